This is an optimization exercise on Yosys and OpenROAD, whose aim is small area, not a production implementation.
At most, simulation tests tie the RTL to the original design; equivalence was not proved.
Order is by start time. A run may have started before the one above it ended, and the first run may already hold edits.
Not every run is shown, and edits may drop behaviour that the tests do not exercise.
For run 14, only the layout was checked, not whether the RTL still works.
Power figures rest on the tool's default switching activity, not on a simulated workload.

==> design.v <==
module clk_divider #(
    parameter   input_clk_freq  = 100_000_000,       
    parameter   output_clk_freq =   1_000_000        
)(
    input       clk,
    input       rst_n,
    output      clk_1MHz                                    
);
    reg         clk_1MHz_temp;
    integer     count;
    localparam  integer half_cycle = input_clk_freq / output_clk_freq / 2 - 1;
    always @(posedge clk, negedge rst_n) begin
        if (!rst_n) begin
            clk_1MHz_temp <= 1'b0;
            count <= 0;
        end else if (count == half_cycle) begin
            clk_1MHz_temp <= ~clk_1MHz_temp;
            count <= 0;
        end else
            count <= count + 1;
    end
    assign clk_1MHz = (count == half_cycle) && !clk_1MHz_temp;
endmodule
module i2c_writeframe(
    input       clk,                     
    input       clk_1MHz,                
    input       rst_n,                   
    input       en_write,                
    input       start_frame,             
    input       stop_frame,              
    input [7:0] data,                    
    input       sda_in,                  
    output      sda_low,                 
    output reg  scl,                     
    output      done                     
);
    localparam  DELAY       = 10;        
    reg [20:0]  cnt;                     
    reg         cnt_clr;                 
    localparam  WaitEn      = 0,         
                PreStart    = 1,         
                Start       = 2,         
                AfterStart  = 3,         
                PreWrite    = 4,         
                WriteLow    = 5,         
                WriteHigh   = 6,         
                WriteDone   = 7,         
                WaitAck     = 8,         
                Ack1        = 9,         
                Ack2        = 10,        
                AckDone     = 11,        
                PreStop     = 12,        
                Stop        = 13,        
                Done        = 14;        
    reg [3:0]   state, next_state;
    reg [3:0]   bit_cnt;                 
    reg         sda_out;                 
    reg         sda_en;                  
    assign sda_low = sda_en & ~sda_out;
    always @(posedge clk, negedge rst_n) begin
        if (!rst_n)
            cnt <= 21'd0;
        else if (clk_1MHz) begin
            if (cnt_clr)
                cnt <= 21'd0;
            else
                cnt <= cnt + 1'b1;
        end
    end
    always @(posedge clk, negedge rst_n) begin
        if (!rst_n)
            state <= WaitEn;
        else if (clk_1MHz)
            state <= next_state;
    end
    always @(*) begin
        if (!rst_n)
            next_state = WaitEn;             
        else begin
            case (state)
                WaitEn:     next_state = en_write ? (start_frame ? PreStart : PreWrite) : WaitEn;
                PreStart:   next_state = (cnt == DELAY) ? Start : PreStart;
                Start:      next_state = (cnt == DELAY) ? AfterStart : Start;
                AfterStart: next_state = (cnt == DELAY) ? WriteLow : AfterStart;
                PreWrite:   next_state = (cnt == DELAY) ? WriteLow : PreWrite;
                WriteLow:   next_state = (cnt == DELAY) ? WriteHigh : WriteLow;
                WriteHigh:  next_state = (cnt == DELAY && bit_cnt == 4'd8) ? WriteDone : ((cnt == DELAY) ? WriteLow : WriteHigh);
                WriteDone:  next_state = (cnt == DELAY) ? WaitAck : WriteDone;
                WaitAck:    next_state = (sda_in == 1'b0) ? Ack1 : WaitAck;
                Ack1:       next_state = (cnt == DELAY) ? Ack2 : Ack1;
                Ack2:       next_state = (cnt == DELAY) ? AckDone : Ack2;
                AckDone:    next_state = (cnt == DELAY) ? (stop_frame ? PreStop : Done) : AckDone;
                PreStop:    next_state = (cnt == DELAY) ? Stop : PreStop;
                Stop:       next_state = (cnt == DELAY) ? Done : Stop;
                Done:       next_state = WaitEn;
                default:            next_state = WaitEn;    
            endcase
        end
    end   
    always @(posedge clk, negedge rst_n) begin
        if (!rst_n) begin                    
            sda_en  <= 1'b1;                       
            sda_out <= 1'b1;                 
            scl     <= 1'b1;                 
            cnt_clr <= 1'b1;            
        end else if (clk_1MHz) begin
            case (state)
                WaitEn: begin
                    sda_en  <= 1'b1;         
                    cnt_clr <= 1'b1;         
                end
                PreStart: begin
                    sda_out <= 1'b1;                                 
                    scl     <= 1'b1;        
                    cnt_clr <= (cnt == DELAY-1) ? 1'b1 : 1'b0;       
                end
                Start: begin
                    sda_out <= 1'b0;                                 
                    cnt_clr <= (cnt == DELAY-1) ? 1'b1 : 1'b0;       
                end
                AfterStart: begin
                    scl     <= 1'b0;                                 
                    cnt_clr <= (cnt == DELAY-1) ? 1'b1 : 1'b0;       
                end
                PreWrite: begin
                    cnt_clr <= (cnt == DELAY-1) ? 1'b1 : 1'b0;       
                end
                WriteLow: begin
                    scl     <= 1'b0;                                 
                    if (bit_cnt != 4'd0)                             
                        sda_out <= data[7-(bit_cnt-1)] ? 1'b1 : 1'b0;    
                    cnt_clr <= (cnt == DELAY-1) ? 1'b1 : 1'b0;       
                end
                WriteHigh: begin
                    scl     <= 1'b1;                                 
                    cnt_clr <= (cnt == DELAY-1) ? 1'b1 : 1'b0;       
                end
                WriteDone: begin
                    scl     <= 1'b0;                                 
                    sda_en  <= 1'b0;                                 
                    cnt_clr <= (cnt == DELAY-1) ? 1'b1 : 1'b0;       
                end
                WaitAck: begin
                    cnt_clr <= 1'b1;                                 
                end
                Ack1: begin
                    scl     <= 1'b1;                                 
                    cnt_clr <= (cnt == DELAY-1) ? 1'b1 : 1'b0;       
                end
                Ack2: begin
                    scl     <= 1'b0;                                 
                    cnt_clr <= (cnt == DELAY-1) ? 1'b1 : 1'b0;       
                end
                AckDone: begin      
                    cnt_clr <= (cnt == DELAY-1) ? 1'b1 : 1'b0;       
                end
                PreStop: begin
                    scl     <= 1'b1;                                 
                    cnt_clr <= (cnt == DELAY-1) ? 1'b1 : 1'b0;       
                end   
                Stop: begin
                    sda_en  <= 1'b1;                                 
                    sda_out <= 1'b1;                                 
                    cnt_clr <= (cnt == DELAY-1) ? 1'b1 : 1'b0;       
                end
                Done: begin
                    cnt_clr <= 1'b1;                                 
                end
            endcase
        end
    end
    always @(posedge clk, negedge rst_n) begin
        if (!rst_n)
            bit_cnt <= 4'd0;
        else if (clk_1MHz) begin
            case (state)
                WriteLow:   bit_cnt <= (cnt == 1'b0) ? bit_cnt + 1'b1 : bit_cnt;     
                WaitEn:     bit_cnt <= 4'd0;
                Done:       bit_cnt <= 4'd0;
                default:    bit_cnt <= bit_cnt;
            endcase
        end
    end
    assign done = (state == Done);
endmodule
module lcd_write_cmd_data(
    input       clk,                         
    input       clk_1MHz,                    
    input       rst_n,                       
    input [7:0] data,                        
    input       cmd_data,                    
    input       ena,                         
    input [6:0] i2c_addr,                    
    input       sda_in,                      
    output      sda_low,                     
    output      scl,                         
    output      done                         
);
    localparam  DELAY               = 50;    
    reg [20:0]  cnt;                         
    reg         cnt_clr;                     
    localparam  WaitEn              = 0,     
                Write_Addr          = 1,     
                Wait_AddrDone       = 2,     
                Write_HighNibble1   = 3,     
                Wait_High1Done      = 4,     
                Delay_CMD1          = 5,     
                Write_HighNibble2   = 6,     
                Wait_High2Done      = 7,     
                Write_LowNibble1    = 8,     
                Wait_Low1Done       = 9,     
                Delay_CMD2          = 10,    
                Write_LowNibble2    = 11,    
                Wait_Low2Done       = 12,    
                Done                = 13;    
    reg [3:0]   state, next_state;
    reg         en_write;                    
    wire        en_i2cwrite = en_write;
    wire        i2c_done;                    
    reg [7:0]   i2c_data;                    
    reg         start_frame;                 
    reg         stop_frame;                  
    always @(posedge clk, negedge rst_n) begin
        if (!rst_n)
            cnt <= 21'd0;
        else if (clk_1MHz) begin
            if (cnt_clr)
                cnt <= 21'd0;
            else
                cnt <= cnt + 1'b1;
        end
    end
    always @(posedge clk, negedge rst_n) begin
        if (!rst_n)
            state <= WaitEn;
        else if (clk_1MHz)
            state <= next_state;
    end
    always @(*) begin
        if (!rst_n)
            next_state = WaitEn;                 
        else begin
            case (state)
                WaitEn:             next_state = ena ? Write_Addr : WaitEn;
                Write_Addr:         next_state = Wait_AddrDone;
                Wait_AddrDone:      next_state = i2c_done ? Write_HighNibble1 : Wait_AddrDone;
                Write_HighNibble1:  next_state = Wait_High1Done;
                Wait_High1Done:     next_state = i2c_done ? Delay_CMD1 : Wait_High1Done;
                Delay_CMD1:         next_state = (cnt == DELAY) ? Write_HighNibble2 : Delay_CMD1;
                Write_HighNibble2:  next_state = Wait_High2Done;
                Wait_High2Done:     next_state = i2c_done ? Write_LowNibble1 : Wait_High2Done;
                Write_LowNibble1:   next_state = Wait_Low1Done;
                Wait_Low1Done:      next_state = i2c_done ? Delay_CMD2 : Wait_Low1Done;
                Delay_CMD2:         next_state = (cnt == DELAY) ? Write_LowNibble2 : Delay_CMD2;
                Write_LowNibble2:   next_state = Wait_Low2Done;
                Wait_Low2Done:      next_state = i2c_done ? Done : Wait_Low2Done;
                Done:               next_state = WaitEn;
                default:            next_state = WaitEn;    
            endcase
        end
    end
    always @(posedge clk, negedge rst_n) begin
        if (!rst_n) begin                    
            i2c_data <= 8'd0;
            en_write <= 1'b0;
            cnt_clr  <= 1'b1;
        end else if (clk_1MHz) begin
            case (state)
                WaitEn: begin
                    i2c_data    <= 8'd0;
                    en_write    <= 1'b0;
                    cnt_clr     <= 1'b1;
                end
                Write_Addr: begin
                    start_frame <= 1'b1;                 
                    stop_frame  <= 1'b0;
                    i2c_data    <= {i2c_addr, 1'b0};     
                    en_write    <= 1'b1;                 
                end
                Wait_AddrDone: begin
                    en_write    <= 1'b0;                 
                end
                Write_HighNibble1: begin
                    start_frame <= 1'b0;
                    stop_frame  <= 1'b0;
                    i2c_data    <= (data & 8'hF0) | 8'h0C | cmd_data;
                    en_write    <= 1'b1;                 
                end
                Wait_High1Done: begin
                    en_write    <= 1'b0;                 
                end
                Delay_CMD1: begin
                    cnt_clr     <= 1'b0;                 
                end
                Write_HighNibble2: begin
                    start_frame <= 1'b0;
                    stop_frame  <= 1'b0;
                    i2c_data    <= ((data & 8'hF0) | 8'h0C | cmd_data) & 8'hFB;
                    en_write    <= 1'b1;                 
                    cnt_clr     <= 1'b1;                 
                end
                Wait_High2Done: begin
                    en_write    <= 1'b0;                 
                end
                Write_LowNibble1: begin              
                    start_frame <= 1'b0;
                    stop_frame  <= 1'b0;
                    i2c_data    <= ((data & 8'h0F) << 4) | 8'h0C | cmd_data;
                    en_write    <= 1'b1;                
                end
                Wait_Low1Done: begin
                    en_write    <= 1'b0;                 
                end
                Delay_CMD2: begin
                    cnt_clr     <= 1'b0;                 
                end
                Write_LowNibble2: begin
                    start_frame <= 1'b0;
                    stop_frame  <= 1'b1;                 
                    i2c_data    <= (((data & 8'h0F) << 4) | 8'h0C | cmd_data) & 8'hFB;
                    en_write    <= 1'b1;                 
                    cnt_clr     <= 1'b1;                 
                end
                Wait_Low2Done: begin
                    en_write    <= 1'b0;                 
                end
            endcase
        end
    end
    assign done = (state == Done);
    i2c_writeframe i2c_writframe_inst(
        .clk        (clk),
        .clk_1MHz   (clk_1MHz),
        .rst_n      (rst_n),
        .en_write   (en_i2cwrite),
        .start_frame(start_frame),
        .stop_frame (stop_frame),
        .data       (i2c_data),
        .sda_in     (sda_in),
        .sda_low    (sda_low),
        .scl        (scl),
        .done       (i2c_done)
    );
endmodule
module lcd_display(
    input           clk,                     
    input           clk_1MHz,                
    input           rst_n,                   
    input           ena,                     
    input           done_write,              
    input  [127:0]  row1,                    
    input  [127:0]  row2,                    
    output reg[7:0] data,                    
    output          cmd_data,                
    output reg      ena_write                
);
    localparam  DELAY           = 50;        
    localparam  WaitEn          = 0,
                Write           = 1,
                WaitWrite       = 3,
                WaitDelay       = 4,
                Done            = 5;
    reg [2:0]   state, next_state;          
    reg [20:0]  cnt;                         
    reg         cnt_clr;                     
    wire [7:0]  cmd_data_array [0:39];
    assign cmd_data_array[0]    = 8'h02;     
    assign cmd_data_array[1]    = 8'h28;     
    assign cmd_data_array[2]    = 8'h0C;     
    assign cmd_data_array[3]    = 8'h06;     
    assign cmd_data_array[4]    = 8'h01;     
    assign cmd_data_array[5]    = 8'h80;     
    assign cmd_data_array[22]   = 8'hC0;     
    assign cmd_data_array[39]   = 8'h00;     
    generate
        genvar i;
        for (i = 1; i < 17; i=i+1) begin: for_name
            assign cmd_data_array[22-i] = row1[(i*8)-1:i*8-8];       
            assign cmd_data_array[39-i] = row2[(i*8)-1:i*8-8];       
        end
    endgenerate
    reg [5:0]   ptr;                         
    assign cmd_data = (ptr <= 6'd6 || ptr == 6'd23) ? 1'b0 : 1'b1;   
    always @(posedge clk, negedge rst_n) begin
        if (!rst_n)
            cnt <= 21'd0;
        else if (clk_1MHz) begin
            if (cnt_clr)
                cnt <= 21'd0;
            else 
                cnt <= cnt + 1'b1;
        end
    end
    always @(posedge clk, negedge rst_n) begin
        if (!rst_n)
            state <= WaitEn;
        else if (clk_1MHz)
            state <= next_state;
    end
    always @(*) begin
        if (!rst_n)
            next_state = WaitEn;
        else begin
            case (state)
                WaitEn:     next_state = ena ? Write : WaitEn;
                Write:      next_state = WaitWrite;
                WaitWrite:  next_state = done_write ? WaitDelay : WaitWrite;
                WaitDelay:  next_state = (ptr == 6'd39) ? Done : ((cnt == DELAY) ? Write : WaitDelay);
                Done:       next_state = Done;
                default:            next_state = WaitEn;    
            endcase
        end
    end
    always @(posedge clk, negedge rst_n) begin
        if (!rst_n) begin
            cnt_clr    <= 1'b1;
            ena_write  <= 1'b0;
        end else if (clk_1MHz) begin
            case (state)
                WaitEn: begin
                    cnt_clr    <= 1'b1;                  
                    ena_write  <= 1'b0;                  
                end
                Write: begin
                    cnt_clr    <= 1'b1;                  
                    data       <= cmd_data_array[ptr];   
                    ena_write  <= 1'b1;                  
                end
                WaitWrite: begin
                    ena_write  <= 1'b0;                  
                end
                WaitDelay: begin
                    cnt_clr    <= 1'b0;
                end
            endcase
        end
    end
    always @(posedge clk, negedge rst_n) begin
        if (!rst_n)
            ptr <= 6'd0;
        else if (clk_1MHz && state == Write)
            ptr <= ptr + 1'b1;
        else
            ptr <= ptr;
    end
endmodule
module lcd_i2c_top(
    input           clk,                     
    input           rst_n,                   
    input  [6:0]    i2c_addr,                
    input  [127:0]  row1,                    
    input  [127:0]  row2,                    
    input           sda_in,                  
    output          scl,                     
    output          sda_low                  
);
    wire            clk_1MHz;
    wire            done_write;
    wire [7:0]      data;
    wire            cmd_data;
    wire            ena_write;
    clk_divider clk_1MHz_gen(
        .clk        (clk),
        .rst_n      (rst_n),
        .clk_1MHz   (clk_1MHz)
    );
    lcd_display lcd_display_inst(
        .clk        (clk),
        .clk_1MHz   (clk_1MHz),
        .rst_n      (rst_n),
        .ena        (1'b1),
        .done_write (done_write),
        .row1       (row1),
        .row2       (row2),
        .data       (data),
        .cmd_data   (cmd_data),
        .ena_write  (ena_write)
    );
    lcd_write_cmd_data lcd_write_cmd_data_inst(
        .clk        (clk),
        .clk_1MHz   (clk_1MHz),
        .rst_n      (rst_n),
        .data       (data),
        .cmd_data   (cmd_data),
        .ena        (ena_write),
        .i2c_addr   (i2c_addr),
        .sda_in     (sda_in),
        .sda_low    (sda_low),
        .scl        (scl),
        .done       (done_write)
    );
endmodule
==> run.sh <==
#!/bin/bash
# synth_recipe.tcl (not shown) runs the flow's synth.tcl, then flattens the netlist and writes it again
# the make line also repeats each setting of config.mk as NAME=value (left out here)
make -C /OpenROAD-flow-scripts/flow DESIGN_CONFIG=/design/flow/config.mk WORK_HOME=/design/flow/orfs CLKGATE_MAP_FILE= SYNTH_SCRIPT=/design/flow/synth_recipe.tcl finish
==> config.mk <==
export PLATFORM = sky130hd
export DESIGN_NAME = lcd_i2c_top
export DESIGN_NICKNAME = lcd_i2c_top
export VERILOG_FILES = /design/flow/design.v
export SDC_FILE = /design/flow/constraint.sdc
export NUM_CORES = 4
export LEC_CHECK = 0
export CAP_MARGIN = 20
export CORE_MARGIN = 2
export CORE_UTILIZATION = 40
export SLEW_MARGIN = 20
==> constraint.sdc <==
create_clock -name core_clock -period 10.0 [get_ports {clk}]
set_input_delay 2.0000 -clock core_clock [delete_from_list [all_inputs] [get_ports {clk}]]
set_output_delay 2.0000 -clock core_clock [all_outputs]
set_load 0.01 [all_outputs]
==> run notes, run 1 <==
WL/cell 25.28 µm; Unique masters post-synth 88; unrepaired setup endpoints after global routing false; worst hold-check path type register to register; # setup viols final 0; Die Height 167.2 µm; Worst Setup Path Type register to primary output; CTS Buffer Depth 2; Period Utilization, post-route 37.41%; detailed-route via count 11.69k; Buf/Inv on CP 1; worst-skew pair later-pin latency 0.43 ns; Worst Path Max Fanout 4; Final Max Tran Viols 0; Total GRT Usage 32.41%; most numerous cell in the Yosys netlist dfrtp_1; PortBufs 267; Critical Path Max Stage Delay 0.57 ns; H-tree levels 4; CP max-delay cell clkdlybuf4s50_1; TNS Setup 0 ns; max_slew headroom 32.77%; highest metal used met5; share of the synthesized area in the top cell type 29.85%; DP HPWL 35290 µm; Max-Cap Viols 0; post-CTS setup buffers 0; min Tclk post-route 3.741 ns; Primary FF master, synth dfrtp_1; TritonCTS clock tree done; syn_nets 1560; leakage 5.543 nW; share of cells above drive strength 1 6.242%; Worst Min Path Start clk_1MHz_gen.count[31]$_DFF_PN0_; synthesized area 10650 µm²; Routed met3 length 2566 µm; largest net degree at the start of global routing 88; Placed Instances 1793; register area share after synthesis 34.15%; clk_skew 0.01470 ns; Synthesis Warnings 4; Post-synth EDFFs 10; clock sink count 143; FFs w/ async S/R, synth 93.01%; Post-CTS Hold Buffers 0; area grow syn2layout 31.80%; Req. time, crit path 8.00 ns; Rows 59; post-cts resize count 0; initial antenna violation count 14; Top delay family on crit path buffers and inverters; Syn Area/Cell 8.332 µm²; CP Cell Sequence nor2b_1 > clkdlybuf4s50_1; Reg2Reg Launch Point lcd_display_inst.ptr[0]$_DFFE_PN0P_; vias in the first global route 11.38k; clk slew on worst S/H paths 0.07 ns; VDD IR max 0.00007530 V; Worst Setup Start Kind register; Pwr Density 95.20 nW/µm²; met2 WL post-DR 22960 µm; Congestion Overflow GR 0; Min Hold Slack 0.4948 ns; final net count 1759; gpl congestion 0.9934; DIE WIDTH 167.2 µm; DRT Pass-1 Iters 17; post-synthesis register bit count 143; Starting Density 40.74%; met1 WL 18270 µm; drt total wl 46410 µm; Non-Filler Instances 1836; clock root buffer clkbuf_16; initial DRC count 1324; number of primary I/O pins 268; global-route wire length before repair 68950 µm; core area 26130 µm²; DRT antenna net count 0; Hold Fails Final Rpt 0; synth top area cells dfrtp_1 30%, nand3_1 5.2%, o21ai_0 3.9%, nand4_1 3.6%, nand2_1 3.6%; fmax 0.2673 GHz; Commonest cells post-synth 127 x dfrtp_1, 111 x nand3_1, 101 x nand2_1; number of CTS-inserted buffers 17; critical path arrival 1.74 ns; critical path capture point type primary output; worst-margin pin slew 0.9992 ns; die area 27940 µm²; status no timing/DRC/antenna violations; synthesized netlist cell count 1278; Via density 6.365; Yosys top cell by area dfrtp_1; DRC 0
## registers in the layout, indices dropped and copies added, names as in the netlist, 3 cells and up
name and flops:
lcd_display_inst.data 8, lcd_display_inst.ptr 6, lcd_display_inst.cnt 21, lcd_write_cmd_data_inst.i2c_writframe_inst.cnt 21, lcd_write_cmd_data_inst.i2c_writframe_inst.state 4, lcd_display_inst.state 3
clk_1MHz_gen.count 32, lcd_write_cmd_data_inst.i2c_writframe_inst.bit_cnt 4, lcd_write_cmd_data_inst.state 4, lcd_write_cmd_data_inst.cnt 21, lcd_write_cmd_data_inst.i2c_data 8
## path summary, 6_finish.rpt
path | endpoint | slack (ns) | cells past startpoint
worst min-delay path | clk_1MHz_gen.count[31]$_DFF_PN0_ | 0.49 | 1
worst min register to register | clk_1MHz_gen.count[31]$_DFF_PN0_ | 0.49 | 1
worst max-delay path | sda_low | 6.26 | 2
worst max register to register | lcd_display_inst.data[3]$_DFFE_PP_ | 6.54 | 8
min in group asynchronous | clk_1MHz_gen.count[16]$_DFF_PN0_ | 1.62 | 1
max in group asynchronous | lcd_display_inst.state[0]$_DFFE_PN0P_ | 7.17 | 2
## placed cells by master, fill, tap and decap left out, drive strengths merged, types with 7 or more instances in the layout
cell             n
nand3          111
nor3            25
xor2            12
a31oi           19
dfrtp          127
a32oi           41
xnor2           24
a22o            11
and2            34
a22oi           41
o211ai          12
buf             20
nand2          102
diode           11
edfxtp          10
clkdlybuf4s50  266
o41ai           10
or3              9
and4            13
ha              16
nand2b          14
inv             49
nor4            34
clkbuf          17
a2111oi          7
mux2             8
nor2            66
a21o             7
a21oi           27
or4             15
and3            39
nor2b           18
nand4           62
nor3b            8
o21ai           86
o31ai           15
## area by class of cell
| type | count | area [µm²] |
|---|---|---|
| multi-input cells | 989 | 6417 |
| clock buffers | 17 | 425.4 |
| diodes | 11 | 27.53 |
| well taps | 335 | 419.2 |
| fillers | 2503 | 12100 |
| flip-flops and latches | 143 | 3636 |
| inverters | 40 | 150.1 |
| clock inverters | 15 | 141.4 |
| repair buffers | 286 | 2816 |
## where the power goes
| part | internal, mW | switching, mW |
|---|---|---|
| clock network | 0.332 | 0.288 |
| logic | 0.0926 | 0.0404 |
| registers | 0.583 | 0 |
| total | 1.01 | 0.328 |
## cells by family after synthesis
| kind of cell | Yosys count | synth area share (%) |
|---|---|---|
| XOR/XNOR | 36 | 2.961 |
| AO/OA/AOI/OAI | 347 | 23.53 |
| flip-flops | 143 | 34.15 |
| multiplexers | 14 | 1.645 |
| AND/OR/NAND/NOR | 576 | 29.91 |
| adder cells (fa/ha/maj) | 16 | 1.880 |
| buffers and inverters | 146 | 5.934 |
## layer usage
layer	global-route usage [%]	vias up
li1	-	5345
met1	38.07	5715
met2	56.02	504
met4	18.90	6
met5	0	-
met3	5.412	117
## metrics by stage
step	power (mW)	area [µm²]	setup slack, ns	util [%]
CTS	1.345	14010	6.220	53.60
global route	1.377	14030	6.184	53.70
global placement	0.7270	13440	5.963	51.43
floorplan	0.5981	10650	6.701	-
finish	1.336	14030	6.259	53.70
detailed placement	0.7267	13440	5.981	51.43
==> run 2, diff against run 1 <==
==> design.v (replaced) <==
module lcd_i2c_top(
    input           clk,                     
    input           rst_n,                   
    input  [6:0]    i2c_addr,                
    input  [127:0]  row1,                    
    input  [127:0]  row2,                    
    input           sda_in,                  
    output          scl,                     
    output          sda_low                  
);
    reg  [6:0]  pre;
    wire        tick = (pre == 7'd49);
    always @(posedge clk, negedge rst_n) begin
        if (!rst_n)
            pre <= 7'd0;
        else
            pre <= (pre == 7'd99) ? 7'd0 : pre + 7'd1;
    end
    localparam  WAIT   = 4'd0,   
                START  = 4'd1,   
                ASTART = 4'd2,   
                WL     = 4'd3,   
                WH     = 4'd4,   
                WDONE  = 4'd5,   
                WACK   = 4'd6,   
                ACK1   = 4'd7,   
                ACK2   = 4'd8,   
                ACKD   = 4'd9,   
                GAP    = 4'd10,  
                ACKDL  = 4'd11,  
                PSTOP  = 4'd12,  
                STOP   = 4'd13,  
                FIN    = 4'd14;  
    reg  [3:0]  ph;
    reg  [6:0]  cnt;                         
    reg  [2:0]  kb;                          
    reg         A;                           
    reg  [1:0]  q;                           
    reg  [1:0]  s;                           
    reg  [3:0]  j;                           
    reg         scl_r, sda_out, sda_en;
    assign scl     = scl_r;
    assign sda_low = sda_en & ~sda_out;
    wire [255:0] rows = {row1, row2};
    wire [255:0] rrev;
    genvar g;
    generate
        for (g = 0; g < 256; g = g + 1) begin : rv
            assign rrev[g] = rows[255 - g];
        end
    endgenerate
    wire        rbit = rrev[{s[1], j, q[1], kb[1:0]}];
    reg  [7:0]  cmd;
    always @(*) begin
        case (j[2:0])
            3'd2:    cmd = 8'h02;
            3'd3:    cmd = 8'h28;
            3'd4:    cmd = 8'h0C;
            3'd5:    cmd = 8'h06;
            3'd6:    cmd = 8'h01;
            default: cmd = {1'b1, s[1], 6'd0};
        endcase
    end
    wire [7:0]  cmdr = {cmd[0], cmd[1], cmd[2], cmd[3], cmd[4], cmd[5], cmd[6], cmd[7]};
    wire        cbit = cmdr[{q[1], kb[1:0]}];
    wire        dbit = s[0] ? rbit : cbit;
    reg         tail;
    always @(*) begin
        case (kb[1:0])
            2'd0:    tail = 1'b1;            
            2'd1:    tail = ~q[0];           
            2'd2:    tail = 1'b0;            
            default: tail = s[0];            
        endcase
    end
    wire [7:0]  abyte = {i2c_addr, 1'b0};
    wire        abit  = abyte[3'd7 - kb];
    wire        bit_o = A ? abit : (kb[2] ? tail : dbit);
    wire        pend  = (cnt == 7'd10);
    wire        last  = (s == 2'd3) && (j == 4'd15);
    always @(posedge clk, negedge rst_n) begin
        if (!rst_n) begin
            ph      <= WAIT;
            cnt     <= 7'd122;
            kb      <= 3'd0;
            A       <= 1'b1;
            q       <= 2'd0;
            s       <= 2'd0;
            j       <= 4'd10;
            scl_r   <= 1'b1;
            sda_out <= 1'b1;
            sda_en  <= 1'b1;
        end else if (tick) begin
            cnt <= cnt + 7'd1;
            case (ph)
                WAIT:   if (pend) begin ph <= START; cnt <= 7'd0; end
                START:  begin
                    sda_out <= 1'b0;
                    if (pend) begin ph <= ASTART; cnt <= 7'd0; end
                end
                ASTART: begin
                    scl_r <= 1'b0;
                    if (pend) begin ph <= WL; cnt <= 7'd0; kb <= 3'd0; end
                end
                WL:     begin
                    scl_r <= 1'b0;
                    if (cnt != 7'd0) sda_out <= bit_o;
                    if (pend) begin ph <= WH; cnt <= 7'd0; end
                end
                WH:     begin
                    scl_r <= 1'b1;
                    if (pend) begin
                        cnt <= 7'd0;
                        kb  <= kb + 3'd1;
                        ph  <= (kb == 3'd7) ? WDONE : WL;
                    end
                end
                WDONE:  begin
                    scl_r  <= 1'b0;
                    sda_en <= 1'b0;
                    if (pend) begin ph <= WACK; cnt <= 7'd0; end
                end
                WACK:   begin
                    cnt <= 7'd127;
                    if (!sda_in) ph <= ACK1;
                end
                ACK1:   begin
                    scl_r <= 1'b1;
                    if (pend) begin ph <= ACK2; cnt <= 7'd0; end
                end
                ACK2:   begin
                    scl_r <= 1'b0;
                    if (pend) begin
                        if (!A && q == 2'd3) begin ph <= ACKDL; cnt <= 7'd0; end
                        else begin ph <= ACKD; cnt <= 7'd127; end
                    end
                end
                ACKD:   if (pend) begin
                    ph  <= GAP;
                    cnt <= (!A && !q[0]) ? 7'd73 : 7'd125;
                    A   <= 1'b0;
                    q   <= A ? 2'd0 : q + 2'd1;
                end
                GAP:    begin
                    sda_en <= 1'b1;
                    if (pend) begin ph <= WL; cnt <= 7'd0; kb <= 3'd0; end
                end
                ACKDL:  if (pend) begin ph <= PSTOP; cnt <= 7'd0; end
                PSTOP:  begin
                    scl_r <= 1'b1;
                    if (pend) begin ph <= STOP; cnt <= 7'd0; end
                end
                STOP:   begin
                    sda_en  <= 1'b1;
                    sda_out <= 1'b1;
                    if (pend) begin
                        cnt <= 7'd69;
                        A   <= 1'b1;
                        q   <= 2'd0;
                        ph  <= last ? FIN : WAIT;
                        j   <= (s == 2'd1 && j == 4'd15) ? j : j + 4'd1;
                        s   <= (j == 4'd15) ? s + 2'd1 : s;
                    end
                end
                default: ;
            endcase
        end
    end
endmodule
==> run notes, run 2 <==
WL/cell 20.96 µm; Via density 5.879; VDD IR max 0.00007552 V; Primary FF master, synth dfrtp_1; PortBufs 267; post-synthesis register bit count 33; CTS Buffer Depth 2; most numerous cell in the Yosys netlist nand2_1; area grow syn2layout 59.56%; number of CTS-inserted buffers 5; setup ws final 6.323 ns; drt total wl 17610 µm; share of cells above drive strength 1 9.756%; critical path arrival 3.87 ns; number of primary I/O pins 268; share of the synthesized area in the top cell type 20.78%; unrepaired setup endpoints after global routing false; max_slew headroom 35.71%; synthesized area 4678 µm²; detailed-route via count 4938; register area share after synthesis 17.95%; Unique masters post-synth 71; initial DRC count 390; Top delay family on crit path compound AO/OA/AOI/OAI gates; status no timing/DRC/antenna violations; commonest cells after routing, fill and taps aside 267 x clkdlybuf4s50_1, 49 x nand2_1, 38 x nor2_1; Hold Fails Final Rpt 0; post-CTS setup buffers 0; Post-synth EDFFs 0; worst-margin pin slew 0.9643 ns; Period Utilization, post-route 36.77%; Post-CTS Hold Buffers 0; clk slew on worst S/H paths 0.06 ns; most common cell after layout, fill and taps aside clkdlybuf4s50_1; TritonCTS clock tree done; Placed Instances 832; Max-Cap Viols 0; Congestion Overflow GR 0; worst hold-check path type register to register; critical path capture point type register; Commonest cells post-synth 49 x nand2_1, 38 x nor2_1, 37 x mux4_1; post-cts resize count 0; Syn Area/Cell 10.28 µm²; synthesized netlist cell count 455; Req. time, crit path 10.20 ns; Ant. Diodes 0; Reg2Reg Setup Slack 6.78 ns; Place WS 6.051 ns; Yosys top cell by area mux4_1; clock sink count 33; DRT antenna net count 0; Worst Path Max Fanout 1; global-route wire length before repair 27560 µm; DIE WIDTH 112.1 µm; Rows 39; Worst Setup Start Kind primary input; H-tree levels 2; CP max-delay cell clkdlybuf4s50_1; DRC 0; TNS Setup 0 ns; Die Height 112.1 µm; DP HPWL 14470 µm; leakage 2.791 nW; Non-Filler Instances 840; Total GRT Usage 27.65%; Worst Setup Path Type primary input to register; initial antenna violation count 0; # setup viols final 0; syn_nets 738; Buf/Inv on CP 1; gpl congestion 0.8678; fmax 0.2720 GHz; Pwr Density 56.27 nW/µm²; CP Cell Sequence clkdlybuf4s50_1 > mux4_1 > nand2_1 > nand3_1 > o21ai_0 > a221oi_1 > a31oi_1 > a211oi_1; min Tclk post-route 3.677 ns; die area 12580 µm²; FFs w/ async S/R, synth 100.0%; DRT Pass-1 Iters 4; Final Max Tran Viols 0; largest registers cnt (7), pre (7); largest net degree at the start of global routing 53; Critical Path Max Stage Delay 0.49 ns; vias in the first global route 5162; synth top area cells mux4_1 21%, dfrtp_1 12%, mux4_2 11%, dfstp_2 6.2%, ha_1 4.5%; worst-skew pair later-pin latency 0.28 ns; Starting Density 40.97%; clk_skew 0.003243 ns; clock root buffer clkbuf_16; final net count 979; core area 11420 µm²; Synthesis Warnings 1
run 2: changes by cell type after synthesis, moves of 37 or more:
| cell | change |
|---|---|
| nand2_1 | -52 |
| nand4_1 | -58 |
| mux4_1 | +37 |
| clkbuf_1 | -59 |
| a32oi_1 | -41 |
| dfrtp_1 | -105 |
| nand3_1 | -96 |
| o21ai_0 | -61 |
run 2: area by class of cell:
class	instances	area (µm²)
Clock buffer	6	128.9
Clock inverter	2	10.01
Fill cell	924	3954
Inverter	20	75.07
Multi-Input combinational cell	366	3531
Sequential cell	33	845.8
Tap cell	143	178.9
Timing Repair Buffer	270	2695
run 2: where the power goes:
group	switching, mW	internal, mW	leakage (nW)
registers	0	0.134	0.391
logic	0.0262	0.109	2.33
clock network	0.0599	0.0915	0.0706
total	0.0861	0.334	2.79
run 2: final timing paths:
kind / from / endpoint / depth (start not counted)
min in group asynchronous: rst_n / pre[4]$_DFF_PN0_ / 2
max in group asynchronous: rst_n / kb[0]$_DFFE_PN0P_ / 2
worst max-delay path: row2[123] / sda_out$_DFFE_PN1P_ / 8
worst max register to register: kb[1]$_DFFE_PN0P_ / sda_out$_DFFE_PN1P_ / 9
worst min-delay path: pre[0]$_DFF_PN0_ / pre[0]$_DFF_PN0_ / 1
worst min register to register: pre[0]$_DFF_PN0_ / pre[0]$_DFF_PN0_ / 1
run 2: cell families after synthesis:
kind of cell / count (synthesis) / synth area share [%]
AND/OR/NAND/NOR: 149 / 15.49
buffers and inverters: 56 / 6.579
flip-flops: 33 / 17.95
multiplexers: 89 / 38.27
AO/OA/AOI/OAI: 103 / 15.67
XOR/XNOR: 8 / 1.498
adder cells (fa/ha/maj): 17 / 4.547
run 2: per-layer routing:
layer	up-vias	routed length, µm	part of all wire (%)	track usage, %
li1	2299	-	-	-
met1	2436	7045	40	34.96
met2	174	9177	52	49.16
met3	29	986	5.6	4.752
met4	0	398	2.3	7.154
met5	-	0	0	0
run 2: metrics by stage:
stage | utilization, % | total power [mW] | hold slack, ns | instance area (µm²)
after floorplan | - | 0.1600 | 0.4535 | 4678
after global placement | 64.16 | 0.2690 | 0.4700 | 7326
after detailed placement | 64.16 | 0.2708 | 0.4903 | 7326
after CTS | 65.37 | 0.4221 | 0.4978 | 7465
after global routing | 65.37 | 0.4340 | 0.5139 | 7465
final | 65.37 | 0.4201 | 0.4929 | 7465
==> run 3, diff against run 2 <==
==> design.v (replaced) <==
module lcd_i2c_top(
    input           clk,                     
    input           rst_n,                   
    input  [6:0]    i2c_addr,                
    input  [127:0]  row1,                    
    input  [127:0]  row2,                    
    input           sda_in,                  
    output          scl,                     
    output          sda_low                  
);
    reg  [6:0]  pre;
    wire        tick = (pre == 7'd49);
    always @(posedge clk, negedge rst_n) begin
        if (!rst_n)
            pre <= 7'd0;
        else
            pre <= (pre == 7'd99) ? 7'd0 : pre + 7'd1;
    end
    localparam  HEAD  = 3'd0,    
                BITS  = 3'd1,    
                WDONE = 3'd2,    
                WACK  = 3'd3,    
                ACK   = 3'd4,    
                FIN   = 3'd5;    
    reg  [2:0]  ph;
    reg  [3:0]  c;
    reg  [3:0]  b;
    reg         A;                           
    reg  [1:0]  q;                           
    reg  [1:0]  s;                           
    reg  [3:0]  j;                           
    reg         scl_r, sl;
    assign scl     = scl_r;
    assign sda_low = sl;
    wire [2:0]  kb = b[3:1];
    wire [255:0] rows = {row1, row2};
    wire [255:0] rrev;
    genvar g;
    generate
        for (g = 0; g < 256; g = g + 1) begin : rv
            assign rrev[g] = rows[255 - g];
        end
    endgenerate
    wire [2:0]  i1 = {q[1], kb[1:0]};
    wire [2:0]  i2 = j[2:0];
    wire [1:0]  i3 = {s[1], j[3]};
    wire [7:0]  l1 = ~(8'd1 << i1);
    wire [7:0]  l2 = ~(8'd1 << i2);
    wire [3:0]  l3 = ~(4'd1 << i3);
    wire [31:0] c1;
    wire [3:0]  c2;
    generate
        for (g = 0; g < 32; g = g + 1) begin : m1
            lcd_sel8 u1 (.d(rrev[g*8 +: 8]), .l(l1), .y(c1[g]));
        end
        for (g = 0; g < 4; g = g + 1) begin : m2
            lcd_sel8 u2 (.d(c1[g*8 +: 8]), .l(l2), .y(c2[g]));
        end
    endgenerate
    wire        rbit = &(c2 | l3);
    reg  [7:0]  cmd;
    always @(*) begin
        case (j[2:0])
            3'd2:    cmd = 8'h02;
            3'd3:    cmd = 8'h28;
            3'd4:    cmd = 8'h0C;
            3'd5:    cmd = 8'h06;
            3'd6:    cmd = 8'h01;
            default: cmd = {1'b1, s[1], 6'd0};
        endcase
    end
    wire [7:0]  cmdr = {cmd[0], cmd[1], cmd[2], cmd[3], cmd[4], cmd[5], cmd[6], cmd[7]};
    wire        cbit = cmdr[{q[1], kb[1:0]}];
    wire        dbit = s[0] ? rbit : cbit;
    reg         tail;
    always @(*) begin
        case (kb[1:0])
            2'd0:    tail = 1'b1;            
            2'd1:    tail = ~q[0];           
            2'd2:    tail = 1'b0;            
            default: tail = s[0];            
        endcase
    end
    wire [7:0]  abyte = {i2c_addr, 1'b0};
    wire        abit  = abyte[3'd7 - kb];
    wire        bit_o = A ? abit : (kb[2] ? tail : dbit);
    wire        rend  = (c == 4'd10);         
    wire        fin_b = !A && (q == 2'd3);   
    wire        last  = (s == 2'd3) && (j == 4'd15);
    always @(posedge clk, negedge rst_n) begin
        if (!rst_n) begin
            ph    <= HEAD;
            c     <= 4'd5;
            b     <= 4'd5;
            A     <= 1'b1;
            q     <= 2'd0;
            s     <= 2'd0;
            j     <= 4'd10;
            scl_r <= 1'b1;
            sl    <= 1'b0;
        end else if (tick) begin
            c <= rend ? 4'd0 : c + 4'd1;
            if (rend) b <= b + 4'd1;
            case (ph)
                HEAD: begin
                    if (b == 4'd7 && c == 4'd0) sl <= 1'b1;          
                    if (b == 4'd8) scl_r <= 1'b0;
                    if (b == 4'd8 && rend) begin ph <= BITS; b <= 4'd0; end
                end
                BITS: begin
                    scl_r <= b[0];
                    if (!b[0] && c == 4'd1) sl <= ~bit_o;
                    if (b == 4'd15 && rend) begin ph <= WDONE; end
                end
                WDONE: begin
                    scl_r <= 1'b0;
                    sl    <= 1'b0;
                    if (rend) ph <= WACK;
                end
                WACK: begin
                    c <= 4'd15;
                    b <= 4'd0;
                    if (!sda_in) ph <= ACK;
                end
                ACK: begin
                    if (b == 4'd0) scl_r <= 1'b1;
                    if (b == 4'd1) scl_r <= 1'b0;
                    if (fin_b) begin
                        if (b == 4'd3) scl_r <= 1'b1;                 
                        if (b == 4'd4) sl <= 1'b0;                    
                        if (b == 4'd4 && rend) begin
                            ph <= last ? FIN : HEAD;
                            c  <= 4'd7;
                            b  <= 4'd0;
                            A  <= 1'b1;
                            q  <= 2'd0;
                            j  <= (s == 2'd1 && j == 4'd15) ? j : j + 4'd1;
                            s  <= (j == 4'd15) ? s + 2'd1 : s;
                        end
                    end else begin
                        if (b == 4'd3 && c == 4'd1) sl <= A | ~s[0];   
                        if ((!A && !q[0]) ? (b == 4'd9 && c == 4'd0) : (b == 4'd4 && c == 4'd3)) begin
                            ph <= BITS;
                            c  <= 4'd0;
                            b  <= 4'd0;
                            A  <= 1'b0;
                            q  <= A ? 2'd0 : q + 2'd1;
                        end
                    end
                end
                default: ;
            endcase
        end
    end
endmodule
module lcd_sel8(
    input  [7:0] d,
    input  [7:0] l,
    output       y
);
    assign y = &(d | l);
endmodule
==> flow/run.sh (new file) <==
#!/bin/bash
# Layout flow: the standard ORFS flow (standard.sh, unchanged synthesis), with every
# input and output port buffered by the smallest buffer cell, sky130_fd_sc_hd__buf_1,
# instead of the buffer that buffer_ports picks by itself.
# The make output goes to flow_make.log; each ORFS step also logs to orfs/logs/.
set -euo pipefail
bash standard.sh 'BUFFER_PORTS_ARGS=-buffer_cell sky130_fd_sc_hd__buf_1' finish > flow_make.log 2>&1
==> standard.sh (new file) <==
#!/bin/bash
# synth_recipe.tcl (not shown) runs the flow's synth.tcl, then flattens the netlist and writes it again
# the make line also repeats each setting of config.mk as NAME=value (left out here)
make -C /OpenROAD-flow-scripts/flow DESIGN_CONFIG=/design/flow/config.mk WORK_HOME=/design/flow/orfs CLKGATE_MAP_FILE= SYNTH_SCRIPT=/design/flow/synth_recipe.tcl "${@:-finish}"
--- a/config.mk
+++ b/config.mk
@@ -10,2 +10,3 @@
 export CORE_UTILIZATION = 40
 export SLEW_MARGIN = 20
+export SYNTH_HIERARCHICAL = 1
removed: run.sh
==> run notes, run 3 <==
Synthesis Warnings 7; Worst Path Max Fanout 22; CP max-delay cell dfrtp_1; Placed Instances 811; setup ws final 5.775 ns; synthesized netlist cell count 440; number of primary I/O pins 268; Top reg by flops pre; worst hold-check path type register to register; Worst Setup Path Type register to register; Max-Cap Viols 0; Req. time, crit path 10.17 ns; Via density 6.178; DIE WIDTH 99.03 µm; Period Utilization, post-route 42.25%; Comb pwr share 22.8%; FFs w/ async S/R, synth 100.0%; clk slew on worst S/H paths 0.06 ns; initial antenna violation count 1; Syn Area/Cell 8.210 µm²; Yosys top cell by area o22ai_1; Top delay family on crit path simple AND/OR/NAND/NOR gates; share of the synthesized area in the top cell type 24.94%; Tot Pwr 0.2753 mW; clock sink count 29; drt total wl 17230 µm; most common cell after layout, fill and taps aside buf_1; DRT antenna net count 0; synthesized area 3612 µm²; Die Height 99.03 µm; final net count 990; min Tclk post-route 4.225 ns; most numerous cell in the Yosys netlist o22ai_1; Post-synth EDFFs 0; Sw Share 27.44%; DRT Pass-1 Iters 7; VDD IR max 0.00004476 V; Largest register FFs 7; Non-Filler Instances 820; Rows 34; register area share after synthesis 20.37%; Final Cell Area 4835 µm²; Starting Density 41.42%; Post-CTS Hold Buffers 0; largest net degree at the start of global routing 30; clk_skew 0.009990 ns; leakage 1.635 nW; fmax 0.2367 GHz; critical path capture point type register; # setup viols final 0; share of cells above drive strength 1 10.55%; Pint 0.1998 mW; synth top area cells o22ai_1 25%, dfrtp_1 15%, nor4_2 13%, dfstp_2 5.8%, ha_1 4.8%; TritonCTS clock tree done; DRC 0; max_slew headroom 53.55%; die area 9807 µm²; Total GRT Usage 33.19%; number of CTS-inserted buffers 5; Buf/Inv on CP 1; H-tree levels 2; post-CTS setup buffers 0; Hold Fails Final Rpt 0; detailed-route via count 5066; global-route wire length before repair 25660 µm; WL/cell 21.01 µm; CTS Buffer Depth 2; Worst Setup Start Kind register; initial DRC count 461; post-synthesis register bit count 29; Critical Path Max Stage Delay 0.74 ns; core area 8721 µm²; status no timing/DRC/antenna violations; Psw 0.07553 mW; CP Cell Sequence nor2b_1 > nand2_1 > buf_4 > o22ai_1 > nor4_2 > o22ai_1 > nor4_2 > mux4_2 > nor3b_1 > a2111oi_0 > o31a_1 > o31ai_1; Sequential Power Share 42.7%; final core utilization 55.44%; post-cts resize count 0; vias in the first global route 4701; DP Area 4750 µm²; Commonest cells post-synth 144 x o22ai_1, 37 x nor4_2, 34 x nand2_1; worst-skew pair later-pin latency 0.29 ns; syn_nets 720; Place WS 5.620 ns; Min Hold Slack 0.4927 ns; Pwr Density 56.94 nW/µm²; critical path arrival 4.39 ns; worst-margin pin slew 0.6951 ns; TNS Setup 0 ns; gpl congestion 1.034; DP HPWL 13930 µm; Final Max Tran Viols 0; area grow syn2layout 33.84%; Congestion Overflow GR 0; PortBufs 267; Unique masters post-synth 60; Primary FF master, synth dfrtp_1; unrepaired setup endpoints after global routing false; clock root buffer clkbuf_8; commonest cells after routing, fill and taps aside 267 x buf_1, 144 x o22ai_1, 37 x nor4_2; clock power share 34.5%
[run 3: cell count changes after synthesis, sizes merged, moves of 12 or more]
cell / before / now
nand2: 49 / 35
nor4: 3 / 38
mux2i: 18 / 4
buf: 23 / 6
o21ai: 24 / 10
o22ai: 1 / 144
nor2: 38 / 26
mux4: 59 / 1
[run 3: area by class of cell]
type	count	area, µm²
Antenna cell	1	2.502
Clock buffer	6	72.57
Clock inverter	2	10.01
Fill cell	890	3886
Inverter	12	45.04
Multi-Input combinational cell	386	2764
Sequential cell	29	735.7
Tap cell	108	135.1
Timing Repair Buffer	276	1070
[run 3: cells by family (layout without fill, tap and decap cells)]
group	count (synthesis)	count (layout)	share of synthesized area [%]
buffers and inverters	25	296	3.117
xor gates and xnor gates	11	11	2.667
muxes	9	9	3.291
and+or+nand+nor	152	152	30.00
AOI/OAI and AO/OA	200	200	35.71
adders and majority gates	14	14	4.849
DFF	29	29	20.37
other	0	1	0
[run 3: worst paths after layout]
path | cells after the start | to | slack, ns | start
worst min register to register | 1 | pre[0]$_DFF_PN0_ | 0.49 | pre[0]$_DFF_PN0_
min in group asynchronous | 2 | c[1]$_DFFE_PN0N_ | 1.70 | rst_n
worst max-delay path | 12 | sl$_DFFE_PN0P_ | 5.77 | b[1]$_DFFE_PN0N_
max in group asynchronous | 2 | b[0]$_DFFE_PN1N_ | 7.96 | rst_n
worst max register to register | 12 | sl$_DFFE_PN0P_ | 5.77 | b[1]$_DFFE_PN0N_
worst min-delay path | 1 | pre[0]$_DFF_PN0_ | 0.49 | pre[0]$_DFF_PN0_
[run 3: per-module statistics from Yosys (local to each module, per instance)]
| module | cells | area (µm²) | copies in the design | flip-flops and latches |
|---|---|---|---|---|
| lcd_i2c_top | 260 | 2261 | 1 | 29 |
| lcd_sel8 | 5 | 37.54 | 36 | 0 |
[run 3: metal layers]
| layer | global-route usage (%) | vias up | part of all wire, % |
|---|---|---|---|
| met5 | 0 | - | 0 |
| met4 | 10.22 | 0 | 2.9 |
| met3 | 8.794 | 49 | 9.2 |
| met2 | 54.05 | 269 | 48 |
| met1 | 43.04 | 2366 | 40 |
| li1 | - | 2382 | - |
[run 3: power by group through the flow]
stage | sequential [mW] | clock [mW] | combinational (mW)
floorplan | 0.120 | 0 | 0.0153
global placement | 0.120 | 0 | 0.0613
detailed placement | 0.120 | 0 | 0.0616
CTS | 0.117 | 0.0977 | 0.0620
global route | 0.117 | 0.102 | 0.0677
finish | 0.117 | 0.0951 | 0.0628
==> run 4, diff against run 3 <==
==> design.v (replaced) <==
module lcd_i2c_top(
    input           clk,                     
    input           rst_n,                   
    input  [6:0]    i2c_addr,                
    input  [127:0]  row1,                    
    input  [127:0]  row2,                    
    input           sda_in,                  
    output          scl,                     
    output          sda_low                  
);
    reg  [6:0]  pre;
    wire        tick = (pre == 7'd113);
    always @(posedge clk, negedge rst_n) begin
        if (!rst_n)
            pre <= 7'd48;
        else
            pre <= {pre[5:0], pre[6] ^ pre[5] ^ tick};
    end
    reg  [3:0]  c;
    reg  [4:0]  r;
    reg  [2:0]  y;                           
    reg  [1:0]  s;                           
    reg  [3:0]  j;                           
    reg         scl_r, sl;
    assign scl     = scl_r;
    assign sda_low = sl;
    wire        A     = y[2];
    wire [2:0]  kb    = r[3:1];              
    wire        cend  = (c == 4'd15);
    wire        fin_b = (y == 3'b011);       
    wire        lgap  = !y[2] && !y[0];      
    wire        done  = (s == 2'd0) && (j == 4'd0);
    wire        hold  = (r == 5'd17 && c == 4'd3 && sda_in) || (done && r == 5'd22);
    wire        inc   = tick && !hold;
    wire [255:0] rows = {row1, row2};
    wire [255:0] rrev;
    genvar g;
    generate
        for (g = 0; g < 256; g = g + 1) begin : rv
            assign rrev[g] = rows[255 - g];
        end
    endgenerate
    wire [3:0]  l1 = ~(4'd1 << kb[1:0]);
    wire [3:0]  l2 = ~(4'd1 << {j[0], y[1]});
    wire [3:0]  l3 = ~(4'd1 << j[2:1]);
    wire [3:0]  l4 = ~(4'd1 << {s[1], j[3]});
    wire [63:0] m1;
    wire [15:0] m2;
    wire [3:0]  m3;
    wire        rbit;
    generate
        for (g = 0; g < 64; g = g + 1) begin : s1
            lcd_sel4 u (.d(rrev[g*4 +: 4]), .l(l1), .y(m1[g]));
        end
        for (g = 0; g < 16; g = g + 1) begin : s2
            lcd_sel4 u (.d(m1[g*4 +: 4]), .l(l2), .y(m2[g]));
        end
        for (g = 0; g < 4; g = g + 1) begin : s3
            lcd_sel4 u (.d(m2[g*4 +: 4]), .l(l3), .y(m3[g]));
        end
    endgenerate
    lcd_sel4 s4 (.d(m3), .l(l4), .y(rbit));
    reg  [7:0]  cmd;
    always @(*) begin
        case (j[2:0])
            3'd2:    cmd = 8'h02;
            3'd3:    cmd = 8'h28;
            3'd4:    cmd = 8'h0C;
            3'd5:    cmd = 8'h06;
            3'd6:    cmd = 8'h01;
            default: cmd = {1'b1, s[1], 6'd0};
        endcase
    end
    wire [7:0]  cmdr = {cmd[0], cmd[1], cmd[2], cmd[3], cmd[4], cmd[5], cmd[6], cmd[7]};
    wire        cbit = cmdr[{y[1], kb[1:0]}];
    wire        dbit = s[0] ? rbit : cbit;
    reg         tail;
    always @(*) begin
        case (kb[1:0])
            2'd0:    tail = 1'b1;            
            2'd1:    tail = ~y[0];           
            2'd2:    tail = 1'b0;            
            default: tail = s[0];            
        endcase
    end
    wire [7:0]  abyte = {i2c_addr, 1'b0};
    wire        abit  = abyte[3'd7 - kb];
    wire        bit_o = A ? abit : (kb[2] ? tail : dbit);
    always @(posedge clk, negedge rst_n) begin
        if (!rst_n) begin
            c     <= 4'd10;
            r     <= 5'd28;
            y     <= 3'b100;
            s     <= 2'd0;
            j     <= 4'd10;
            scl_r <= 1'b1;
            sl    <= 1'b0;
        end else if (tick) begin
            if (!r[4])
                scl_r <= r[0];
            else if (r == 5'd16 || r == 5'd18 || r == 5'd31)
                scl_r <= 1'b0;
            else if ((r == 5'd17 && c == 4'd4) || (r == 5'd21 && c == 4'd12))
                scl_r <= 1'b1;
            if (!r[4] && !r[0] && c == 4'd6)
                sl <= ~bit_o;                                
            else if (r == 5'd16)
                sl <= 1'b0;                                  
            else if (r == 5'd30 && c == 4'd5 && A)
                sl <= 1'b1;                                  
            else if ((r == 5'd30 && c == 4'd13) || (r == 5'd26 && c == 4'd5))
                if (!A) sl <= (y == 3'b000) | ~s[0];         
            if (inc) begin
                if (cend) begin
                    if (r == 5'd16) begin
                        c <= 4'd3;
                        r <= 5'd17;
                    end else if (r == 5'd18) begin
                        c <= lgap ? 4'd15 : 4'd12;
                        r <= fin_b ? 5'd20 : (lgap ? 5'd24 : 5'd29);
                        y <= y[2] ? 3'b000 : (fin_b ? 3'b100 : y + 3'd1);
                        if (fin_b) begin
                            j <= (s == 2'd1 && j == 4'd15) ? j : j + 4'd1;
                            s <= (j == 4'd15) ? s + 2'd1 : s;
                        end
                    end else begin
                        c <= 4'd5;
                        r <= r + 5'd1;
                    end
                end else
                    c <= c + 4'd1;
            end
        end
    end
endmodule
module lcd_sel4(
    input  [3:0] d,
    input  [3:0] l,
    output       y
);
    assign y = &(d | l);
endmodule
==> flow/run.sh (replaced) <==
#!/bin/bash
# Layout flow: the standard ORFS flow (standard.sh) with two changes.
#  - Synthesis maps the logic with an area-oriented ABC script (flow/abc.script, used in
#    place of ORFS's abc_speed.script in a private copy of ORFS's scripts folder) and
#    without ORFS's adder extraction (ADDER_MAP_FILE empty). Registers are mapped exactly
#    as in the standard synthesis (same names and cells).
#  - Every input and output port is buffered with sky130_fd_sc_hd__buf_1.
# make's output goes to flow_make.log here; each ORFS step also logs to orfs/logs/.
set -euo pipefail
W=$(pwd)
rm -rf "$W/orfs_scripts"
cp -r "$FLOW_HOME/scripts" "$W/orfs_scripts"
cp "$W/flow/abc.script" "$W/orfs_scripts/abc_speed.script"
bash standard.sh "SCRIPTS_DIR=$W/orfs_scripts" "ADDER_MAP_FILE=" \
    'BUFFER_PORTS_ARGS=-buffer_cell sky130_fd_sc_hd__buf_1' finish > flow_make.log 2>&1
==> flow/abc.script (new file) <==
strash
&get -n
&dch -f
&nf -R 1000
&put
--- a/config.mk
+++ b/config.mk
@@ -10,3 +10,2 @@
 export CORE_UTILIZATION = 40
 export SLEW_MARGIN = 20
-export SYNTH_HIERARCHICAL = 1
==> run notes, run 4 <==
synthesized netlist cell count 407; Worst Path Max Fanout 40; TritonCTS clock tree done; drt total wl 13590 µm; Commonest cells post-synth 131 x o22ai_1, 80 x o21ai_0, 35 x nand2_1; DRC 0; clk slew on worst S/H paths 0.10 ns; PortBufs 267; Req. time, crit path 10.15 ns; Total GRT Usage 32.91%; Largest register FFs 7; post-CTS setup buffers 0; worst-skew pair later-pin latency 0.28 ns; leakage 1.273 nW; status no timing/DRC/antenna violations; Place WS 6.137 ns; # setup viols final 0; fmax 0.2640 GHz; Via density 6.149; Final Max Tran Viols 0; share of cells above drive strength 1 3.947%; Die Height 88.66 µm; vias in the first global route 4314; Placed Instances 776; TNS Setup 0 ns; Primary FF master, synth dfrtp_1; H-tree levels 1; clock root buffer clkbuf_8; number of primary I/O pins 268; CP startpoint r[2]$_DFFE_PN1P_; critical path capture point type register; core area 6869 µm²; number of CTS-inserted buffers 3; Psw 0.06385 mW; Ant. Diodes 0; initial antenna violation count 0; Syn Area/Cell 7.043 µm²; gpl congestion 0.9800; critical path arrival 3.94 ns; Yosys top cell by area o22ai_1; VDD IR max 0.00005256 V; Post-synth EDFFs 0; Sw Share 27.36%; most numerous cell in the Yosys netlist o22ai_1; Top reg by flops pre; FFs w/ async S/R, synth 100.0%; Starting Density 41.73%; Reg2Reg Launch Point r[2]$_DFFE_PN1P_; worst-margin pin slew 0.9611 ns; max_slew headroom 35.89%; syn_nets 673; synth top area cells o22ai_1 29%, dfrtp_1 14%, o21ai_0 14%, dfstp_2 10%, nand2_1 4.6%; Unique masters post-synth 37; Post-CTS Hold Buffers 0; post-cts resize count 0; Rows 30; clock power share 28.9%; most common cell after layout, fill and taps aside buf_1; Pwr Density 56.93 nW/µm²; Comb pwr share 24.2%; Sequential Power Share 46.9%; clk_skew 0.004623 ns; die area 7860 µm²; register area share after synthesis 24.05%; Worst Min Path Start pre[4]$_DFF_PN1_; Hold Fails Final Rpt 0; Max-Cap Viols 0; Worst Setup Path Type register to register; min Tclk post-route 3.789 ns; synthesized area 2866 µm²; FILL cells 689; DRT Pass-1 Iters 5; Pint 0.1695 mW; clock sink count 27; setup ws final 6.211 ns; WL/cell 17.43 µm; area grow syn2layout 42.99%; largest net degree at the start of global routing 67; DIE WIDTH 88.66 µm; DP HPWL 10350 µm; largest registers pre (7), r (5); commonest cells after routing, fill and taps aside 267 x buf_1, 131 x o22ai_1, 80 x o21ai_0; Period Utilization, post-route 37.89%; global-route wire length before repair 20510 µm; DRT antenna net count 0; CTS Buffer Depth 2; share of the synthesized area in the top cell type 28.59%; Congestion Overflow GR 0; worst hold-check path type register to register; initial DRC count 307; unrepaired setup endpoints after global routing false; Worst Setup Start Kind register; Synthesis Warnings 1; final net count 951; Non-Filler Instances 780; detailed-route via count 4796; post-synthesis register bit count 27
==> run 4: kinds of logic after synthesis <==
group           Yosys count  synth area share (%)
compound gates          249                 51.68
xor+xnor                  8                 2.444
buf+inv                   7                0.9168
flops                    27                 24.05
mux                       3                 1.135
simple gates            113                 19.77
==> run 4: power groups by stage <==
stage,Sequential (mW),Combinational [mW],Clock [mW]
floorplan,0.111,0.0114,0
global placement,0.111,0.0547,0
detailed placement,0.111,0.0552,0
CTS,0.109,0.0558,0.0684
global route,0.109,0.0627,0.0731
finish,0.109,0.0566,0.0674
==> run 4: layout make-up <==
cell class | count | area (µm²) | share of cell area (%)
inverter | 7 | 26.28 | 0.6410
tap | 96 | 120.1 | 2.930
clock buffer | 3 | 41.29 | 1.007
sequential | 27 | 689.4 | 16.82
timing repair buffer | 273 | 1047 | 25.55
multi-input combinational | 373 | 2166 | 52.84
clock inverter | 1 | 8.758 | 0.2137
==> run 4: worst paths after layout <==
kind / slack, ns / endpoint / cells after the start
worst max-delay path: 6.21 / sl$_DFFE_PN0P_ / 14
worst min-delay path: 0.38 / pre[5]$_DFF_PN1_ / 0
worst max register to register: 6.21 / sl$_DFFE_PN0P_ / 14
worst min register to register: 0.38 / pre[5]$_DFF_PN1_ / 0
max in group asynchronous: 7.98 / c[3]$_DFFE_PN1P_ / 2
min in group asynchronous: 1.70 / c[2]$_DFFE_PN0P_ / 2
==> run 4: through the flow <==
| stage | hold slack, ns | util [%] | cell area, µm² | power, mW |
|---|---|---|---|---|
| 4_1_cts | 0.3833 | 59.64 | 4096 | 0.2335 |
| 6_report | 0.3822 | 59.67 | 4099 | 0.2333 |
| 5_1_grt | 0.3886 | 59.67 | 4099 | 0.2452 |
| 2_1_floorplan | 0.3463 | - | 2867 | 0.1227 |
| 3_3_place_gp | 0.3654 | 58.87 | 4044 | 0.1660 |
| 3_5_place_dp | 0.3631 | 58.91 | 4046 | 0.1665 |
==> run 4: worst max-delay path, cell delays in order (launching register included) <==
cell and delay [ns]:
dfstp_2 0.66, clkinv_1 0.27, nand2_2 0.51, buf_4 0.49, o22ai_1 0.14, o21ai_0 0.37
nand4_1 0.17, a22oi_1 0.25, nand3_1 0.12, nand3_1 0.09, a41oi_1 0.11, mux2i_1 0.18
o22ai_1 0.10, nand2_1 0.08, a41oi_1 0.10
==> run 4: per-layer routing <==
metal / up-vias / global-route usage (%) / share of wire (%)
met5: - / 0 / 0
met4: 0 / 7.438 / 1.4
met3: 31 / 6.903 / 9.0
met2: 295 / 57.19 / 49
met1: 2182 / 41.84 / 41
li1: 2288 / - / -
==> run 5, diff against run 4 <==
--- a/design.v
+++ b/design.v
@@ -29,8 +29,9 @@
     wire        cend  = (c == 4'd15);
     wire        fin_b = (y == 3'b011);       
-    wire        lgap  = !y[2] && !y[0];      
     wire        done  = (s == 2'd0) && (j == 4'd0);
     wire        hold  = (r == 5'd17 && c == 4'd3 && sda_in) || (done && r == 5'd22);
     wire        inc   = tick && !hold;
+    wire        gend  = (!y[2] && !y[0]) ? (r == 5'd26 && c == 4'd5)
+                                         : (r == 5'd21 && c == 4'd8 && !fin_b);
     wire [255:0] rows = {row1, row2};
     wire [255:0] rrev;
@@ -41,24 +42,18 @@
         end
     endgenerate
-    wire [3:0]  l1 = ~(4'd1 << kb[1:0]);
-    wire [3:0]  l2 = ~(4'd1 << {j[0], y[1]});
-    wire [3:0]  l3 = ~(4'd1 << j[2:1]);
-    wire [3:0]  l4 = ~(4'd1 << {s[1], j[3]});
-    wire [63:0] m1;
-    wire [15:0] m2;
-    wire [3:0]  m3;
-    wire        rbit;
+    wire [7:0]  l1 = ~(8'd1 << {y[1], kb[1:0]});
+    wire [7:0]  l2 = ~(8'd1 << j[2:0]);
+    wire [3:0]  l3 = ~(4'd1 << {s[1], j[3]});
+    wire [31:0] m1;
+    wire [3:0]  m2;
     generate
-        for (g = 0; g < 64; g = g + 1) begin : s1
-            lcd_sel4 u (.d(rrev[g*4 +: 4]), .l(l1), .y(m1[g]));
+        for (g = 0; g < 32; g = g + 1) begin : s1
+            assign m1[g] = &(rrev[g*8 +: 8] | l1);
         end
-        for (g = 0; g < 16; g = g + 1) begin : s2
-            lcd_sel4 u (.d(m1[g*4 +: 4]), .l(l2), .y(m2[g]));
-        end
-        for (g = 0; g < 4; g = g + 1) begin : s3
-            lcd_sel4 u (.d(m2[g*4 +: 4]), .l(l3), .y(m3[g]));
+        for (g = 0; g < 4; g = g + 1) begin : s2
+            assign m2[g] = &(m1[g*8 +: 8] | l2);
         end
     endgenerate
-    lcd_sel4 s4 (.d(m3), .l(l4), .y(rbit));
+    wire        rbit = &(m2 | l3);
     reg  [7:0]  cmd;
     always @(*) begin
@@ -90,5 +85,5 @@
         if (!rst_n) begin
             c     <= 4'd10;
-            r     <= 5'd28;
+            r     <= 5'd27;
             y     <= 3'b100;
             s     <= 2'd0;
@@ -99,7 +94,7 @@
             if (!r[4])
                 scl_r <= r[0];
-            else if (r == 5'd16 || r == 5'd18 || r == 5'd31)
+            else if (r == 5'd16 || r == 5'd18 || r == 5'd30)
                 scl_r <= 1'b0;
-            else if ((r == 5'd17 && c == 4'd4) || (r == 5'd21 && c == 4'd12))
+            else if ((r == 5'd17 && c != 4'd3) || (r == 5'd20 && fin_b))
                 scl_r <= 1'b1;
             if (!r[4] && !r[0] && c == 4'd6)
@@ -107,25 +102,24 @@
             else if (r == 5'd16)
                 sl <= 1'b0;                                  
-            else if (r == 5'd30 && c == 4'd5 && A)
+            else if (r == 5'd29)
                 sl <= 1'b1;                                  
-            else if ((r == 5'd30 && c == 4'd13) || (r == 5'd26 && c == 4'd5))
-                if (!A) sl <= (y == 3'b000) | ~s[0];         
+            else if (r == 5'd20 && c == 4'd6 && !fin_b)
+                sl <= A | ~s[0];                             
             if (inc) begin
-                if (cend) begin
-                    if (r == 5'd16) begin
+                if (gend) begin
+                    c <= 4'd5;
+                    r <= 5'd0;
+                    y <= y[2] ? 3'b000 : y + 3'd1;
+                end else if (cend) begin
+                    r <= (r == 5'd30) ? 5'd0 : r + 5'd1;
+                    if (r == 5'd16)
                         c <= 4'd3;
-                        r <= 5'd17;
-                    end else if (r == 5'd18) begin
-                        c <= lgap ? 4'd15 : 4'd12;
-                        r <= fin_b ? 5'd20 : (lgap ? 5'd24 : 5'd29);
-                        y <= y[2] ? 3'b000 : (fin_b ? 3'b100 : y + 3'd1);
-                        if (fin_b) begin
-                            j <= (s == 2'd1 && j == 4'd15) ? j : j + 4'd1;
-                            s <= (j == 4'd15) ? s + 2'd1 : s;
-                        end
-                    end else begin
+                    else if (r == 5'd21 && fin_b) begin
+                        c <= 4'd12;
+                        y <= 3'b100;
+                        j <= (s == 2'd1 && j == 4'd15) ? j : j + 4'd1;
+                        s <= (j == 4'd15) ? s + 2'd1 : s;
+                    end else
                         c <= 4'd5;
-                        r <= r + 5'd1;
-                    end
                 end else
                     c <= c + 4'd1;
@@ -134,9 +128,2 @@
     end
 endmodule
-module lcd_sel4(
-    input  [3:0] d,
-    input  [3:0] l,
-    output       y
-);
-    assign y = &(d | l);
-endmodule
==> run notes, run 5 <==
status no timing/DRC/antenna violations; syn_nets 640; max_slew headroom 25.37%; synthesized area 2824 µm²; Placed Instances 747; global-route wire length before repair 20880 µm; storage element area 690.7 µm²; DRT antenna net count 0; Req. time, crit path 10.16 ns; WL/cell 18.71 µm; Pwr Density 55.68 nW/µm²; fmax 0.2536 GHz; Rows 30; post-synthesis register bit count 27; Min Hold Slack 0.3737 ns; # setup viols final 0; PortBufs 267; number of primary I/O pins 268; TritonCTS clock tree done; largest registers pre (7), r (5); Primary FF master, synth dfrtp_1; Die Height 88.03 µm; worst-margin pin slew 1.105 ns; worst hold-check path type register to register; Period Utilization, post-route 39.44%; CP max-delay cell o41ai_1; CP Cell Sequence buf_1 > o22ai_1 > o41ai_1 > nand4_1 > nor2_1 > or3_1 > nand4_1 > a21oi_1 > nor2_1 > a311oi_1 > o21ai_0 > nand2_1 > a41oi_1; Place WS 5.805 ns; Post-CTS Hold Buffers 0; FFs w/ async S/R, synth 100.0%; CTS Buffer Depth 2; area grow syn2layout 44.13%; Top reg by flops pre; Syn Area/Cell 7.551 µm²; most common cell after layout, fill and taps aside buf_1; register area share after synthesis 24.46%; DRC 0; clock sink count 27; Commonest cells post-synth 130 x o22ai_1, 37 x nand2_1, 32 x o41ai_1; Congestion Overflow GR 0; initial DRC count 284; largest net degree at the start of global routing 33; Tot Pwr 0.2266 mW; gpl congestion 0.9862; VDD IR max 0.00005204 V; FILL cells 695; vias in the first global route 4340; min Tclk post-route 3.944 ns; post-CTS setup buffers 0; final net count 922; drt total wl 14050 µm; leakage 1.236 nW; share of the synthesized area in the top cell type 28.80%; share of cells above drive strength 1 4.122%; most numerous cell in the Yosys netlist o22ai_1; Worst Setup Start Kind primary input; Buf/Inv on CP 1; Final Max Tran Viols 0; Post-synth EDFFs 0; Starting Density 41.34%; final core utilization 59.58%; detailed-route via count 4647; Top delay family on crit path compound AO/OA/AOI/OAI gates; unrepaired setup endpoints after global routing false; DRT Pass-1 Iters 5; worst-skew pair later-pin latency 0.28 ns; clk_skew 0.004087 ns; Hold Fails Final Rpt 0; TNS Setup 0 ns; number of CTS-inserted buffers 3; die area 7748 µm²; Max-Cap Viols 0; Worst Path Max Fanout 1; DIE WIDTH 88.03 µm; Total GRT Usage 34.48%; Critical Path Max Stage Delay 0.65 ns; DP HPWL 10870 µm; Synthesis Warnings 1; critical path capture point type register; Ant. Diodes 0; core area 6832 µm²; synthesized netlist cell count 374; clk slew on worst S/H paths 0.10 ns; commonest cells after routing, fill and taps aside 267 x buf_1, 130 x o22ai_1, 37 x nand2_1; post-cts resize count 0; synth top area cells o22ai_1 29%, dfrtp_1 13%, dfstp_2 11%, o41ai_1 9.9%, nand2_1 4.9%; clock root buffer clkbuf_8; H-tree levels 1; Unique masters post-synth 43; Final Cell Area 4070 µm²; critical path arrival 4.10 ns; Yosys top cell by area o22ai_1; Worst Setup Path Type primary input to register; Via density 6.188; area of the multi-input gates 2115 µm²; Largest register FFs 7; setup ws final 6.056 ns; DP Area 4021 µm²; initial antenna violation count 0; Non-Filler Instances 751
-- run 5: path summary, 6_finish.rpt --
kind,slack (ns),start,depth (start not counted),end
max,6.06,row2[87],13,sl$_DFFE_PN0P_
min,0.37,pre[4]$_DFF_PN1_,0,pre[5]$_DFF_PN1_
max reg2reg,6.27,r[2]$_DFFE_PN0P_,15,sl$_DFFE_PN0P_
min reg2reg,0.37,pre[4]$_DFF_PN1_,0,pre[5]$_DFF_PN1_
max in group asynchronous,7.99,rst_n,2,r[3]$_DFFE_PN1P_
min in group asynchronous,1.70,rst_n,2,pre[0]$_DFF_PN0_
-- run 5: routing by layer --
layer	GRT usage (%)	share of wire (%)
met5	0	0
met4	12.95	3.4
met3	4.053	6.7
met2	61.98	49
met1	42.17	41
-- run 5: final cells by class --
class,count,share of cell area [%]
clock inverter,1,0.1844
sequential,27,16.97
timing repair buffer,277,26.47
inverter,5,0.4611
clock buffer,3,1.014
tap,96,2.951
multi-input combinational,342,51.95
-- run 5: where the power goes --
part           leakage, nW  switching [mW]  internal (mW)
Combinational        0.896          0.0213         0.0300
Clock               0.0217          0.0376         0.0284
Sequential           0.318               0          0.109
-- run 5: cell families (layout without fill, tap and decap cells) --
| family | after synthesis | count (layout) | share of synthesized area, % |
|---|---|---|---|
| AO/OA/AOI/OAI | 205 | 205 | 48.47 |
| AND/OR/NAND/NOR | 127 | 127 | 22.73 |
| flip-flops | 27 | 27 | 24.46 |
| XOR/XNOR | 8 | 8 | 2.481 |
| buffers and inverters | 5 | 286 | 0.6647 |
| multiplexers | 2 | 2 | 1.196 |
==> run 6, diff against run 5 <==
--- a/design.v
+++ b/design.v
@@ -42,5 +42,5 @@
         end
     endgenerate
-    wire [7:0]  l1 = ~(8'd1 << {y[1], kb[1:0]});
+    wire [7:0]  l1 = ~(8'd1 << {A ? kb[2] : y[1], kb[1:0]});
     wire [7:0]  l2 = ~(8'd1 << j[2:0]);
     wire [3:0]  l3 = ~(4'd1 << {s[1], j[3]});
@@ -56,17 +56,17 @@
     endgenerate
     wire        rbit = &(m2 | l3);
-    reg  [7:0]  cmd;
-    always @(*) begin
-        case (j[2:0])
-            3'd2:    cmd = 8'h02;
-            3'd3:    cmd = 8'h28;
-            3'd4:    cmd = 8'h0C;
-            3'd5:    cmd = 8'h06;
-            3'd6:    cmd = 8'h01;
-            default: cmd = {1'b1, s[1], 6'd0};
-        endcase
-    end
-    wire [7:0]  cmdr = {cmd[0], cmd[1], cmd[2], cmd[3], cmd[4], cmd[5], cmd[6], cmd[7]};
-    wire        cbit = cmdr[{y[1], kb[1:0]}];
+    function [7:0] rev8(input [7:0] v);
+        rev8 = {v[0], v[1], v[2], v[3], v[4], v[5], v[6], v[7]};
+    endfunction
+    wire [7:0]  cg;
+    assign cg[0] = 1'b0;
+    assign cg[1] = 1'b0;
+    assign cg[2] = &(rev8(8'h02) | l1);
+    assign cg[3] = &(rev8(8'h28) | l1);
+    assign cg[4] = &(rev8(8'h0C) | l1);
+    assign cg[5] = &(rev8(8'h06) | l1);
+    assign cg[6] = &(rev8(8'h01) | l1);
+    assign cg[7] = &(rev8({1'b1, s[1], 6'd0}) | l1);     
+    wire        cbit = &(cg | l2);
     wire        dbit = s[0] ? rbit : cbit;
     reg         tail;
@@ -79,6 +79,6 @@
         endcase
     end
-    wire [7:0]  abyte = {i2c_addr, 1'b0};
-    wire        abit  = abyte[3'd7 - kb];
+    wire [7:0]  arev  = {1'b0, i2c_addr[0], i2c_addr[1], i2c_addr[2], i2c_addr[3], i2c_addr[4], i2c_addr[5], i2c_addr[6]};
+    wire        abit  = &(arev | l1);
     wire        bit_o = A ? abit : (kb[2] ? tail : dbit);
     always @(posedge clk, negedge rst_n) begin
--- a/config.mk
+++ b/config.mk
@@ -6,6 +6,8 @@
 export NUM_CORES = 4
 export LEC_CHECK = 0
-export CAP_MARGIN = 20
+export CAP_MARGIN = 0
 export CORE_MARGIN = 2
 export CORE_UTILIZATION = 40
-export SLEW_MARGIN = 20
+export CTS_BUF_LIST = sky130_fd_sc_hd__clkbuf_8
+export GPL_TIMING_DRIVEN = 0
+export SLEW_MARGIN = 0
==> run notes, run 6 <==
fmax 0.2385 GHz; storage element area 690.7 µm²; Worst Path Max Fanout 34; Total GRT Usage 36.41%; PortBufs 267; CTS Buffer Depth 2; clock sink count 27; H-tree levels 1; Die Height 86.43 µm; Req. time, crit path 10.16 ns; DP Area 3854 µm²; Final Max Tran Viols 0; register area share after synthesis 25.41%; synth top area cells o22ai_1 30%, dfrtp_1 14%, dfstp_2 12%, o41ai_1 10%, nor2_1 4.0%; Reg2Reg Launch Point r[3]$_DFFE_PN1P_; DRT antenna net count 0; Ant. Diodes 0; Non-Filler Instances 709; Syn Area/Cell 7.677 µm²; clk_skew 0.01125 ns; DIE WIDTH 86.43 µm; DP HPWL 10720 µm; status no timing/DRC/antenna violations; syn_nets 620; Critical Path End sl$_DFFE_PN0P_; Rows 30; Post-CTS Hold Buffers 0; most common cell after layout, fill and taps aside buf_1; Worst Setup Start Kind register; area grow syn2layout 46.04%; worst-skew pair later-pin latency 0.29 ns; Commonest cells post-synth 131 x o22ai_1, 32 x o41ai_1, 29 x nor2_1; FILL cells 671; critical path arrival 4.36 ns; post-synthesis register bit count 27; # setup viols final 0; core area 6681 µm²; Starting Density 40.67%; largest net degree at the start of global routing 36; largest registers pre (7), r (5); Pwr Density 56.67 nW/µm²; worst-margin pin slew 1.380 ns; leakage 1.248 nW; Largest register FFs 7; Period Utilization, post-route 41.93%; drt total wl 14600 µm; WL/cell 20.59 µm; cells on worst reg2reg path 11; Placed Instances 702; DRC 0; clock root buffer clkbuf_8; Max-Cap Viols 0; initial DRC count 394; max_slew headroom 7.749%; initial antenna violation count 0; vias in the first global route 4181; number of primary I/O pins 268; global-route wire length before repair 21290 µm; Post-synth EDFFs 0; most numerous cell in the Yosys netlist o22ai_1; min Tclk post-route 4.193 ns; number of CTS-inserted buffers 3; reg-to-reg endpoint sl$_DFFE_PN0P_; final core utilization 59.40%; Unique masters post-synth 43; DRT Pass-1 Iters 5; critical path capture point type register; synthesized area 2718 µm²; Hold Crit Depth 0; Congestion Overflow GR 0; detailed-route via count 4601; unrepaired setup endpoints after global routing false; post-cts resize count 0; Yosys top cell by area o22ai_1; die area 7469 µm²; Worst Min Path Start pre[4]$_DFF_PN1_; commonest cells after routing, fill and taps aside 266 x buf_1, 131 x o22ai_1, 32 x o41ai_1; CP startpoint r[3]$_DFFE_PN1P_; share of the synthesized area in the top cell type 30.16%; Primary FF master, synth dfrtp_1; final net count 896; Via density 6.489; post-CTS setup buffers 0; gpl congestion 0.9264; FFs w/ async S/R, synth 100.0%; VDD IR max 0.00008653 V; Synthesis Warnings 1; Top reg by flops pre; Min Hold Slack 0.3780 ns; Worst Setup Path Type register to register; clk slew on worst S/H paths 0.10 ns; share of cells above drive strength 1 3.339%; worst hold-check path type register to register; Reg2Reg Setup Slack 5.81 ns; TritonCTS clock tree done; Final Cell Area 3969 µm²; TNS Setup 0 ns; synthesized netlist cell count 354; Hold Fails Final Rpt 0; area of the multi-input gates 2009 µm²
==> run 6: cell types whose count changed in the layout (fill, tap and decap cells not counted), sizes merged, moves of 4 or more <==
cell	delta
a21oi	-4
nand2b	-8
nand2	-15
buf	-6
or3	-4
nor2	+6
nor2b	-6
==> run 6: cell type report <==
| cell class | instances | share of cell area (%) |
|---|---|---|
| Multi-Input combinational cell | 321 | 50.63 |
| Timing Repair Buffer | 271 | 27.74 |
| Sequential cell | 27 | 17.40 |
| Tap cell | 80 | 2.522 |
| Clock buffer | 3 | 1.040 |
| Inverter | 6 | 0.5675 |
| Clock inverter | 1 | 0.09458 |
==> run 6: metrics by stage <==
step | power, mW | worst slack, ns
2_1_floorplan | 0.1177 | 6.353
3_3_place_gp | 0.1599 | 5.721
3_5_place_dp | 0.1603 | 5.768
4_1_cts | 0.2234 | 5.890
5_1_grt | 0.2324 | 5.572
6_report | 0.2249 | 5.807
==> run 6: kinds of logic (layout without fill, tap and decap cells) <==
family,after synthesis,in the layout,synth area share [%]
AOI/OAI and AO/OA,208,208,51.15
buffers and inverters,6,281,0.8287
DFF,27,27,25.41
muxes,1,1,0.4143
and+or+nand+nor,104,104,19.61
xor gates and xnor gates,8,8,2.578
==> run 6: how the worst min path moves through the flow <==
stage                                   to  slack (ns)
final                     pre[5]$_DFF_PN1_        0.38
after CTS                 pre[5]$_DFF_PN1_        0.38
after floorplan           pre[1]$_DFF_PN0_        0.35
after global routing      pre[5]$_DFF_PN1_        0.38
after detailed placement  pre[2]$_DFF_PN0_        0.36
after global placement    pre[5]$_DFF_PN1_        0.36
==> run 6: critical path: stages (launching register included) <==
cell	delay, ns
dfstp_2	0.68
a21oi_1	0.20
nand2_1	1.04
o22ai_1	0.15
o41ai_1	0.80
nand4_1	0.24
o21ai_0	0.21
a311oi_1	0.12
a311oi_1	0.32
o21ai_0	0.13
nand2_1	0.08
a31oi_1	0.07
==> run 6: power breakdown <==
group | internal, mW | switching, mW
combinational | 0.0274 | 0.0232
sequential | 0.109 | 0
clock | 0.0277 | 0.0372
==> run 6: routing by layer <==
layer,wire length [µm],global-route usage (%)
met3,1747,10.57
met1,5886,50.81
met5,0,0
met4,312,8.949
met2,6652,55.66
==> run 7, diff against run 6 <==
--- a/config.mk
+++ b/config.mk
@@ -9,5 +9,4 @@
 export CORE_MARGIN = 2
 export CORE_UTILIZATION = 40
-export CTS_BUF_LIST = sky130_fd_sc_hd__clkbuf_8
 export GPL_TIMING_DRIVEN = 0
 export SLEW_MARGIN = 0
==> run notes, run 7 <==
status no timing/DRC/antenna violations; Hold Fails Final Rpt 0; detailed-route via count 4610; initial DRC count 403; Total GRT Usage 36.41%; post-synthesis simple-gate area fraction 19.61%; Final Max Tran Viols 0; clk slew on worst S/H paths 0.10 ns; clk_skew 0.01229 ns; gpl congestion 0.9264; CTS Buffer Depth 2; FFs w/ async S/R, synth 100.0%; TritonCTS clock tree done; DRT Pass-1 Iters 5; critical path arrival 4.32 ns; commonest cells after routing, fill and taps aside 266 x buf_1, 131 x o22ai_1, 32 x o41ai_1; post-CTS setup buffers 0; Worst Path Max Fanout 34; Die Height 86.43 µm; number of primary I/O pins 268; hold worst-path end pre[5]$_DFF_PN1_; unrepaired setup endpoints after global routing false; reg-to-reg endpoint sl$_DFFE_PN0P_; register area share after synthesis 25.41%; Max-Cap Viols 0; met2 Usage GRT 55.66%; Psw 0.06045 mW; final core utilization 59.40%; Ant. Diodes 0; critical path capture point type register; Most Used Layer, Global Route met2; clock root buffer clkbuf_8; min Tclk post-route 4.158 ns; Post-synth EDFFs 0; global-route wire length before repair 21290 µm; VDD IR max 0.00008829 V; Worst Min Path Start pre[4]$_DFF_PN1_; Unique masters post-synth 43; most numerous cell in the Yosys netlist o22ai_1; area of the multi-input gates 2009 µm²; largest net degree at the start of global routing 36; cells on worst reg2reg path 11; fmax 0.2405 GHz; Largest register FFs 7; Reg2Reg Launch Point r[3]$_DFFE_PN1P_; PortBufs 267; Primary FF master, synth dfrtp_1; Yosys top cell by area o22ai_1; syn_nets 620; Synthesis Warnings 1; multiplexer share of the synthesized area 0.4144%; compound-gate portion of the synthesized area 51.15%; Sequential Power Share 48.4%; Reg2Reg Setup Slack 5.84 ns; TNS Setup 0 ns; Min Hold Slack 0.3780 ns; Worst Setup Path Type register to register; WL/cell 20.54 µm; share of the synthesized area in the top cell type 30.16%; grt met1 use 50.81%; storage element area 690.7 µm²; DP HPWL 10720 µm; FILL cells 671; largest registers pre (7), r (5); post-synthesis register bit count 27; final net count 896; die area 7469 µm²; Comb pwr share 22.4%; post-cts resize count 0; Top reg by flops pre; synth top area cells o22ai_1 30%, dfrtp_1 14%, dfstp_2 12%, o41ai_1 10%, nor2_1 4.0%; adder-cell share of the synthesized area 0%; worst-margin pin slew 1.356 ns; # setup viols final 0; most common cell after layout, fill and taps aside buf_1; synthesized netlist cell count 354; clock sink count 27; Tot Pwr 0.2260 mW; Period Utilization, post-route 41.58%; worst hold-check path type register to register; CP startpoint r[3]$_DFFE_PN1P_; Pwr Density 56.94 nW/µm²; H-tree levels 1; DRT antenna net count 0; max_slew headroom 9.368%; Starting Density 40.67%; Hold Crit Depth 0; share of cells above drive strength 1 3.339%; drt total wl 14560 µm; main combinational cell family by area after synthesis compound AO/OA/AOI/OAI gates; leakage 1.244 nW; DIE WIDTH 86.43 µm; synthesized area 2718 µm²; Commonest cells post-synth 131 x o22ai_1, 32 x o41ai_1, 29 x nor2_1; Sw Share 26.75%; Post-CTS Hold Buffers 0; initial antenna violation count 0; clock power share 29.2%; DRC 0; Pint 0.1655 mW; Req. time, crit path 10.16 ns; Syn Area/Cell 7.677 µm²; Worst Setup Start Kind register; Via density 6.502; core area 6681 µm²; number of CTS-inserted buffers 3; vias in the first global route 4181; XOR/XNOR Fraction of Synth Area 2.578%; area grow syn2layout 46.04%; Congestion Overflow GR 0; Rows 30; worst-skew pair later-pin latency 0.29 ns; GR Layer Usage met3 10.57%
[run 7: cell counts after synthesis]
No cell type changed its count.
[run 7: cell families after synthesis]
kind of cell / after synthesis
DFF: 27
AOI/OAI and AO/OA: 208
xor gates and xnor gates: 8
muxes: 1
and+or+nand+nor: 104
buffers and inverters: 6
[run 7: through the flow]
step | setup WS, ns | std cells | cell area [µm²]
6_report | 5.842 | 709 | 3969
5_1_grt | 5.572 | 709 | 3969
2_1_floorplan | 6.353 | 354 | 2718
3_5_place_dp | 5.768 | 702 | 3854
4_1_cts | 5.890 | 706 | 3899
3_3_place_gp | 5.721 | 701 | 3820
[run 7: metal layers]
layer	up-vias	wire length (µm)
li1	2124	-
met1	2123	5816
met2	335	6610
met3	28	1838
met4	0	297
met5	-	0
[run 7: power groups by stage]
stage,clock network (mW),logic (mW),registers [mW]
global placement,0,0.0486,0.111
CTS,0.0655,0.0495,0.109
detailed placement,0,0.0489,0.111
finish,0.0661,0.0505,0.109
floorplan,0,0.00636,0.111
global route,0.0687,0.0552,0.109
[run 7: worst max-delay path by stage]
stage	to	slack, ns
final	sl$_DFFE_PN0P_	5.84
after floorplan	y[0]$_DFFE_PN0P_	6.35
after global routing	sl$_DFFE_PN0P_	5.57
after detailed placement	sl$_DFFE_PN0P_	5.77
after CTS	sl$_DFFE_PN0P_	5.89
after global placement	sl$_DFFE_PN0P_	5.72
[run 7: worst max-delay path: stages, from the launching register on]
cell and delay, ns:
dfstp_2 0.68, a21oi_1 0.20, nand2_1 1.02, o22ai_1 0.15, o41ai_1 0.81, nand4_1 0.24
o21ai_0 0.21, a311oi_1 0.12, a311oi_1 0.32, o21ai_0 0.13, nand2_1 0.08, a31oi_1 0.07
[run 7: final cells by class]
class | count | area share (%)
clock buffer | 4 | 1.135
inverter | 6 | 0.5675
multi-input combinational | 321 | 50.63
sequential | 27 | 17.40
tap | 80 | 2.522
timing repair buffer | 271 | 27.74
==> run 8, diff against run 7 <==
--- a/config.mk
+++ b/config.mk
@@ -6,7 +6,6 @@
 export NUM_CORES = 4
 export LEC_CHECK = 0
-export CAP_MARGIN = 0
+export CAP_MARGIN = 20
 export CORE_MARGIN = 2
 export CORE_UTILIZATION = 40
-export GPL_TIMING_DRIVEN = 0
-export SLEW_MARGIN = 0
+export SLEW_MARGIN = 20
==> run notes, run 8 <==
Via density 6.483; DRC 0; TNS Setup 0 ns; Synthesis Warnings 1; DRT Pass-1 Iters 5; number of CTS-inserted buffers 3; drt total wl 14700 µm; DP Area 3887 µm²; share of the synthesized area in the top cell type 30.16%; global-route wire length before repair 21560 µm; final core utilization 58.97%; Yosys top cell by area o22ai_1; final net count 901; worst hold-check path type register to register; H-tree levels 1; detailed-route via count 4635; Starting Density 40.67%; worst-margin pin slew 1.203 ns; syn_nets 620; largest net degree at the start of global routing 35; WL/cell 20.55 µm; fmax 0.2558 GHz; unrepaired setup endpoints after global routing false; status no timing/DRC/antenna violations; largest registers pre (7), r (5); Post-CTS Hold Buffers 0; initial DRC count 494; clock root buffer clkbuf_8; DP HPWL 11370 µm; most common cell after layout, fill and taps aside buf_1; number of primary I/O pins 268; Worst Setup Start Kind register; Syn Area/Cell 7.677 µm²; gpl congestion 0.9218; Rows 30; Final Max Tran Viols 0; # setup viols final 0; synthesized area 2718 µm²; Total GRT Usage 37.21%; PortBufs 267; Min Hold Slack 0.3737 ns; initial antenna violation count 0; post-synthesis register bit count 27; post-cts resize count 0; most numerous cell in the Yosys netlist o22ai_1; core area 6681 µm²; critical path capture point type register; synth top area cells o22ai_1 30%, dfrtp_1 14%, dfstp_2 12%, o41ai_1 10%, nor2_1 4.0%; DIE WIDTH 86.43 µm; DRT antenna net count 0; clk_skew 0.002925 ns; vias in the first global route 4254; Largest register FFs 7; Worst Path Max Fanout 20; Congestion Overflow GR 0; Final Cell Area 3940 µm²; clock sink count 27; leakage 1.235 nW; VDD IR max 0.00006237 V; area grow syn2layout 44.98%; FFs w/ async S/R, synth 100.0%; Top reg by flops pre; setup ws final 6.090 ns; share of cells above drive strength 1 3.943%; min Tclk post-route 3.910 ns; post-CTS setup buffers 0; Commonest cells post-synth 131 x o22ai_1, 32 x o41ai_1, 29 x nor2_1; die area 7469 µm²; Unique masters post-synth 43; max_slew headroom 19.60%; TritonCTS clock tree done; CTS Buffer Depth 2; Placed Instances 710; Period Utilization, post-route 39.10%; synthesized netlist cell count 354; critical path arrival 4.07 ns; clk slew on worst S/H paths 0.10 ns; commonest cells after routing, fill and taps aside 267 x buf_1, 131 x o22ai_1, 32 x o41ai_1; register area share after synthesis 25.41%; Pwr Density 57.90 nW/µm²; Non-Filler Instances 715; Post-synth EDFFs 0; Hold Fails Final Rpt 0; Primary FF master, synth dfrtp_1; Tot Pwr 0.2281 mW; Max-Cap Viols 0; Place WS 5.914 ns; Worst Setup Path Type register to register; Req. time, crit path 10.16 ns; Die Height 86.43 µm; worst-skew pair later-pin latency 0.28 ns
run 8: cell counts after synthesis:
Identical to the previous run, type by type.
run 8: metal layers:
layer / part of all wire, % / wire [µm] / vias to the layer above / track usage, %
li1: - / - / 2145 / -
met2: 45 / 6583 / 326 / 56.99
met5: 0 / 0 / - / 0
met4: 2.4 / 355 / 0 / 11.51
met3: 13 / 1926 / 39 / 14.10
met1: 40 / 5830 / 2125 / 48.78
run 8: worst paths after layout:
| check | startpoint | to | slack [ns] | depth (start not counted) |
|---|---|---|---|---|
| worst max register to register | y[2]$_DFFE_PN1P_ | sl$_DFFE_PN0P_ | 6.09 | 14 |
| worst min-delay path | pre[4]$_DFF_PN1_ | pre[5]$_DFF_PN1_ | 0.37 | 0 |
| min in group asynchronous | rst_n | pre[0]$_DFF_PN0_ | 1.70 | 2 |
| worst max-delay path | y[2]$_DFFE_PN1P_ | sl$_DFFE_PN0P_ | 6.09 | 14 |
| worst min register to register | pre[4]$_DFF_PN1_ | pre[5]$_DFF_PN1_ | 0.37 | 0 |
| max in group asynchronous | rst_n | r[3]$_DFFE_PN1P_ | 8.00 | 2 |
run 8: cells by family (layout without fill, tap and decap cells):
logic type / count (synthesis) / in the layout / share of synthesized area [%]
flops: 27 / 27 / 25.41
mux: 1 / 1 / 0.4143
xor+xnor: 8 / 8 / 2.578
buf+inv: 6 / 286 / 0.8287
compound gates: 208 / 208 / 51.15
other cells: 0 / 1 / 0
simple gates: 104 / 104 / 19.61
run 8: layout make-up:
class,count,area (µm²)
fill,661,2741
multi-input combinational,321,2004
timing repair buffer,276,1070
sequential,27,690.7
tap,80,100.1
clock buffer,3,41.29
inverter,6,22.52
clock inverter,1,8.758
antenna,1,2.502
run 8: report_power, final:
group | internal (mW) | switching [mW]
Clock | 0.0293 | 0.0373
Combinational | 0.0276 | 0.0245
Sequential | 0.109 | 0
run 8: critical path: stages (launching register included):
cell and delay (ns):
dfstp_2 0.63, nor2_1 0.10, a21o_1 0.20, nand2_1 0.56, buf_4 0.40, o22ai_1 0.12, o41ai_1 0.68, nand4_1 0.21
nor2_1 0.13, o311a_1 0.15, a311oi_1 0.10, a311oi_1 0.27, o21ai_0 0.10, nand2_1 0.07, a31oi_1 0.07
==> run 9, diff against run 8 <==
--- a/config.mk
+++ b/config.mk
@@ -9,3 +9,4 @@
 export CORE_MARGIN = 2
 export CORE_UTILIZATION = 40
+export GPL_TIMING_DRIVEN = 0
 export SLEW_MARGIN = 20
==> run notes, run 9 <==
number of CTS-inserted buffers 3; FFs w/ async S/R, synth 100.0%; Synthesis Warnings 1; most common cell after layout, fill and taps aside buf_1; status no timing/DRC/antenna violations; WL/cell 20.82 µm; DP HPWL 10810 µm; Congestion Overflow GR 0; post-synthesis simple-gate area fraction 19.61%; clk slew on worst S/H paths 0.08 ns; main combinational cell family by area after synthesis compound AO/OA/AOI/OAI gates; share of cells above drive strength 1 4.153%; drt total wl 14700 µm; Final Max Tran Viols 0; critical path capture point type register; fmax 0.2496 GHz; initial DRC count 405; Max-Cap Viols 0; Via density 6.593; post-CTS setup buffers 0; area grow syn2layout 44.38%; max_slew headroom 30.95%; Largest register FFs 7; final core utilization 58.73%; largest registers pre (7), r (5); final net count 893; synthesized area 2718 µm²; # setup viols final 0; global-route wire length before repair 21380 µm; Placed Instances 702; Syn Area/Cell 7.677 µm²; XOR/XNOR Fraction of Synth Area 2.578%; Unique masters post-synth 43; clk_skew 0.01548 ns; Worst Setup Start Kind primary input; multiplexer share of the synthesized area 0.4144%; critical path arrival 4.16 ns; gpl congestion 0.9264; Ant. Diodes 0; Min Hold Slack 0.3706 ns; Non-Filler Instances 706; Worst Min Path Start pre[4]$_DFF_PN1_; initial antenna violation count 0; Reg2Reg Launch Point y[2]$_DFFE_PN1P_; DRT Pass-1 Iters 6; Die Height 86.43 µm; detailed-route via count 4655; vias in the first global route 4074; Hold Fails Final Rpt 0; unrepaired setup endpoints after global routing false; worst-margin pin slew 1.034 ns; Rows 30; DRC 0; syn_nets 620; Post-synth EDFFs 0; CP startpoint row2[80]; commonest cells after routing, fill and taps aside 266 x buf_1, 131 x o22ai_1, 32 x o41ai_1; compound-gate portion of the synthesized area 51.15%; DIE WIDTH 86.43 µm; worst hold-check path type register to register; Starting Density 40.67%; DRT antenna net count 0; Yosys top cell by area o22ai_1; adder-cell share of the synthesized area 0%; core area 6681 µm²; TritonCTS clock tree done; Total GRT Usage 36.57%; Commonest cells post-synth 131 x o22ai_1, 32 x o41ai_1, 29 x nor2_1; PortBufs 267; Tot Pwr 0.2235 mW; worst-skew pair later-pin latency 0.28 ns; TNS Setup 0 ns; Primary FF master, synth dfrtp_1; clock root buffer clkbuf_8; Worst Setup Path Type primary input to register; number of primary I/O pins 268; VDD IR max 0.00005660 V; CTS Buffer Depth 2; Pwr Density 56.96 nW/µm²; largest net degree at the start of global routing 36; Period Utilization, post-route 40.07%; Req. time, crit path 10.15 ns; share of the synthesized area in the top cell type 30.16%; min Tclk post-route 4.007 ns; post-synthesis register bit count 27; Top reg by flops pre; Worst Path Max Fanout 1; synth top area cells o22ai_1 30%, dfrtp_1 14%, dfstp_2 12%, o41ai_1 10%, nor2_1 4.0%; register area share after synthesis 25.41%; most numerous cell in the Yosys netlist o22ai_1; synthesized netlist cell count 354; post-cts resize count 0; H-tree levels 1; Post-CTS Hold Buffers 0; leakage 1.216 nW; clock sink count 27; die area 7469 µm²
-- run 9: cell counts after synthesis --
Identical to the previous run, type by type.
-- run 9: cells by family (layout without fill, tap and decap cells) --
kind of cell	after synthesis	count (layout)
compound gates	208	208
simple gates	104	104
flops	27	27
xor+xnor	8	8
buf+inv	6	278
mux	1	1
-- run 9: final cells by class --
class	instances	area [µm²]
Clock buffer	4	45.04
Tap cell	80	100.1
Sequential cell	27	690.7
Inverter	6	22.52
Fill cell	671	2758
Multi-Input combinational cell	321	2034
Timing Repair Buffer	268	1031
-- run 9: layer usage --
metal | vias up | GRT usage, % | share of wire [%]
met5 | - | 0 | 0
met4 | 0 | 7.813 | 1.4
met3 | 24 | 10.38 | 12
met2 | 325 | 55.45 | 46
met1 | 2187 | 52.02 | 41
li1 | 2119 | - | -
-- run 9: through the flow --
stage	area [µm²]	setup slack, ns
floorplan	2718	6.353
global placement	3820	5.721
detailed placement	3874	5.820
CTS	3919	6.091
global route	3924	5.712
finish	3924	5.993
-- run 9: critical path, stage by stage --
cell,delay [ns]
buf_1,0.19
o22ai_1,0.10
o41ai_1,0.69
nand4_1,0.21
nor2_1,0.13
o311a_1,0.15
a311oi_1,0.10
a311oi_1,0.31
o21ai_0,0.13
nand2_1,0.08
a31oi_1,0.07
-- run 9: worst paths after layout --
kind,end,slack [ns],cells after the start
worst max-delay path,sl$_DFFE_PN0P_,5.99,11
worst min-delay path,pre[5]$_DFF_PN1_,0.37,0
worst max register to register,sl$_DFFE_PN0P_,6.06,13
worst min register to register,pre[5]$_DFF_PN1_,0.37,0
max in group asynchronous,s[1]$_DFFE_PN0P_,7.85,1
min in group asynchronous,c[0]$_DFFE_PN0P_,1.72,1
-- run 9: where the power goes --
| part | internal, mW | switching (mW) | total, mW |
|---|---|---|---|
| Clock | 0.0286 | 0.0346 | 0.0632 |
| Combinational | 0.0274 | 0.0235 | 0.0509 |
| Sequential | 0.109 | 0 | 0.109 |
==> run 10, diff against run 9 <==
--- a/config.mk
+++ b/config.mk
@@ -9,4 +9,7 @@
 export CORE_MARGIN = 2
 export CORE_UTILIZATION = 40
+export CTS_BUF_LIST = sky130_fd_sc_hd__clkbuf_8
+export CTS_CLUSTER_DIAMETER = 200
+export CTS_CLUSTER_SIZE = 30
 export GPL_TIMING_DRIVEN = 0
 export SLEW_MARGIN = 20
==> run notes, run 10 <==
Die Height 86.43 µm; syn_nets 620; # setup viols final 0; Congestion Overflow GR 0; post-cts resize count 0; Top delay family on crit path compound AO/OA/AOI/OAI gates; most common cell after layout, fill and taps aside buf_1; Final Cell Area 3924 µm²; Reg2Reg Launch Point y[2]$_DFFE_PN1P_; Worst Setup Path Type primary input to register; Top reg by flops pre; CP startpoint row2[80]; Buf/Inv on CP 1; TNS Setup 0 ns; DRT antenna net count 0; clk_skew 0.01463 ns; critical path arrival 4.16 ns; Worst Setup Start Kind primary input; max_slew headroom 29.37%; post-CTS setup buffers 0; DP HPWL 10810 µm; CP max-delay cell o41ai_1; Rows 30; Place WS 5.820 ns; core area 6681 µm²; synthesized netlist cell count 354; CTS Buffer Depth 2; global-route wire length before repair 21380 µm; final net count 893; initial DRC count 405; initial antenna violation count 0; WL/cell 20.76 µm; Max-Cap Viols 0; Final Max Tran Viols 0; share of cells above drive strength 1 4.153%; FFs w/ async S/R, synth 100.0%; number of CTS-inserted buffers 3; Post-CTS Hold Buffers 0; die area 7469 µm²; status no timing/DRC/antenna violations; synthesized area 2718 µm²; drt total wl 14660 µm; largest registers pre (7), r (5); leakage 1.220 nW; Syn Area/Cell 7.677 µm²; Ant. Diodes 0; synth top area cells o22ai_1 30%, dfrtp_1 14%, dfstp_2 12%, o41ai_1 10%, nor2_1 4.0%; critical path capture point type register; FILL cells 671; Synthesis Warnings 1; gpl congestion 0.9264; clk slew on worst S/H paths 0.08 ns; largest net degree at the start of global routing 36; DIE WIDTH 86.43 µm; Commonest cells post-synth 131 x o22ai_1, 32 x o41ai_1, 29 x nor2_1; Unique masters post-synth 43; worst-margin pin slew 1.057 ns; vias in the first global route 4074; Worst Path Max Fanout 1; Period Utilization, post-route 40.04%; commonest cells after routing, fill and taps aside 266 x buf_1, 131 x o22ai_1, 32 x o41ai_1; setup ws final 5.996 ns; Tot Pwr 0.2227 mW; Via density 6.596; Top cell by count, worst path a311oi_1; TritonCTS clock tree done; CP Cell Sequence buf_1 > o22ai_1 > o41ai_1 > nand4_1 > nor2_1 > o311a_1 > a311oi_1 > a311oi_1 > o21ai_0 > nand2_1 > a31oi_1; VDD IR max 0.00005690 V; Total GRT Usage 36.57%; worst-skew pair later-pin latency 0.28 ns; worst hold-check path type register to register; Primary FF master, synth dfrtp_1; clock root buffer clkbuf_8; Worst Min Path Start pre[4]$_DFF_PN1_; fmax 0.2498 GHz; min Tclk post-route 4.004 ns; Hold Fails Final Rpt 0; number of primary I/O pins 268; Largest register FFs 7; register area share after synthesis 25.41%; DRC 0; share of the synthesized area in the top cell type 30.16%; DRT Pass-1 Iters 7; area grow syn2layout 44.38%; detailed-route via count 4657; Min Hold Slack 0.3710 ns; Critical Path Max Stage Delay 0.69 ns; DP Area 3874 µm²; post-synthesis register bit count 27; Starting Density 40.67%; most numerous cell in the Yosys netlist o22ai_1; PortBufs 267; clock sink count 27; H-tree levels 1; Post-synth EDFFs 0; Req. time, crit path 10.15 ns; Yosys top cell by area o22ai_1; Pwr Density 56.75 nW/µm²; unrepaired setup endpoints after global routing false
run 10: cell types whose count changed in the layout (fill, tap and decap cells not counted):
cell / previous run / this run
inv_1: 0 / 1
clkbuf_1: 1 / 0
run 10: layout make-up:
cell class              count  area [µm²]  share of cell area (%)
multi-input cells         321        2034                   51.85
well taps                  80       100.1                   2.551
clock buffers               3       41.29                   1.052
flip-flops and latches     27       690.7                   17.60
repair buffers            268        1031                   26.28
inverters                   6       22.52                  0.5740
clock inverters             1       3.754                 0.09566
run 10: per-stage QoR:
| step | util, % | std cells |
|---|---|---|
| global route | 58.73 | 706 |
| global placement | 57.17 | 701 |
| finish | 58.73 | 706 |
| detailed placement | 57.98 | 702 |
| floorplan | - | 354 |
| CTS | 58.65 | 706 |
run 10: report_power, final:
group / internal [mW] / switching, mW
registers: 0.109 / 0
clock network: 0.0276 / 0.0348
logic: 0.0274 / 0.0235
total: 0.164 / 0.0583
run 10: path summary, 6_finish.rpt:
check | depth (start not counted) | to | slack [ns]
min reg2reg | 0 | pre[5]$_DFF_PN1_ | 0.37
min in group asynchronous | 1 | c[0]$_DFFE_PN0P_ | 1.72
max | 11 | sl$_DFFE_PN0P_ | 6.00
min | 0 | pre[5]$_DFF_PN1_ | 0.37
max in group asynchronous | 1 | s[1]$_DFFE_PN0P_ | 7.86
max reg2reg | 13 | sl$_DFFE_PN0P_ | 6.06
run 10: kinds of logic (layout without fill, tap and decap cells):
family                 after synthesis  count (layout)  synth area share, %
AO/OA/AOI/OAI                      208             208                51.15
XOR/XNOR                             8               8                2.578
buffers and inverters                6             278               0.8287
flip-flops                          27              27                25.41
multiplexers                         1               1               0.4143
AND/OR/NAND/NOR                    104             104                19.61
run 10: per-layer routing:
metal | wire length, µm | global-route usage (%)
met4 | 193 | 7.813
met3 | 1664 | 10.38
met1 | 6025 | 52.02
met2 | 6777 | 55.45
met5 | 0 | 0
==> run 11, diff against run 10 <==
--- a/config.mk
+++ b/config.mk
@@ -9,7 +9,4 @@
 export CORE_MARGIN = 2
 export CORE_UTILIZATION = 40
-export CTS_BUF_LIST = sky130_fd_sc_hd__clkbuf_8
-export CTS_CLUSTER_DIAMETER = 200
-export CTS_CLUSTER_SIZE = 30
 export GPL_TIMING_DRIVEN = 0
-export SLEW_MARGIN = 20
+export SLEW_MARGIN = 0
==> run notes, run 11 <==
status no timing/DRC/antenna violations; largest net degree at the start of global routing 35; most common cell after layout, fill and taps aside buf_1; area grow syn2layout 49.26%; DP HPWL 11250 µm; clock power share 28.5%; Primary FF master, synth dfrtp_1; most numerous cell in the Yosys netlist o22ai_1; Die Height 86.43 µm; Sequential Power Share 48.8%; Syn Area/Cell 7.677 µm²; DRT antenna net count 0; CP max-delay cell o41ai_1; max_slew headroom 28.38%; Reg2Reg Launch Point y[2]$_DFFE_PN1P_; Max-Cap Viols 0; Worst Setup Start Kind primary input; VDD IR max 0.00007317 V; share of cells above drive strength 1 3.949%; Pint 0.1654 mW; Non-Filler Instances 713; TNS Setup 0 ns; CP Cell Sequence buf_1 > o22ai_1 > o41ai_1 > nand4_1 > nor2_1 > o311a_1 > a311oi_1 > a311oi_1 > o21ai_0 > nand2_1 > a31oi_1; TritonCTS clock tree done; Synthesis Warnings 1; Worst Setup Path Type primary input to register; Placed Instances 708; Hold Crit Depth 0; leakage 1.288 nW; initial antenna violation count 0; Ant. Diodes 0; cells on worst reg2reg path 14; die area 7469 µm²; CTS Buffer Depth 2; clock sink count 27; min Tclk post-route 4.065 ns; CP startpoint row2[80]; clk_skew 0.01014 ns; post-cts resize count 0; commonest cells after routing, fill and taps aside 266 x buf_1, 131 x o22ai_1, 32 x o41ai_1; Period Utilization, post-route 40.65%; Final Max Tran Viols 0; Post-synth EDFFs 0; synthesized area 2718 µm²; Sw Share 26.14%; critical path capture point type register; WL/cell 20.59 µm; initial DRC count 370; register area share after synthesis 25.41%; largest registers pre (7), r (5); share of the synthesized area in the top cell type 30.16%; post-synthesis register bit count 27; worst hold-check path type register to register; worst-margin pin slew 1.072 ns; DP Area 4006 µm²; Critical Path End sl$_DFFE_PN0P_; post-CTS setup buffers 0; Post-CTS Hold Buffers 0; Critical Path Max Stage Delay 0.68 ns; Hold Fails Final Rpt 0; Req. time, crit path 10.15 ns; Rows 30; gpl congestion 0.9264; unrepaired setup endpoints after global routing false; drt total wl 14680 µm; number of primary I/O pins 268; DRC 0; synthesized netlist cell count 354; number of CTS-inserted buffers 3; # setup viols final 0; detailed-route via count 4601; Starting Density 40.67%; synth top area cells o22ai_1 30%, dfrtp_1 14%, dfstp_2 12%, o41ai_1 10%, nor2_1 4.0%; syn_nets 620; DIE WIDTH 86.43 µm; DRT Pass-1 Iters 5; global-route wire length before repair 21690 µm; Congestion Overflow GR 0; Largest register FFs 7; Worst Path Max Fanout 1; critical path arrival 4.21 ns; fmax 0.2460 GHz; Final Cell Area 4056 µm²; Top reg by flops pre; Commonest cells post-synth 131 x o22ai_1, 32 x o41ai_1, 29 x nor2_1; Comb pwr share 22.6%; H-tree levels 1; Reg2Reg Setup Slack 5.93 ns; worst-skew pair later-pin latency 0.28 ns; clock root buffer clkbuf_8; core area 6681 µm²; final net count 900; Psw 0.05853 mW; Total GRT Usage 37.01%; Min Hold Slack 0.3699 ns; vias in the first global route 4275; clk slew on worst S/H paths 0.09 ns; Unique masters post-synth 43; Pwr Density 55.21 nW/µm²; Top cell by count, worst path a311oi_1; Via density 6.453; PortBufs 267; FFs w/ async S/R, synth 100.0%; reg-to-reg endpoint sl$_DFFE_PN0P_; Yosys top cell by area o22ai_1
[run 11: per-stage QoR]
step | setup WS, ns | power [mW] | utilization (%)
after floorplan | 6.353 | 0.1177 | -
after global placement | 5.721 | 0.1599 | 57.17
after detailed placement | 5.772 | 0.1603 | 59.96
after CTS | 5.967 | 0.2237 | 60.64
after global routing | 5.668 | 0.2337 | 60.71
final | 5.935 | 0.2239 | 60.71
[run 11: final cells by class]
type / count / area [µm²]
repair buffers: 275 / 1189
multi-input cells: 321 / 2009
inverters: 6 / 22.52
fillers: 634 / 2625
flip-flops and latches: 27 / 690.7
well taps: 80 / 100.1
clock buffers: 4 / 45.04
[run 11: how the worst min path moves through the flow]
stage / end / slack [ns] / from
floorplan: pre[1]$_DFF_PN0_ / 0.35 / pre[0]$_DFF_PN0_
global placement: pre[5]$_DFF_PN1_ / 0.36 / pre[4]$_DFF_PN1_
detailed placement: pre[2]$_DFF_PN0_ / 0.36 / pre[1]$_DFF_PN0_
CTS: pre[5]$_DFF_PN1_ / 0.37 / pre[4]$_DFF_PN1_
global route: pre[5]$_DFF_PN1_ / 0.38 / pre[4]$_DFF_PN1_
finish: pre[5]$_DFF_PN1_ / 0.37 / pre[4]$_DFF_PN1_
[run 11: layer usage]
layer | GRT usage, % | part of all wire [%]
met3 | 12.57 | 12
met1 | 50.65 | 40
met5 | 0 | 0
met2 | 56.01 | 45
met4 | 9.801 | 2.4
[run 11: kinds of logic (layout without fill, tap and decap cells)]
kind of cell / after synthesis / after routing / share of synthesized area, %
AO/OA/AOI/OAI: 208 / 208 / 51.15
AND/OR/NAND/NOR: 104 / 104 / 19.61
flip-flops: 27 / 27 / 25.41
XOR/XNOR: 8 / 8 / 2.578
buffers and inverters: 6 / 285 / 0.8287
multiplexers: 1 / 1 / 0.4143
[run 11: critical path: cells and delay by family]
| family | cells | cell delay [ns] |
|---|---|---|
| AOI/OAI and AO/OA | 7 | 1.57 |
| buffers and inverters | 1 | 0.20 |
| and+or+nand+nor | 3 | 0.44 |
[run 11: power groups by stage]
stage	Combinational, mW	Clock (mW)	Sequential (mW)
after floorplan	0.00636	0	0.111
after global placement	0.0486	0	0.111
after detailed placement	0.0490	0	0.111
after CTS	0.0495	0.0648	0.109
after global routing	0.0556	0.0686	0.109
final	0.0506	0.0639	0.109
==> run 12, diff against run 11 <==
--- a/config.mk
+++ b/config.mk
@@ -8,5 +8,6 @@
 export CAP_MARGIN = 20
 export CORE_MARGIN = 2
-export CORE_UTILIZATION = 40
+export CORE_UTILIZATION = 55
 export GPL_TIMING_DRIVEN = 0
-export SLEW_MARGIN = 0
+export PLACE_DENSITY = 0.7
+export SLEW_MARGIN = 20
==> run notes, run 12 <==
Syn Area/Cell 7.677 µm²; Yosys top cell by area o22ai_1; synthesized netlist cell count 354; adder-cell share of the synthesized area 0%; synthesized area 2718 µm²; post-synthesis simple-gate area fraction 19.61%; Last stage I/O pin placement (3_2_place_iop); FFs w/ async S/R, synth 100.0%; syn_nets 620; synth top area cells o22ai_1 30%, dfrtp_1 14%, dfstp_2 12%, o41ai_1 10%, nor2_1 4.0%; XOR/XNOR Fraction of Synth Area 2.578%; Unique masters post-synth 43; Post-synth EDFFs 0; register area share after synthesis 25.41%; Rows 25; main combinational cell family by area after synthesis compound AO/OA/AOI/OAI gates; most numerous cell in the Yosys netlist o22ai_1; Die Height 74.29 µm; error message [ERROR PPL-0024] Number of IO pins (268) exceeds maximum number of available positions (260). Increase the die perimeter from 297.16um to 364.48um.; post-synthesis register bit count 27; multiplexer share of the synthesized area 0.4144%; Synthesis Warnings 1; DIE WIDTH 74.29 µm; compound-gate portion of the synthesized area 51.15%; Commonest cells post-synth 131 x o22ai_1, 32 x o41ai_1, 29 x nor2_1; Primary FF master, synth dfrtp_1; share of the synthesized area in the top cell type 30.16%; Starting Density 57.16%; status aborted with a tool error
-- run 12: kinds of logic after synthesis --
kind of cell / count (synthesis)
flops: 27
simple gates: 104
mux: 1
buf+inv: 6
compound gates: 208
xor+xnor: 8
==> run 13, diff against run 12 <==
--- a/config.mk
+++ b/config.mk
@@ -8,6 +8,6 @@
 export CAP_MARGIN = 20
 export CORE_MARGIN = 2
-export CORE_UTILIZATION = 55
+export CORE_UTILIZATION = 70
 export GPL_TIMING_DRIVEN = 0
-export PLACE_DENSITY = 0.7
+export PLACE_DENSITY = 0.8
 export SLEW_MARGIN = 20
==> run notes, run 13 <==
Synthesis Warnings 1; Commonest cells post-synth 131 x o22ai_1, 32 x o41ai_1, 29 x nor2_1; status aborted with a tool error; post-synthesis register bit count 27; error message [ERROR PPL-0024] Number of IO pins (268) exceeds maximum number of available positions (230). Increase the die perimeter from 265.24um to 364.48um.; Die Height 66.31 µm; share of the synthesized area in the top cell type 30.16%; register area share after synthesis 25.41%; syn_nets 620; synth top area cells o22ai_1 30%, dfrtp_1 14%, dfstp_2 12%, o41ai_1 10%, nor2_1 4.0%; synthesized area 2718 µm²; DIE WIDTH 66.31 µm; FFs w/ async S/R, synth 100.0%; Syn Area/Cell 7.677 µm²; synthesized netlist cell count 354; Unique masters post-synth 43; Yosys top cell by area o22ai_1; Starting Density 73.68%; most numerous cell in the Yosys netlist o22ai_1; Post-synth EDFFs 0; Rows 22; Last stage I/O pin placement (3_2_place_iop); Primary FF master, synth dfrtp_1
## run 13: cell counts after synthesis
Identical to the previous run, type by type.
## run 13: cells by family after synthesis
logic type,share of synthesized area (%)
XOR/XNOR,2.578
AO/OA/AOI/OAI,51.15
AND/OR/NAND/NOR,19.61
buffers and inverters,0.8287
multiplexers,0.4143
flip-flops,25.41
==> run 14, diff against run 13 <==
--- a/design.v
+++ b/design.v
@@ -45,15 +45,6 @@
     wire [7:0]  l2 = ~(8'd1 << j[2:0]);
     wire [3:0]  l3 = ~(4'd1 << {s[1], j[3]});
-    wire [31:0] m1;
-    wire [3:0]  m2;
-    generate
-        for (g = 0; g < 32; g = g + 1) begin : s1
-            assign m1[g] = &(rrev[g*8 +: 8] | l1);
-        end
-        for (g = 0; g < 4; g = g + 1) begin : s2
-            assign m2[g] = &(m1[g*8 +: 8] | l2);
-        end
-    endgenerate
-    wire        rbit = &(m2 | l3);
+    wire        rbit;
+    lcd_rowsel u_rs (.rrev(rrev), .l1(l1), .l2(l2), .l3(l3), .y(rbit));
     function [7:0] rev8(input [7:0] v);
         rev8 = {v[0], v[1], v[2], v[3], v[4], v[5], v[6], v[7]};
@@ -128,2 +119,22 @@
     end
 endmodule
+module lcd_rowsel(
+    input  [255:0] rrev,
+    input  [7:0]   l1,
+    input  [7:0]   l2,
+    input  [3:0]   l3,
+    output         y
+);
+    wire [31:0] m1;
+    wire [3:0]  m2;
+    genvar g;
+    generate
+        for (g = 0; g < 32; g = g + 1) begin : s1
+            assign m1[g] = &(rrev[g*8 +: 8] | l1);
+        end
+        for (g = 0; g < 4; g = g + 1) begin : s2
+            assign m2[g] = &(m1[g*8 +: 8] | l2);
+        end
+    endgenerate
+    assign y = &(m2 | l3);
+endmodule
--- a/config.mk
+++ b/config.mk
@@ -8,6 +8,6 @@
 export CAP_MARGIN = 20
 export CORE_MARGIN = 2
-export CORE_UTILIZATION = 70
+export CORE_UTILIZATION = 40
 export GPL_TIMING_DRIVEN = 0
-export PLACE_DENSITY = 0.8
 export SLEW_MARGIN = 20
+export SYNTH_HIERARCHICAL = 1
==> run notes, run 14 <==
CP startpoint y[2]$_DFFE_PN1P_; Post-synth EDFFs 0; Total GRT Usage 36.37%; Largest register FFs 7; DRT antenna net count 0; share of cells above drive strength 1 4.037%; critical path arrival 4.15 ns; Worst Setup Start Kind register; unrepaired setup endpoints after global routing false; Sw Share 27.78%; reg-to-reg endpoint sl$_DFFE_PN0P_; grt met1 use 51.92%; Worst Path Max Fanout 34; core area 6681 µm²; most common cell after layout, fill and taps aside buf_1; Ant. Diodes 0; detailed-route via count 4682; Psw 0.06463 mW; Syn Area/Cell 7.342 µm²; Commonest cells post-synth 146 x o22ai_1, 40 x nor4_1, 28 x nand2_1; Reg2Reg Launch Point y[2]$_DFFE_PN1P_; DRC 0; TNS Setup 0 ns; clk_skew 0.001605 ns; H-tree levels 1; # setup viols final 0; Max-Cap Viols 0; Starting Density 40.88%; DP HPWL 11210 µm; Pwr Density 59.17 nW/µm²; largest registers pre (7), r (5); Period Utilization, post-route 39.79%; register area share after synthesis 25.29%; Die Height 86.64 µm; Synthesis Warnings 7; DIE WIDTH 86.64 µm; CTS Buffer Depth 2; CP Cell Sequence nor2b_1 > a21oi_1 > or3_2 > o22ai_1 > nor4_1 > o22ai_1 > nor4_1 > nor2_1 > nor4_1 > a21oi_1 > o31ai_1 > nand3_1 > nand3_1 > a31oi_1; number of CTS-inserted buffers 3; Top reg by flops pre; Pint 0.1680 mW; global-route wire length before repair 21220 µm; worst-margin pin slew 0.8178 ns; Hold Fails Final Rpt 0; clock root buffer clkbuf_8; Worst Setup Path Type register to register; Post-CTS Hold Buffers 0; share of the synthesized area in the top cell type 33.44%; status no timing/DRC/antenna violations; VDD IR max 0.00006809 V; clk slew on worst S/H paths 0.10 ns; CP max-delay cell or3_2; initial antenna violation count 0; drt total wl 14610 µm; Unique masters post-synth 36; synthesized area 2731 µm²; Rows 30; initial DRC count 503; clock sink count 27; DRT Pass-1 Iters 5; clock power share 28.5%; Reg2Reg Setup Slack 6.02 ns; most numerous cell in the Yosys netlist o22ai_1; Via density 6.467; Tot Pwr 0.2326 mW; WL/cell 20.18 µm; GR Layer Usage met3 9.714%; max_slew headroom 45.42%; FFs w/ async S/R, synth 100.0%; worst-skew pair later-pin latency 0.28 ns; Primary FF master, synth dfrtp_1; TritonCTS clock tree done; post-synthesis register bit count 27; leakage 1.230 nW; min Tclk post-route 3.979 ns; final net count 911; met2 Usage GRT 53.15%; worst hold-check path type register to register; synth top area cells o22ai_1 33%, dfrtp_1 14%, dfstp_2 12%, nor4_1 9.2%, nand2_1 3.8%; synthesized netlist cell count 372; die area 7506 µm²; Place WS 5.880 ns; commonest cells after routing, fill and taps aside 266 x buf_1, 146 x o22ai_1, 40 x nor4_1; FILL cells 700; vias in the first global route 4145; largest net degree at the start of global routing 36; Critical Path End sl$_DFFE_PN0P_; Comb pwr share 24.5%; Most Used Layer, Global Route met2; critical path capture point type register; Congestion Overflow GR 0; post-CTS setup buffers 0; post-cts resize count 0; Sequential Power Share 47.0%; setup ws final 6.021 ns; cells on worst reg2reg path 14; Final Max Tran Viols 0; Top cell by count, worst path nor4_1; area grow syn2layout 43.93%; Req. time, crit path 10.17 ns; fmax 0.2513 GHz; number of primary I/O pins 268; gpl congestion 0.9471; Critical Path Max Stage Delay 0.72 ns; PortBufs 267; Yosys top cell by area o22ai_1; syn_nets 638
## run 14: cell types whose count changed after synthesis, sizes merged, moves of 4 or more
| cell | previous run | this run |
|---|---|---|
| o21ai | 15 | 7 |
| a21oi | 7 | 14 |
| nand4 | 14 | 3 |
| nand2 | 22 | 28 |
| o41ai | 32 | 0 |
| nor2 | 29 | 21 |
| nor2b | 2 | 7 |
| nand3 | 8 | 15 |
| nand2b | 1 | 5 |
| nor4 | 1 | 40 |
| o22ai | 131 | 146 |
| or3 | 0 | 4 |
## run 14: worst min-delay path by stage
stage                          start               end  slack (ns)  depth (start not counted)
global route        pre[4]$_DFF_PN1_  pre[5]$_DFF_PN1_        0.38                          0
CTS                 pre[4]$_DFF_PN1_  pre[5]$_DFF_PN1_        0.37                          0
floorplan           pre[0]$_DFF_PN0_  pre[1]$_DFF_PN0_        0.35                          0
finish              pre[4]$_DFF_PN1_  pre[5]$_DFF_PN1_        0.37                          0
global placement    pre[4]$_DFF_PN1_  pre[5]$_DFF_PN1_        0.36                          0
detailed placement  pre[4]$_DFF_PN1_  pre[5]$_DFF_PN1_        0.36                          0
## run 14: stage by stage
stage / area (µm²) / instances / hold slack [ns] / util (%)
2_1_floorplan: 2731 / 372 / 0.3463 / -
3_3_place_gp: 3834 / 719 / 0.3567 / 57.38
3_5_place_dp: 3885 / 720 / 0.3594 / 58.15
4_1_cts: 3931 / 724 / 0.3716 / 58.84
5_1_grt: 3931 / 724 / 0.3781 / 58.84
6_report: 3931 / 724 / 0.3712 / 58.84
## run 14: worst max-delay path, delay by kind of cell (launching register included)
kind / cells / cell delay (ns)
flip-flops: 1 / 0.64
AND/OR/NAND/NOR: 8 / 2.04
AO/OA/AOI/OAI: 6 / 1.15
## run 14: metal layers
| layer | vias up | wire length [µm] | share of wire (%) |
|---|---|---|---|
| met5 | - | 0 | 0 |
| met4 | 0 | 369 | 2.5 |
| met3 | 44 | 1595 | 11 |
| met2 | 337 | 6337 | 43 |
| met1 | 2149 | 6304 | 43 |
| li1 | 2152 | - | - |
## run 14: per-module statistics from Yosys, one instance, submodules excluded
module | cells | area, µm² | flops+latches
lcd_i2c_top | 187 | 1584 | 27
lcd_rowsel | 185 | 1147 | 0
## run 14: power by group through the flow
stage          Combinational [mW]  Clock, mW  Sequential (mW)
6_report                   0.0570     0.0663            0.109
3_3_place_gp               0.0549          0            0.111
3_5_place_dp               0.0554          0            0.111
2_1_floorplan              0.0107          0            0.111
5_1_grt                    0.0620     0.0722            0.109
4_1_cts                    0.0560     0.0666            0.109
## run 14: kinds of logic (layout without fill, tap and decap cells)
family                 Yosys count  after routing  share of synthesized area (%)
flip-flops                      27             27                          25.29
XOR/XNOR                         7              7                          2.245
buffers and inverters            6            278                         0.8245
AO/OA/AOI/OAI                  191            191                          44.11
multiplexers                     2              2                         0.8245
AND/OR/NAND/NOR                139            139                          26.71
## run 14: area by class of cell
type | count | area, µm² | share of cell area (%)
clock inverters | 1 | 5.005 | 0.1273
clock buffers | 3 | 41.29 | 1.050
well taps | 80 | 100.1 | 2.546
inverters | 6 | 22.52 | 0.5729
repair buffers | 268 | 1031 | 26.23
multi-input cells | 339 | 2041 | 51.91
flip-flops and latches | 27 | 690.7 | 17.57
==> run 15, diff against run 14 <==
--- a/design.v
+++ b/design.v
@@ -28,9 +28,12 @@
     wire [2:0]  kb    = r[3:1];              
     wire        cend  = (c == 4'd15);
-    wire        fin_b = (y == 3'b011);       
+    wire        fin_b = y[1] & y[0];         
     wire        done  = (s == 2'd0) && (j == 4'd0);
-    wire        hold  = (r == 5'd17 && c == 4'd3 && sda_in) || (done && r == 5'd22);
+    wire        c3    = !c[3] && !c[2];      
+    wire        c6    = !c[3] && c[1] && !c[0];  
+    wire        r30   = &r[4:1];             
+    wire        hold  = (r == 5'd17 && c3 && sda_in) || (done && r == 5'd22);
     wire        inc   = tick && !hold;
-    wire        gend  = (!y[2] && !y[0]) ? (r == 5'd26 && c == 4'd5)
+    wire        gend  = (!y[2] && !y[0]) ? (r == 5'd26 && !c[3] && !c[1])
                                          : (r == 5'd21 && c == 4'd8 && !fin_b);
     wire [255:0] rows = {row1, row2};
@@ -45,6 +48,15 @@
     wire [7:0]  l2 = ~(8'd1 << j[2:0]);
     wire [3:0]  l3 = ~(4'd1 << {s[1], j[3]});
-    wire        rbit;
-    lcd_rowsel u_rs (.rrev(rrev), .l1(l1), .l2(l2), .l3(l3), .y(rbit));
+    wire [31:0] m1;
+    wire [3:0]  m2;
+    generate
+        for (g = 0; g < 32; g = g + 1) begin : s1
+            assign m1[g] = &(rrev[g*8 +: 8] | l1);
+        end
+        for (g = 0; g < 4; g = g + 1) begin : s2
+            assign m2[g] = &(m1[g*8 +: 8] | l2);
+        end
+    endgenerate
+    wire        rbit = &(m2 | l3);
     function [7:0] rev8(input [7:0] v);
         rev8 = {v[0], v[1], v[2], v[3], v[4], v[5], v[6], v[7]};
@@ -85,15 +97,15 @@
             if (!r[4])
                 scl_r <= r[0];
-            else if (r == 5'd16 || r == 5'd18 || r == 5'd30)
+            else if (r == 5'd16 || r == 5'd18 || r30)
                 scl_r <= 1'b0;
-            else if ((r == 5'd17 && c != 4'd3) || (r == 5'd20 && fin_b))
+            else if ((r == 5'd17 && !c3) || (r == 5'd20 && fin_b))
                 scl_r <= 1'b1;
-            if (!r[4] && !r[0] && c == 4'd6)
+            if (!r[4] && !r[0] && c6)
                 sl <= ~bit_o;                                
             else if (r == 5'd16)
                 sl <= 1'b0;                                  
-            else if (r == 5'd29)
+            else if (&{r[4:2], r[0]})                    
                 sl <= 1'b1;                                  
-            else if (r == 5'd20 && c == 4'd6 && !fin_b)
+            else if (r == 5'd20 && c6 && !fin_b)
                 sl <= A | ~s[0];                             
             if (inc) begin
@@ -103,5 +115,5 @@
                     y <= y[2] ? 3'b000 : y + 3'd1;
                 end else if (cend) begin
-                    r <= (r == 5'd30) ? 5'd0 : r + 5'd1;
+                    r <= r30 ? 5'd0 : r + 5'd1;
                     if (r == 5'd16)
                         c <= 4'd3;
@@ -119,22 +131,2 @@
     end
 endmodule
-module lcd_rowsel(
-    input  [255:0] rrev,
-    input  [7:0]   l1,
-    input  [7:0]   l2,
-    input  [3:0]   l3,
-    output         y
-);
-    wire [31:0] m1;
-    wire [3:0]  m2;
-    genvar g;
-    generate
-        for (g = 0; g < 32; g = g + 1) begin : s1
-            assign m1[g] = &(rrev[g*8 +: 8] | l1);
-        end
-        for (g = 0; g < 4; g = g + 1) begin : s2
-            assign m2[g] = &(m1[g*8 +: 8] | l2);
-        end
-    endgenerate
-    assign y = &(m2 | l3);
-endmodule
--- a/config.mk
+++ b/config.mk
@@ -11,3 +11,2 @@
 export GPL_TIMING_DRIVEN = 0
 export SLEW_MARGIN = 20
-export SYNTH_HIERARCHICAL = 1
==> run notes, run 15 <==
H-tree levels 1; vias in the first global route 4165; VDD IR max 0.00005487 V; Hold Crit Depth 0; number of primary I/O pins 268; largest net degree at the start of global routing 36; unrepaired setup endpoints after global routing false; fmax 0.2641 GHz; area grow syn2layout 44.28%; Tot Pwr 0.2244 mW; Worst Setup Start Kind primary input; CTS Buffer Depth 2; Buf/Inv on CP 1; clock root buffer clkbuf_8; worst hold-check path type register to register; Starting Density 40.73%; DP HPWL 10950 µm; share of cells above drive strength 1 4.167%; TritonCTS clock tree done; global-route wire length before repair 22090 µm; min Tclk post-route 3.786 ns; share of the synthesized area in the top cell type 29.89%; met2 Usage GRT 57.69%; CP Cell Sequence buf_1 > o22ai_1 > o41ai_1 > nand4_1 > nor2_1 > or3_1 > nand4_1 > a21oi_1 > o21ai_0 > nand3_1 > a31oi_1; Post-CTS Hold Buffers 0; number of CTS-inserted buffers 3; initial DRC count 340; post-CTS setup buffers 0; status no timing/DRC/antenna violations; Period Utilization, post-route 37.86%; clock power share 28.8%; worst-skew pair later-pin latency 0.28 ns; Die Height 86.48 µm; GR Layer Usage met3 12.10%; critical path capture point type register; max_slew headroom 27.24%; Top cell by count, worst path nand4_1; Sequential Power Share 48.7%; CP max-delay cell o41ai_1; DRC 0; grt met1 use 53.04%; Largest register FFs 7; Worst Setup Path Type primary input to register; critical path arrival 3.94 ns; Final Max Tran Viols 0; worst-margin pin slew 1.080 ns; PortBufs 267; Comb pwr share 22.5%; Unique masters post-synth 37; Req. time, crit path 10.16 ns; Synthesis Warnings 1; commonest cells after routing, fill and taps aside 266 x buf_1, 130 x o22ai_1, 32 x o41ai_1; Top delay family on crit path compound AO/OA/AOI/OAI gates; Reg2Reg Launch Point r[2]$_DFFE_PN0P_; post-synthesis register bit count 27; Reg2Reg Setup Slack 6.25 ns; syn_nets 618; Most Used Layer, Global Route met2; drt total wl 14780 µm; core area 6681 µm²; DRT antenna net count 0; Via density 6.643; synthesized area 2721 µm²; Critical Path Max Stage Delay 0.73 ns; Rows 30; cells on worst reg2reg path 9; initial antenna violation count 1; synth top area cells o22ai_1 30%, dfrtp_1 14%, dfstp_2 12%, o41ai_1 10%, nor2_1 3.6%; Sw Share 26.57%; most numerous cell in the Yosys netlist o22ai_1; Top reg by flops pre; clk slew on worst S/H paths 0.10 ns; TNS Setup 0 ns; Congestion Overflow GR 0; gpl congestion 0.9361; leakage 1.210 nW; Total GRT Usage 37.65%; Worst Path Max Fanout 1; # setup viols final 0; DIE WIDTH 86.48 µm; Post-synth EDFFs 0; synthesized netlist cell count 352; post-cts resize count 0; Primary FF master, synth dfrtp_1; Syn Area/Cell 7.731 µm²; clock sink count 27; reg-to-reg endpoint r[3]$_DFFE_PN1P_; most common cell after layout, fill and taps aside buf_1; Worst Min Path Start pre[2]$_DFF_PN0_; Pwr Density 57.16 nW/µm²; Pint 0.1648 mW; WL/cell 20.96 µm; Psw 0.05964 mW; register area share after synthesis 25.38%; Commonest cells post-synth 130 x o22ai_1, 32 x o41ai_1, 26 x nor2_1; Max-Cap Viols 0; largest registers pre (7), r (5); FFs w/ async S/R, synth 100.0%; DRT Pass-1 Iters 6; die area 7479 µm²; clk_skew 0.004490 ns; Hold Fails Final Rpt 0; Yosys top cell by area o22ai_1; final net count 891; hold worst-path end pre[3]$_DFF_PN0_; detailed-route via count 4683
==> run 15: cell count changes after synthesis, sizes merged, moves of 5 or more <==
cell and delta:
and3 +5, nand2 -7, nand2b -5, nand3 -6, nand4 +12, nor2 +5, nor4 -37, o22ai -16
o41ai +32
==> run 15: layout make-up <==
type / count / area (µm²)
multi-input combinational: 322 / 2044
tap: 80 / 100.1
clock inverter: 1 / 5.005
inverter: 3 / 11.26
sequential: 27 / 690.7
antenna: 1 / 2.502
clock buffer: 3 / 41.29
timing repair buffer: 268 / 1031
fill: 684 / 2755
==> run 15: cell families (layout without fill, tap and decap cells) <==
logic type | after synthesis | count (layout) | share of synthesized area, %
AO/OA/AOI/OAI | 208 | 208 | 51.13
XOR/XNOR | 8 | 8 | 2.575
buffers and inverters | 3 | 275 | 0.4138
flip-flops | 27 | 27 | 25.38
multiplexers | 1 | 1 | 0.4138
other | 0 | 1 | 0
AND/OR/NAND/NOR | 105 | 105 | 20.09
==> run 15: how the worst max path moves through the flow <==
| stage | startpoint | end | slack [ns] | depth (start not counted) |
|---|---|---|---|---|
| after floorplan | sda_in | r[3]$_DFFE_PN1P_ | 6.60 | 5 |
| after global placement | y[1]$_DFFE_PN0P_ | sl$_DFFE_PN0P_ | 5.83 | 13 |
| after detailed placement | row2[93] | sl$_DFFE_PN0P_ | 6.12 | 11 |
| after CTS | y[1]$_DFFE_PN0P_ | sl$_DFFE_PN0P_ | 6.32 | 13 |
| after global routing | y[1]$_DFFE_PN0P_ | sl$_DFFE_PN0P_ | 5.97 | 13 |
| final | row2[93] | sl$_DFFE_PN0P_ | 6.21 | 11 |
==> run 15: routing by layer <==
layer  vias up  share of wire (%)
li1       2119                  -
met1      2148                 41
met2       383                 45
met3        33                 13
met4         0                1.4
met5         -                  0
==> run 15: stage by stage <==
stage	worst slack, ns	cells	hold WS (ns)	cell area, µm²	util (%)
2_1_floorplan	6.599	352	0.3470	2721	-
3_3_place_gp	5.828	699	0.3525	3824	57.23
3_5_place_dp	6.120	700	0.3568	3877	58.03
4_1_cts	6.324	704	0.3779	3924	58.73
5_1_grt	5.970	704	0.3884	3924	58.73
6_report	6.214	705	0.3781	3926	58.76
==> run 15: power by group through the flow <==
stage,Sequential [mW],Combinational [mW],Clock [mW]
detailed placement,0.111,0.0488,0
global placement,0.111,0.0485,0
global route,0.109,0.0553,0.0710
finish,0.109,0.0504,0.0646
CTS,0.109,0.0494,0.0664
floorplan,0.111,0.00634,0
==> run 16, diff against run 15 <==
--- a/design.v
+++ b/design.v
@@ -48,15 +48,6 @@
     wire [7:0]  l2 = ~(8'd1 << j[2:0]);
     wire [3:0]  l3 = ~(4'd1 << {s[1], j[3]});
-    wire [31:0] m1;
-    wire [3:0]  m2;
-    generate
-        for (g = 0; g < 32; g = g + 1) begin : s1
-            assign m1[g] = &(rrev[g*8 +: 8] | l1);
-        end
-        for (g = 0; g < 4; g = g + 1) begin : s2
-            assign m2[g] = &(m1[g*8 +: 8] | l2);
-        end
-    endgenerate
-    wire        rbit = &(m2 | l3);
+    wire        rbit;
+    lcd_rowsel u_rs (.rrev(rrev), .l1(l1), .l2(l2), .l3(l3), .y(rbit));
     function [7:0] rev8(input [7:0] v);
         rev8 = {v[0], v[1], v[2], v[3], v[4], v[5], v[6], v[7]};
@@ -131,2 +122,22 @@
     end
 endmodule
+module lcd_rowsel(
+    input  [255:0] rrev,
+    input  [7:0]   l1,
+    input  [7:0]   l2,
+    input  [3:0]   l3,
+    output         y
+);
+    wire [31:0] m1;
+    wire [3:0]  m2;
+    genvar g;
+    generate
+        for (g = 0; g < 32; g = g + 1) begin : s1
+            assign m1[g] = &(rrev[g*8 +: 8] | l1);
+        end
+        for (g = 0; g < 4; g = g + 1) begin : s2
+            assign m2[g] = &(m1[g*8 +: 8] | l2);
+        end
+    endgenerate
+    assign y = &(m2 | l3);
+endmodule
==> flow/abc.script (replaced) <==
strash
&get -n
&st
&deepsyn -T 60
&dch -f
&nf -R 1000
&put
--- a/config.mk
+++ b/config.mk
@@ -11,2 +11,3 @@
 export GPL_TIMING_DRIVEN = 0
 export SLEW_MARGIN = 20
+export SYNTH_HIERARCHICAL = 1
==> run notes, run 16 <==
WL/cell 19.11 µm; post-CTS setup buffers 0; VDD IR max 0.00008249 V; clk slew on worst S/H paths 0.09 ns; CP max-delay cell dfstp_2; setup ws final 5.760 ns; synth top area cells o22ai_1 34%, dfrtp_1 14%, dfstp_2 12%, nor4_1 8.8%, nand2_1 3.8%; met1 WL 5701 µm; Reg2Reg Setup Slack 5.76 ns; post-synthesis register bit count 27; Hold Fails Final Rpt 0; Worst Path Max Fanout 18; detailed-route via count 4520; worst hold-check path type register to register; share of the synthesized area in the top cell type 34.23%; main combinational cell family by area after synthesis compound AO/OA/AOI/OAI gates; Routed met3 length 1282 µm; clock root buffer clkbuf_8; Rows 29; Worst Setup Path Type register to register; TritonCTS clock tree done; synthesized area 2686 µm²; multiplexer share of the synthesized area 0.4192%; cells on worst reg2reg path 15; Largest register FFs 7; commonest cells after routing, fill and taps aside 266 x buf_1, 147 x o22ai_1, 38 x nor4_1; Min Hold Slack 0.3789 ns; compound-gate portion of the synthesized area 45.78%; core area 6422 µm²; vias in the first global route 4040; TNS Setup 0 ns; Via density 6.295; DP HPWL 10500 µm; Worst Setup Start Kind register; min Tclk post-route 4.240 ns; register area share after synthesis 25.71%; global-route wire length before repair 20290 µm; number of primary I/O pins 268; Starting Density 41.83%; Yosys top cell by area o22ai_1; DRT antenna net count 0; Non-Filler Instances 718; Unique masters post-synth 37; die area 7387 µm²; adder-cell share of the synthesized area 0%; leakage 1.224 nW; Top cell by count, worst path nor4_1; final net count 908; Max-Cap Viols 0; synthesized netlist cell count 369; clk_skew 0.003692 ns; critical path arrival 4.39 ns; Buf/Inv on CP 2; Tot Pwr 0.2270 mW; Final Max Tran Viols 0; Hold Crit Depth 0; Pwr Density 58.67 nW/µm²; drt total wl 13720 µm; status no timing/DRC/antenna violations; Congestion Overflow GR 0; FFs w/ async S/R, synth 100.0%; Worst Min Path Start pre[0]$_DFF_PN0_; post-synthesis simple-gate area fraction 25.34%; fmax 0.2358 GHz; reg-to-reg endpoint sl$_DFFE_PN0P_; PortBufs 267; DRT Pass-1 Iters 5; largest net degree at the start of global routing 33; Primary FF master, synth dfrtp_1; Reg2Reg Launch Point r[3]$_DFFE_PN1P_; Top reg by flops pre; DRC 0; DIE WIDTH 85.95 µm; Top delay family on crit path simple AND/OR/NAND/NOR gates; Post-synth EDFFs 0; number of CTS-inserted buffers 3; clock sink count 27; Total GRT Usage 34.58%; CTS Buffer Depth 2; Synthesis Warnings 7; Ant. Diodes 0; worst-skew pair later-pin latency 0.27 ns; Die Height 85.95 µm; # setup viols final 0; initial DRC count 320; initial antenna violation count 0; critical path capture point type register; Critical Path Max Stage Delay 0.68 ns; Req. time, crit path 10.15 ns; Commonest cells post-synth 147 x o22ai_1, 38 x nor4_1, 27 x nand2_1; highest metal used met4; most common cell after layout, fill and taps aside buf_1; post-cts resize count 0; unrepaired setup endpoints after global routing false; gpl congestion 0.9035; Syn Area/Cell 7.280 µm²; worst-margin pin slew 0.8074 ns; CP Cell Sequence clkinv_1 > a21o_1 > nand2_1 > buf_8 > o22ai_1 > nor4_1 > o22ai_1 > nor4_1 > nor2_1 > nor4_1 > o31ai_1 > a21oi_1 > a31oi_1 > o221ai_1 > a21oi_1; Post-CTS Hold Buffers 0; hold worst-path end pre[1]$_DFF_PN0_; share of cells above drive strength 1 3.900%; XOR/XNOR Fraction of Synth Area 1.630%; Place WS 5.715 ns; most numerous cell in the Yosys netlist o22ai_1; met2 WL post-DR 6395 µm; H-tree levels 1; max_slew headroom 46.11%; syn_nets 635; Period Utilization, post-route 42.40%; area grow syn2layout 44.06%; Placed Instances 714; largest registers pre (7), r (5)
run 16: cell types whose count changed after synthesis, sizes merged, moves of 5 or more:
cell and change:
nor4 +35, nand2 +6, o22ai +17, o41ai -31, clkinv +5, nand2b +5, nand3 +5, nand4 -12
run 16: per-stage QoR:
step | utilization (%) | instance area [µm²]
2_1_floorplan | - | 2686
3_3_place_gp | 58.93 | 3785
3_5_place_dp | 59.54 | 3824
4_1_cts | 60.26 | 3870
5_1_grt | 60.26 | 3870
6_report | 60.26 | 3870
run 16: how the worst max path moves through the flow:
stage	startpoint	end	slack [ns]	cells past startpoint
floorplan	row1[100]	sl$_DFFE_PN0P_	6.36	11
global placement	r[3]$_DFFE_PN1P_	sl$_DFFE_PN0P_	5.62	14
detailed placement	row2[73]	sl$_DFFE_PN0P_	5.72	12
CTS	r[3]$_DFFE_PN1P_	sl$_DFFE_PN0P_	5.85	15
global route	r[3]$_DFFE_PN1P_	sl$_DFFE_PN0P_	5.57	15
finish	r[3]$_DFFE_PN1P_	sl$_DFFE_PN0P_	5.76	15
run 16: per-module statistics from Yosys, one instance, submodules excluded:
module,flip-flops and latches,cells,cell area [µm²]
lcd_i2c_top,27,184,1539
lcd_rowsel,0,185,1147
run 16: logic make-up (layout without fill, tap and decap cells):
kind of cell,count (synthesis),after routing
buffers and inverters,8,280
flip-flops,27,27
AND/OR/NAND/NOR,133,133
XOR/XNOR,5,5
AO/OA/AOI/OAI,195,195
multiplexers,1,1
run 16: metal layers:
layer / global-route usage (%) / vias up
met5: 0 / -
met4: 11.11 / 0
met3: 7.411 / 30
met2: 55.53 / 272
met1: 46.31 / 2083
li1: - / 2135
run 16: layout make-up:
| cell class | count | area [µm²] |
|---|---|---|
| Fill cell | 662 | 2552 |
| Sequential cell | 27 | 690.7 |
| Inverter | 8 | 30.03 |
| Tap cell | 77 | 96.34 |
| Timing Repair Buffer | 268 | 1018 |
| Multi-Input combinational cell | 334 | 1988 |
| Clock buffer | 3 | 41.29 |
| Clock inverter | 1 | 5.005 |
run 16: where the power goes:
part | switching, mW | internal (mW)
Sequential | 0 | 0.109
Clock | 0.0343 | 0.0280
Combinational | 0.0241 | 0.0314

what the ideal ports hide:
In the flow no input, the clock included, has a driving cell. The finished layouts below were timed again as built, in two steps. Step 1 assumes that a clkbuf_16 drives the clock port and a buf_2 every other input. Step 2 adds t to the input delays and takes it off the output delays; t is the mean of the earliest and latest rising clock arrival at the registers after step 1. Input paths then give back, and output paths get back, about the clock's delay inside the block. Slacks: no drivers / after step 1 / after step 2; pairs: no drivers / after step 1.
run	t, ns	setup slack, ns	latest minus earliest clock arrival (ns)	worst register clock-pin slew, ns
run 1	0.476	6.259 / 6.209 / 5.953	0.017 / 0.016	0.07 / 0.07
run 2	0.315	6.323 / 6.332 / 6.017	0.004 / 0.004	0.06 / 0.06
run 3	0.315	5.775 / 5.775 / 5.556	0.010 / 0.010	0.07 / 0.07
run 4	0.306	6.211 / 6.211 / 6.098	0.005 / 0.005	0.10 / 0.10
run 5	0.307	6.056 / 6.057 / 5.750	0.004 / 0.004	0.10 / 0.10
run 6	0.309	5.807 / 5.807 / 5.680	0.011 / 0.011	0.10 / 0.10
run 7	0.307	5.842 / 5.842 / 5.692	0.012 / 0.012	0.10 / 0.10
run 8	0.310	6.090 / 6.090 / 5.789	0.003 / 0.003	0.10 / 0.10
run 9	0.300	5.993 / 5.969 / 5.669	0.015 / 0.016	0.10 / 0.10
run 10	0.300	5.996 / 5.972 / 5.671	0.014 / 0.015	0.10 / 0.10
run 11	0.299	5.935 / 5.899 / 5.600	0.011 / 0.010	0.10 / 0.10
run 14	0.307	6.021 / 6.021 / 5.778	0.002 / 0.001	0.10 / 0.10
run 15	0.298	6.214 / 6.216 / 5.918	0.005 / 0.005	0.10 / 0.10
run 16	0.297	5.760 / 5.760 / 5.599	0.003 / 0.004	0.09 / 0.09
After both steps setup and hold are still met in every run listed. For run 11, which loses most, drivers alone change the setup slack by -0.036 ns; drivers and shift together by -0.335 ns.
